From an optimization exercise on the open Yosys and OpenROAD flow, aimed at a short achievable clock period and few clock cycles; shortcuts taken in it are not production practice.
Function was checked by simulation only, so behaviour that the tests miss may differ from the original.
Runs are listed by start time; runs that overlapped did not see each other's results, and the first one shown may already differ from the original design.
Not every run is shown, and edits may drop behaviour that the tests do not exercise.
Power and IR drop assume default switching activity.

==> flow/design.v <==
module alu(input  logic [31:0] a,
			  input  logic [31:0] b, 
			  input  logic [2:0]  control,
			  output logic [31:0] out, 
			  output logic zero);
		logic [31:0]tmp;
		always_comb
        begin
				tmp = a - b;
				out = 32'h00000000;
				if (control == 3'b010)     
					out = a & b;
				else if( control == 3'b011)    
					out = a | b;
				else if( control == 3'b000)    
					out = a + b;
				else if( control == 3'b001)    
					out = a - b;
				else if( control == 3'b101)    
				begin
					out[31:1] = 31'h0;
					out[0] = (tmp[31] ==  1'b1);
				end
				if (out == 32'h00000000)
					zero = 1;
				else
					zero = 0;
		end
endmodule
module alu_dec(input  logic [1:0] aluop,
					input  logic       op5,
					input  logic [2:0] func3,
					input  logic       func7b5,
					output logic [2:0] alucontrol);
	logic RtypeSub;
	assign RtypeSub = func7b5 & op5;  
	always_comb
		case(aluop)
			2'b00: 
			alucontrol = 3'b000;  
			2'b01: 
			alucontrol = 3'b001;  
			default:
				case(func3)  
					3'b000: 
						if (RtypeSub)
							alucontrol = 3'b001;  
						else
							alucontrol = 3'b000;  
					3'b010: 
						alucontrol = 3'b101;  
					3'b110: 
						alucontrol = 3'b011;  
					3'b111: 
						alucontrol = 3'b010;  
					default: 
						alucontrol = 3'b000;
				endcase
		endcase
	endmodule 
module extend(input  logic [31:7] instr,
				  input  logic [1:0]  immsrc,
				  output logic [31:0] immext);
	always_comb
		case(immsrc)
			3'b00: immext = {{20{instr[31]}}, instr[31:20]};
			3'b01: immext = {{20{instr[31]}}, instr[31:25], instr[11:7]};
			3'b10: immext = {{20{instr[31]}}, instr[7], instr[30:25], instr[11:8], 1'b0};
			3'b11: immext = {{12{instr[31]}}, instr[19:12], instr[20], instr[30:21], 1'b0};
			default: immext = 32'b0;  
		endcase
endmodule
module flopenr #(parameter WIDTH = 8)
		  	       (input  logic               clk,
				     input  logic               reset,
					  input  logic               en,
				     input  logic [WIDTH - 1:0] d,
				     output logic [WIDTH - 1:0] q);
		always_ff @(posedge clk, posedge reset)
			if(reset)
				q <= 0;
			else if(en)
				q <= d;
endmodule 
module flopr #(parameter WIDTH = 8)
				  (input  logic        clk,
				   input  logic        reset,
				   input  logic [WIDTH - 1: 0] d,
				   output logic [WIDTH - 1: 0] q);
		always_ff @(posedge clk, posedge reset)
			if(reset)
				q <= 0;
			else 
				q <= d;
endmodule 
module instr_dec(input  logic [6:0] op,
					  output logic [1:0] immsrc);
	always_comb
		case(op)
			7'b0110011: 
				immsrc = 2'b00;  
			7'b0010011: 
				immsrc = 2'b00;  
			7'b0000011: 
				immsrc = 2'b00;  
			7'b0100011: 
				immsrc = 2'b01;  
			7'b1100011: 
				immsrc = 2'b10;  
			7'b1101111: 
				immsrc = 2'b11;  
			default: 
				immsrc = 2'b00;
		endcase
endmodule 
module main_FSM(input  logic       clk,
					 input  logic       rst,
					 input  logic [6:0] op,
					 output logic       branch,
					 output logic       pcupdate,
					 output logic       regwrite,
					 output logic       memwrite,
					 output logic       irwrite,
					 output logic [1:0] resultsrc,
					 output logic [1:0] alusrca,
					 output logic [1:0] alusrcb,
					 output logic       adrsrc,
					 output logic [1:0] aluop);
	logic [3:0] current_state, next_state;
	always_ff @(posedge clk, posedge rst)
		if(rst)
			current_state <= 0;
		else
			current_state <= next_state;
		always_comb
			begin
				case(current_state)
					0:
					begin
						next_state = 1;
					end
					1:
					begin
						if     (op == 7'b0000011 | op == 7'b0100011) next_state = 2;
						else if(op == 7'b0110011)                    next_state = 6;
						else if(op == 7'b0010011)                    next_state = 8;
						else if(op == 7'b1101111)                    next_state = 9;
						else if(op == 7'b1100011)                    next_state = 10;
						else                                         next_state = 2;
					end
					2:
					begin
						if     (op == 7'b0000011) next_state = 3;
						else if(op == 7'b0100011) next_state = 5;
						else                      next_state = 2;
					end
					3:
					begin
						next_state = 4;
					end
					4:
					begin
						next_state = 0;
					end
					5:
					begin
						next_state = 0;
					end
					6:
					begin
						next_state = 7;
					end
					7:
					begin
						next_state = 0;
					end
					8:
					begin
						next_state = 7;
					end
					9:
					begin
						next_state = 7;
					end
					10:
					begin
						next_state = 0;
					end
					default:
					begin
						next_state = 0;
					end
				endcase
			end
		always_comb
		begin
			case(current_state)
		0:
			begin
				adrsrc = 0;
				irwrite = 1;
				alusrca = 2'b00;
				alusrcb = 2'b10;
				aluop = 2'b00;
				resultsrc = 2'b10;
				pcupdate = 1;
				regwrite = 0;
				memwrite = 0;
				branch = 0;
			end
		1:
			begin
				alusrca = 2'b01;
				alusrcb = 2'b01;
				aluop = 2'b00;
				regwrite = 0;
				memwrite = 0;
				irwrite = 0;
				resultsrc = 0;
				adrsrc = 0;
				pcupdate = 0;
				branch = 0;
			end
		2:
			begin
				alusrca = 2'b10;
				alusrcb = 2'b01;
				aluop = 2'b00;
				regwrite = 0;
				memwrite = 0;
				irwrite = 0;
				resultsrc = 0;
				adrsrc = 0;
				pcupdate = 0;
				branch = 0;
			end
		3:
			begin
				resultsrc = 2'b00;
				adrsrc = 1'b1;
				regwrite = 0;
				memwrite = 0;
				irwrite = 0;
				alusrca = 0;
				alusrcb = 0;
				aluop = 0;
				pcupdate = 0;
				branch = 0;
			end
		4:
			begin
				resultsrc = 2'b01;
				regwrite = 1;
				memwrite = 0;
				irwrite = 0;
				alusrca = 0;
				alusrcb = 0;
				adrsrc = 0;
				aluop = 0;
				pcupdate = 0;
				branch = 0;
			end
		5:
			begin
				resultsrc = 2'b00;
				adrsrc = 1;
				memwrite = 1;
				regwrite = 0;
				irwrite = 0;
				alusrca = 0;
				alusrcb = 0;
				aluop = 0;
				pcupdate = 0;
				branch = 0;
			end
			6:
				begin
					alusrca = 2'b10;
					alusrcb = 2'b00;
					aluop = 2'b10;
					regwrite = 0;
					memwrite = 0;
					irwrite = 0;
					resultsrc = 0;
					adrsrc = 0;
					pcupdate = 0;
					branch = 0;
				end
			7:
				begin
					resultsrc = 2'b00;
					regwrite = 1;
					memwrite = 0;
					irwrite = 0;
					alusrca = 0;
					alusrcb = 0;
					adrsrc = 0;
					aluop = 0;
					pcupdate = 0;
					branch = 0;
				end
			8:
				begin
					alusrca = 2'b10;
					alusrcb = 2'b01;
					aluop = 2'b10;
					regwrite = 0;
					memwrite = 0;
					irwrite = 0;
					resultsrc = 0;
					adrsrc = 0;
					pcupdate = 0;
					branch = 0;
				end
			9:
				begin
					alusrca = 2'b01;
					alusrcb = 2'b10;
					aluop = 2'b00;
					resultsrc = 2'b00;
					pcupdate = 1;
					regwrite = 0;
					memwrite = 0;
					irwrite = 0;
					adrsrc = 0;
					branch = 0;
				end
			10:
				begin
					alusrca = 2'b10;
					alusrcb = 2'b00;
					aluop = 2'b01;
					resultsrc = 2'b00;
					branch = 1;
					regwrite = 0;
					memwrite = 0;
					irwrite = 0;
					adrsrc = 0;
					pcupdate = 0;
					branch = 1;
				end
			default:
				begin
					adrsrc = 0;
					irwrite = 1;
					alusrca = 2'b00;
					alusrcb = 2'b10;
					aluop = 2'b00;
					resultsrc = 2'b10;
					pcupdate = 1;
					regwrite = 0;
					memwrite = 0;
					branch = 0;
				end
			endcase
		end
endmodule						
module mux2(input  logic [31:0] d0,
				input  logic [31:0] d1,
				input  logic        s,
				output logic [31:0] y);
		assign y = s ? d1 : d0;
endmodule 
module mux3(input  logic [31:0] d0,
				input  logic [31:0] d1,
				input  logic [31:0] d2,
				input  logic [1:0]  s,
				output logic [31:0] y);
		assign y = s[1] ? d2 : (s[0] ? d1 : d0);
endmodule 
module reg_file(input  logic        clk,
					 input  logic        we3,
					 input  logic [4:0]  a1, a2, a3,
					 input  logic [31:0] wd3,
					 output logic [31:0] rd1, rd2);
	logic [31:0] rf[31:0];
	always_ff @(posedge clk)
		if (we3) rf[a3] <= wd3;
			assign rd1 = (a1 != 0) ? rf[a1] : 0;
			assign rd2 = (a2 != 0) ? rf[a2] : 0;
endmodule
module controller(input  logic       clk,
						input  logic       reset,
						input  logic [6:0] op,
						input  logic [2:0] func3,
						input  logic       func7b5,
						input  logic       zero,
						output logic [1:0] immsrc,
						output logic [1:0] alusrca,
						output logic [1:0] alusrcb,
						output logic [1:0] resultsrc,
						output logic       adrsrc,
						output logic [2:0] alucontrol,
						output logic       irwrite,
						output logic       pcwrite,
						output logic       regwrite,
						output logic       memwrite);
		logic pcupdate;
		logic branch;
		logic [1:0] aluop ;
		assign pcwrite = ((zero&branch)|pcupdate);
		alu_dec aludec(aluop, op[5], func3, func7b5, alucontrol);
		main_FSM fsm(clk, reset, op, branch, pcupdate, regwrite, memwrite, irwrite, resultsrc, alusrca, alusrcb, adrsrc, aluop);
		instr_dec instrdec(op, immsrc);
endmodule
module datapath(input  logic        clk,
					 input  logic        reset,
					 input  logic        MemWrite,
					 input  logic        RegWrite,
					 input  logic        IRWrite,
					 input  logic        PCWrite,
					 input  logic        AdrSrc,
					 input  logic [1:0]  ALUSrcA,
					 input  logic [1:0]  ALUSrcB,
					 input  logic [1:0]  ImmSrc,
					 input  logic [1:0]  ResultSrc,
					 input  logic [2:0]  ALUControl,
					 input  logic [31:0] rd,
					 output logic        Zero,
					 output logic [31:0] instr,
					 output logic [31:0] Adr,
					 output logic [31:0] WriteData);
			logic [31:0] Result;
			logic [31:0] SrcA, SrcB;
			logic [31:0] ALUOut;
			logic [31:0] OldPC, A;
			logic [31:0] PC;
			logic [31:0] ImmExt;
			logic [31:0] data;
			logic [31:0] rd1, rd2;
			logic [31:0] ALUResult;
			flopenr #(32) PCReg(clk, reset, PCWrite,Result, PC);
			mux2          PCmux(PC, Result, AdrSrc, Adr);
			flopenr #(64) pc_instr(clk, reset, IRWrite, {rd, PC}, {instr, OldPC});
			flopr   #(32) Data(clk, reset, rd, data);
			reg_file      regfile(clk, RegWrite, instr[19:15], instr[24:20],
										 instr[11:7], Result, rd1, rd2);
			flopr   #(64) wrA(clk, reset, {rd1, rd2}, {A, WriteData});
			extend        ext(instr[31:7], ImmSrc, ImmExt);
			mux3          a(PC, OldPC, A, ALUSrcA, SrcA);
			mux3          b(WriteData, ImmExt, 32'd4, ALUSrcB, SrcB);
			alu           ALU1(SrcA, SrcB, ALUControl, ALUResult, Zero);
			flopr   #(32) aluflop(clk, reset, ALUResult, ALUOut);
			mux3          resmux(ALUOut, data, ALUResult, ResultSrc, Result);
endmodule 
module riscvmulti(input  logic        clk, reset,
                  output logic        MemWrite,
                  output logic [31:0] Adr, WriteData,
                  input  logic [31:0] ReadData);
		logic RegWrite, IRWrite, PCWrite, AdrSrc, Zero;
		logic [1:0] ALUSrcA, ALUSrcB, ImmSrc, ResultSrc;
		logic [2:0] ALUControl;
		logic [31:0] instr;
		controller c (clk, reset, instr[6:0], instr[14:12], instr[30], Zero, ImmSrc, ALUSrcA, ALUSrcB, ResultSrc, AdrSrc, ALUControl, IRWrite, PCWrite, RegWrite, MemWrite);
		datapath   dp(clk, reset, MemWrite, RegWrite, IRWrite, PCWrite, AdrSrc, ALUSrcA, ALUSrcB, ImmSrc, ResultSrc, ALUControl, ReadData, Zero, instr, Adr, WriteData);
endmodule 
==> flow/run.sh <==
#!/bin/bash
# synth_recipe.tcl (not shown) runs the flow's synth.tcl, then flattens the netlist and writes it again
# the make line also repeats each setting of config.mk as NAME=value (left out here)
make -C /OpenROAD-flow-scripts/flow DESIGN_CONFIG=/design/flow/config.mk WORK_HOME=/design/flow/orfs CLKGATE_MAP_FILE= SYNTH_SCRIPT=/design/flow/synth_recipe.tcl finish
==> flow/config.mk <==
export PLATFORM = sky130hd
export DESIGN_NAME = riscvmulti
export DESIGN_NICKNAME = riscvmulti
export VERILOG_FILES = /design/flow/design.v
export SDC_FILE = /design/flow/constraint.sdc
export NUM_CORES = 4
export LEC_CHECK = 0
export CAP_MARGIN = 20
export CORE_MARGIN = 2
export CORE_UTILIZATION = 40
export SLEW_MARGIN = 20
==> flow/constraint.sdc <==
create_clock -name core_clock -period 9.0 [get_ports {clk}]
set_input_delay 1.8000 -clock core_clock [delete_from_list [all_inputs] [get_ports {clk}]]
set_output_delay 1.8000 -clock core_clock [all_outputs]
set_load 0.01 [all_outputs]
==> flow_summary.toml, run 1 <==
[sta]
fin_crit_ns = 8.689
fmax_mhz = 115.1
fin_skew_ns = 0.03091
setup_tns_ns = 0
slew_violations = 0
relSlewSlack_pct = 19.52
finalSetupViolations = 0
grt_setup_unrepaired = "false"
post-route-period-util_pct = 96.55
tightest_slew_ns = 1.190
hold_violations = 0

[grt]
gr-total-overflow = 0
grt_pass1_vias = 36659
grt_pass1_wl_mm = 274.3
grt_max_degree = 156
grt.total_usage_pct = 24.58
antenna_found_initial = 4

[synth]
synth-simple-area-share_pct = 4.095
ys_ff_latch = 1252
synth_top_family_by_area = "multiplexers"
netlist_area_um2 = 61880
synth_ff_type = "edfxtp_1"
syn-instance-count = 3614
synth_nets = 3749
yosysWarnings = 10
synth-compound-area-share_pct = 4.438
synth_adder_area_share_pct = 2.066
synth-edff-count = 1024
async_reset_ff_share_pct = 18.21
synth_xor_area_share_pct = 0.1698
synthMuxAreaShare_pct = 28.06
postSynthAreaPerCell_um2 = 17.12
yosysUniqueCellTypes = 78
ys_seq_area_share_pct = 58.91

[clocking]
cts-htree-levels = 4
cts_tree = "built"
cts.sinks = 1252
clkTransAtPathRegs_ns = 0.06
cts-root-buf = "clkbuf_16"
clk_latency_ns = 0.78
clockBufferDepth = 3
cts_inserted_buffers = 134

[placed_design]
gp_congestion = 0.9521
port_buffers = 98
place_inst = 5625
dpl.hpwl_mm = 117.9

[floorplan]
die_h_um = 397.3
initial_utilization_pct = 40.22
die_area_um2 = 157900
num_io_pins = 99
die_w_um = 397.3
core-area_um2 = 153900
rows = 144

[final_layout]
instances_no_fill = 5874
drive_above_1_share_pct = 32.51
fin_nets = 3855
num-fill-cells = 13187
area_growth_pct = 13.59

[critical_path]
crit_arrival_ns = 6.89
worst-path-max-fanout = 21
crit_type = "reg2out"
start_kind = "register"
required_ns = 7.20
end_kind = "output port"

[min_path]
min_path_type = "reg2reg"

[detailed_routing]
via_count = 36669
drc_errors = 0
drtIter0Drc = 4000
dr.pass1.iters = 5
ant_nets = 0
drt-total-wl_mm = 194.4
avgRoutedWirePerCell_um = 33.10
avgViaCountPerCell = 6.243

[status]
outcome = "no timing/DRC/antenna violations"

[run]
drv_cap = 0
==> flip-flops by register name, summed over array words and instances (netlist names) <==
signal / count
dp.Data.q: 32
dp.aluflop.q: 32
dp.wrA.q: 64
dp.PCReg.q: 32
dp.pc_instr.q: 64
c.fsm.current_state: 4
dp.regfile.rf: 1024
==> worst max-delay path: stages, from the launching register on <==
cell	delay (ns)
dfrtp_1	0.45
inv_1	0.12
ha_1	0.34
nand2_1	0.16
a21oi_4	0.27
buf_4	0.31
mux2i_1	0.10
or2_2	0.31
ha_1	0.53
inv_1	0.18
a21oi_1	0.19
o31ai_1	0.13
a211oi_1	0.56
a31oi_1	0.33
a311oi_1	0.56
xnor2_1	0.24
o41a_1	0.41
a21oi_2	0.19
mux2_2	0.17
clkdlybuf4s50_1	0.53
==> timing repair <==
item                                    in CTS  in global routing
hold buffers                                 0                  0
pin swaps                                    0                  1
resized for setup                            1                 15
endpoints found under the setup margin       1                 16
cloned                                       0                  1
buffers inserted                             0                  2
==> stage by stage <==
| stage | area [µm²] | utilization (%) | setup slack (ns) | hold WS (ns) |
|---|---|---|---|---|
| finish | 70290 | 45.68 | 0.3107 | 0.5044 |
| global route | 70280 | 45.68 | 0.002721 | 0.5169 |
| global placement | 65920 | 42.84 | 0.8691 | 0.4890 |
| detailed placement | 65970 | 42.87 | 0.8138 | 0.4948 |
| floorplan | 61880 | - | 0.9521 | 0.4800 |
| CTS | 70180 | 45.61 | 0.03637 | 0.5073 |
==> cell usage after synthesis, types with 13 or more instances <==
library cell	number	share of area (%)
dfrtp_1	228	9.2
mux4_2	640	23
nand3b_1	13	0.16
nor4_1	15	0.15
nand2_1	124	0.75
ha_1	99	2.0
a31oi_1	16	0.16
o21ai_0	97	0.78
a211oi_1	15	0.18
inv_1	105	0.64
nor2b_1	15	0.15
buf_2	14	0.11
edfxtp_1	1024	50
nand4_1	15	0.15
o31ai_1	14	0.17
nor3_1	23	0.19
clkbuf_1	168	1.0
mux2_4	30	0.73
nand3_1	22	0.18
buf_1	72	0.44
a21oi_1	156	1.3
nor2_1	231	1.4
mux2_2	100	1.8
o22ai_1	14	0.14
mux2i_1	137	2.2
or2_2	37	0.37
==> layer usage <==
metal,share of wire [%],wire length (µm),GRT usage (%),vias to the layer above
li1,-,-,-,14983
met1,39,75720,33.07,19520
met2,49,95650,40.38,1806
met3,8.0,15620,4.120,356
met4,3.8,7398,8.854,4
met5,0.010,20,0,-
==> cells in the final DEF, fill, tap and decap left out, types with 13 or more instances in the layout <==
master           Yosys  routed
inv_1              105     104
mux4_2             640     640
a211oi_1            15      15
a31oi_1             16      13
nor2_4               0      35
o21ai_2              0      28
edfxtp_1          1024    1024
mux2_2             100     100
clkdlybuf4s50_1      0      98
clkinv_2             0      19
mux2i_1            137     137
mux2_4              30      31
ha_1                99      99
nor4_1              15      13
a21oi_1            156     150
clkbuf_16            0     136
clkinv_1             0      15
nand4_1             15      15
buf_4                0     119
o21ai_0             97      67
o31ai_1             14      14
clkbuf_1           168      39
nor3_1              23      23
dfrtp_1            228     217
nor2b_1             15      15
o22ai_1             14      13
nand3_1             22      22
nand3b_1            13      13
nor2_1             231     195
or2_2               37      37
nand2_1            124     123
==> final timing paths <==
kind	start	end	slack (ns)	cells after the start
min reg2reg	dp.pc_instr.q[19]	dp.pc_instr.q[19]	0.50	1
max in group asynchronous	reset	c.fsm.current_state[3]	6.13	3
min	dp.pc_instr.q[19]	dp.pc_instr.q[19]	0.50	1
min in group asynchronous	reset	dp.wrA.q[23]	1.50	2
max	c.fsm.current_state[0]	Adr[0]	0.31	19
max reg2reg	c.fsm.current_state[0]	dp.PCReg.q[12]	1.74	24
==> cell families after synthesis <==
logic type,after synthesis
xor gates and xnor gates,12
muxes,907
buffers and inverters,362
adders and majority gates,101
AOI/OAI and AO/OA,435
DFF,1252
and+or+nand+nor,545
==> cell type report <==
| type | instances | area, µm² | area share [%] |
|---|---|---|---|
| Timing Repair Buffer | 226 | 2046 | 2.910 |
| Sequential cell | 1252 | 36490 | 51.92 |
| Inverter | 105 | 401.6 | 0.5714 |
| Clock buffer | 182 | 3646 | 5.187 |
| Antenna cell | 3 | 7.507 | 0.01068 |
| Multi-Input combinational cell | 2001 | 24570 | 34.96 |
| Tap cell | 2044 | 2557 | 3.638 |
| Clock inverter | 61 | 564.3 | 0.8028 |
Testbench counts, summed over its fixed seeds: cycles 141,991.
Power of run 1 is not shown: default switching activity piles up to over one toggle a cycle in this logic, so the estimate is an artifact.
==> inputs of run 2 (changes only) <==
==> flow/design.v (replaced) <==
module riscvmulti(input  logic        clk, reset,
                  output logic        MemWrite,
                  output logic [31:0] Adr, WriteData,
                  input  logic [31:0] ReadData);
  localparam logic [6:0] OP_R = 7'b0110011, OP_I = 7'b0010011, OP_LW = 7'b0000011,
                         OP_SW = 7'b0100011, OP_BEQ = 7'b1100011, OP_JAL = 7'b1101111;
  localparam int NC = 16;    
  logic [11:2] fa;                  
  logic        id_v;                
  logic [31:0] ir, id_pc;
  logic [31:0] pcn;                 
  logic        ex_v;                
  logic [31:0] ex_a, ex_b, ex_sd, ex_tgt;    
  logic [4:0]  ex_rd;
  logic        ex_wr, ex_sub, ex_and, ex_or, ex_slt, ex_ld, ex_st, ex_br;
  logic        m_v;                 
  logic [31:0] m_adr;
  logic        mm_wr, mm_ld;        
  logic [4:0]  mm_rd;
  logic [31:0] mm_res;
  logic        w_v;                 
  logic [4:0]  w_rd;
  logic [31:0] w_d;
  logic [31:1][31:0] rf;
  logic [NC-1:0]       ic_v;
  logic [NC-1:0][11:6] ic_tag;
  logic [NC-1:0][31:0] ic_dat;
  logic          cs_hit, cf_hit, fa_seq, fa_same;
  logic [31:0]   cs_dat, cf_dat;
  logic [31:0] ex_sum, ex_res;
  logic        ex_eq, ex_taken;
  assign ex_sum = ex_a + ex_b + {31'b0, ex_sub};
  always_comb begin
    if (ex_and)      ex_res = ex_a & ex_b;
    else if (ex_or)  ex_res = ex_a | ex_b;
    else if (ex_slt) ex_res = {31'b0, ex_sum[31]};
    else             ex_res = ex_sum;
  end
  assign ex_eq    = (ex_a == ex_b);
  assign ex_taken = ex_v & ex_br & ex_eq;
  logic [6:0]  op;
  logic [4:0]  rs1, rs2, rd;
  logic [2:0]  f3;
  logic        is_r, is_i, is_lw, is_sw, is_beq, is_jal, is_jmp, is_alu;
  logic        d_sub, d_and, d_or, d_slt;
  logic [31:0] imm_i, imm_s, imm_b, imm_j, tgt_b, tgt_j, pc4, succ;
  logic [31:0] rv1, rv2o, rv2, bo;
  logic        stall, id_go;
  assign op  = ir[6:0];
  assign rd  = ir[11:7];
  assign f3  = ir[14:12];
  assign rs1 = ir[19:15];
  assign rs2 = ir[24:20];
  assign is_r   = (op == OP_R);
  assign is_i   = (op == OP_I);
  assign is_lw  = (op == OP_LW);
  assign is_sw  = (op == OP_SW);
  assign is_beq = (op == OP_BEQ);
  assign is_jal = (op == OP_JAL);
  assign is_jmp = is_jal | (is_beq & (rs1 == rs2));    
  assign is_alu = is_r | is_i;
  assign d_slt  = is_alu & (f3 == 3'b010);
  assign d_sub  = (is_r & ir[30] & (f3 == 3'b000)) | d_slt;
  assign d_and  = is_alu & (f3 == 3'b111);
  assign d_or   = is_alu & (f3 == 3'b110);
  assign imm_i = {{20{ir[31]}}, ir[31:20]};
  assign imm_s = {{20{ir[31]}}, ir[31:25], ir[11:7]};
  assign imm_b = {{20{ir[31]}}, ir[7], ir[30:25], ir[11:8], 1'b0};
  assign imm_j = {{12{ir[31]}}, ir[19:12], ir[20], ir[30:21], 1'b0};
  assign tgt_b = id_pc + imm_b;
  assign tgt_j = id_pc + imm_j;
  assign pc4   = id_pc + 32'd4;
  assign succ  = ~is_jmp ? pc4 : is_jal ? tgt_j : tgt_b;    
  logic byp1_ex, byp2_ex, byp1_mm, byp2_mm, byp1_w, byp2_w;
  assign byp1_ex = ex_v & ex_wr & (ex_rd == rs1);
  assign byp2_ex = ex_v & ex_wr & (ex_rd == rs2);
  assign byp1_mm = mm_wr & (mm_rd == rs1);
  assign byp2_mm = mm_wr & (mm_rd == rs2);
  assign byp1_w  = w_v & (w_rd == rs1);
  assign byp2_w  = w_v & (w_rd == rs2);
  always_comb begin
    if (rs1 == 5'd0)  rv1 = 32'b0;
    else if (byp1_ex) rv1 = ex_res;
    else if (byp1_mm) rv1 = mm_res;
    else if (byp1_w)  rv1 = w_d;
    else              rv1 = rf[rs1];
    if (rs2 == 5'd0)  rv2o = 32'b0;
    else if (byp2_mm) rv2o = mm_res;
    else if (byp2_w)  rv2o = w_d;
    else              rv2o = rf[rs2];
    rv2 = byp2_ex ? ex_res : rv2o;
    if (is_jal)             bo = 32'd4;
    else if (is_sw)         bo = imm_s;
    else if (is_i | is_lw)  bo = d_sub ? ~imm_i : imm_i;
    else if (byp2_ex)       bo = d_sub ? ~ex_res : ex_res;
    else                    bo = d_sub ? ~rv2o : rv2o;
  end
  logic use1, use2;
  assign use1  = is_alu | is_lw | is_sw | (is_beq & ~is_jmp);
  assign use2  = is_r | is_sw | (is_beq & ~is_jmp);
  assign stall = id_v & (((ex_v & ex_ld & (ex_rd != 5'd0)) &
                          ((use1 & (ex_rd == rs1)) | (use2 & (ex_rd == rs2)))) |
                         (mm_ld & ((use1 & (mm_rd == rs1)) | (use2 & (mm_rd == rs2)))));
  assign id_go = id_v & ~stall & ~ex_taken;            
  logic        m_next, c_hit, fetch, take, f_jal, f_jmp;
  logic [31:0] fw;
  logic [11:2] fa_nx;
  assign m_next = ex_v & (ex_ld | ex_st);              
  assign c_hit  = (fa_seq & cs_hit) | (fa_same & cf_hit);
  assign fetch  = (~m_v | c_hit) & ~stall;
  assign fw     = ~m_v ? ReadData : fa_seq ? cs_dat : cf_dat;
  assign take   = fetch & ~ex_taken;                   
  assign f_jal  = (fw[6:0] == OP_JAL);
  assign f_jmp  = f_jal | ((fw[6:0] == OP_BEQ) & (fw[19:15] == fw[24:20]));
  logic [11:2] f_tj, f_tb;
  assign f_tj   = fa + {fw[20], fw[30:22]};
  assign f_tb   = fa + {fw[7], fw[30:25], fw[11:9]};
  logic s_br, s_j, s_b, s_seq, s_hold;
  assign s_br   = ex_taken;
  assign s_j    = take & f_jal;
  assign s_b    = take & ~f_jal & f_jmp;
  assign s_seq  = take & ~f_jmp;
  assign s_hold = ~take & ~ex_taken;
  assign fa_nx  = ({10{s_br}} & ex_tgt[11:2]) | ({10{s_j}} & f_tj) | ({10{s_b}} & f_tb) |
                  ({10{s_seq}} & (fa + 10'd1)) | ({10{s_hold}} & fa);
  assign Adr = m_v ? m_adr : {20'b0, fa, 2'b0};
  logic [11:2] s;
  logic        cs_h, cf_h;
  assign s    = fa + 10'd1;
  assign cs_h = ic_v[s[5:2]] & (ic_tag[s[5:2]] == s[11:6]) & ~(MemWrite & (m_adr[11:2] == s));
  assign cf_h = ic_v[fa[5:2]] & (ic_tag[fa[5:2]] == fa[11:6]) & ~(MemWrite & (m_adr[11:2] == fa));
  always_ff @(posedge clk, posedge reset)
    if (reset) begin
      fa       <= '0;
      mm_wr    <= 1'b0;
      mm_ld    <= 1'b0;
      w_v      <= 1'b0;
      id_v     <= 1'b0;
      ex_v     <= 1'b0;
      m_v      <= 1'b0;
      MemWrite <= 1'b0;
      ic_v     <= '0;
      fa_seq   <= 1'b0;
      fa_same  <= 1'b0;
      pcn      <= 32'b0;
    end else begin
      fa    <= fa_nx;
      mm_wr <= ex_v & ex_wr;
      mm_ld <= ex_v & ex_ld & (ex_rd != 5'd0);
      w_v   <= mm_wr | mm_ld;
      if (ex_taken)   id_v <= 1'b0;
      else if (take)  id_v <= 1'b1;
      else if (id_go) id_v <= 1'b0;
      ex_v     <= id_go & (is_alu | is_lw | is_sw | (is_beq & ~is_jmp) | is_jal);
      m_v      <= m_next;
      MemWrite <= ex_v & ex_st;
      fa_seq   <= take & ~f_jmp;
      fa_same  <= ~take & ~ex_taken;
      if (ex_taken)  pcn <= ex_tgt;
      else if (id_v) pcn <= succ;
      if (~m_v)
        ic_v[fa[5:2]] <= 1'b1;
      else if (MemWrite & (ic_tag[m_adr[5:2]] == m_adr[11:6]))
        ic_v[m_adr[5:2]] <= 1'b0;
    end
  always_ff @(posedge clk) begin
    if (take) begin
      ir    <= fw;
      id_pc <= id_v ? succ : pcn;
    end
    if (~m_v) begin
      ic_tag[fa[5:2]] <= fa[11:6];
      ic_dat[fa[5:2]] <= ReadData;
    end
    cs_hit <= cs_h;
    cs_dat <= ic_dat[s[5:2]];
    cf_hit <= cf_h | ~m_v;                  
    cf_dat <= ~m_v ? ReadData : ic_dat[fa[5:2]];
    begin
      ex_a   <= is_jal ? id_pc : rv1;
      ex_b   <= bo;
      ex_sd  <= rv2;
      ex_tgt <= tgt_b;
      ex_rd  <= rd;
      ex_wr  <= (is_alu | is_jal) & (rd != 5'd0);
      ex_sub <= d_sub;
      ex_and <= d_and;
      ex_or  <= d_or;
      ex_slt <= d_slt;
      ex_ld  <= is_lw;
      ex_st  <= is_sw;
      ex_br  <= is_beq & ~is_jmp;
    end
    m_adr     <= ex_sum;
    WriteData <= ex_sd;
    mm_rd     <= ex_rd;
    mm_res    <= ex_res;
    w_rd      <= mm_rd;
    w_d       <= mm_ld ? ReadData : mm_res;
  end
  always_ff @(posedge clk)
    for (int r = 1; r < 32; r++)
      if (w_v & (w_rd == 5'(r))) rf[r] <= w_d;
endmodule
--- a/flow/config.mk
+++ b/flow/config.mk
@@ -5,7 +5,10 @@
 export SDC_FILE = /design/flow/constraint.sdc
 export NUM_CORES = 4
 export LEC_CHECK = 0
+export ABC_CLOCK_PERIOD_IN_PS = 2500
 export CAP_MARGIN = 20
 export CORE_MARGIN = 2
-export CORE_UTILIZATION = 40
+export CORE_UTILIZATION = 30
+export PLACE_DENSITY = 0.45
+export SETUP_SLACK_MARGIN = 5
 export SLEW_MARGIN = 20
==> flow_summary.toml, run 2 <==
[floorplan]
core-area_um2 = 358700
die_h_um = 603.7
die_w_um = 603.7
rows = 220
initial_utilization_pct = 30.08
num_io_pins = 99
die_area_um2 = 364500

[final_layout]
largest-register = "rf"
final_cell_mix = "1664 x edfxtp_1, 901 x mux4_2, 652 x nand2_1"
largest_reg_flops = 992
final_area_um2 = 125900
seqCellArea_um2 = 58600
drive_above_1_share_pct = 27.69
area_growth_pct = 16.71
instances_no_fill = 12623
fin_nets = 7826
mostFrequentLayoutCell = "edfxtp_1"
num-fill-cells = 34235
multi_input_area_um2 = 47790
finish.utilization_pct = 35.11

[grt]
grt_pass1_vias = 74620
grt.total_usage_pct = 23.53
gr-total-overflow = 0
antenna_found_initial = 31
grt_pass1_wl_mm = 609.7
grt_max_degree = 153

[min_path]
min_path_type = "reg2reg"
hold_start = "ex_sd[20]"

[synth]
syn-instance-count = 7598
yosysMostFrequentCell = "edfxtp_1"
synth-edff-count = 1664
async_reset_ff_share_pct = 3.227
synth_nets = 7783
synth_top_area_share_pct = 46.31
synth_ff_type = "edfxtp_1"
postSynthAreaPerCell_um2 = 14.20
yosysTopAreaCell = "edfxtp_1"
yosysUniqueCellTypes = 99
netlist_area_um2 = 107900
ys_seq_area_share_pct = 54.27
ys_ff_latch = 2076
yosysWarnings = 1
synthTopCellsByArea = "edfxtp_1 46%, mux4_2 19%, dfxtp_1 6.4%"
synth_top_cells_by_count = "1664 x edfxtp_1, 901 x mux4_2, 661 x nand2_1"

[sta]
setup_tns_ns = 0
finalSetupViolations = 0
post-route-period-util_pct = 46.28
fin_crit_ns = 4.165
grt_setup_unrepaired = "true"
hold_slack_ns = 0.3029
fin_ws_ns = 4.835
hold_violations = 0
fmax_mhz = 240.1
tightest_slew_ns = 1.224
relSlewSlack_pct = 18.12
slew_violations = 0
fin_skew_ns = 0.06763

[placed_design]
dpl.hpwl_mm = 262.3
place_ws_ns = 2.961
placed_cell_area_um2 = 114900
port_buffers = 98
gp_congestion = 0.9054
place_inst = 12056

[pwr]
power_density_nw_per_um2 = 331.4
p_leak_nw = 44.10
fin_total_pwr_mw = 41.73
ir_drop_mv = 0.3507

[clocking]
clockBufferDepth = 4
clk_latency_ns = 0.94
cts_inserted_buffers = 231
cts-root-buf = "clkbuf_16"
cts_tree = "built"
cts.sinks = 2076
hold_buffers = 0
cts-htree-levels = 4
clkTransAtPathRegs_ns = 0.06

[run]
drv_cap = 0

[critical_path]
worst-path-max-fanout = 4
timing.rr.start = "ir[20]"
crit_type = "reg2out"
required_ns = 7.20
crit_arrival_ns = 2.37
start_kind = "register"
end_kind = "output port"
crit_path_start = "m_v"

[detailed_routing]
drtIter0Drc = 9352
drt-total-wl_mm = 441.2
drc_errors = 0
ant_nets = 0
avgViaCountPerCell = 6.004
via_count = 75786
dr.pass1.iters = 6
avgRoutedWirePerCell_um = 34.96

[status]
outcome = "no timing/DRC/antenna violations"
-- run 2: final timing paths --
kind	endpoint	slack (ns)	depth (start not counted)
min in group asynchronous	ic_v[11]	1.22	2
hold reg to reg	WriteData[20]	0.30	0
hold / removal	WriteData[20]	0.30	0
max in group asynchronous	m_v	6.48	3
setup / recovery	Adr[7]	4.83	6
setup reg to reg	ex_b[26]	4.94	14
-- run 2: timing repair --
action,CTS,global route
resized for setup,318,144
buffers inserted,76,30
pin swaps,21,16
cloned,14,5
setup endpoints to repair,923,315
endpoints found under the hold margin,0,0
-- run 2: kinds of logic after synthesis --
kind of cell               Yosys count  share of synthesized area, %
AOI/OAI and AO/OA                 1593                         10.55
xor gates and xnor gates           218                         1.790
adders and majority gates          151                         1.800
buffers and inverters              825                         3.125
DFF                               2076                         54.27
muxes                             1257                         22.38
and+or+nand+nor                   1478                         6.086
-- run 2: routing by layer --
metal | global-route usage, % | routed length, µm
met2 | 36.98 | 200300
met4 | 9.825 | 21230
met1 | 32.10 | 182700
met5 | 0 | 52
met3 | 4.093 | 36960
-- run 2: critical path: stages, from the launching register on --
cell and delay [ns]:
dfrtp_4 0.50, buf_12 0.14, buf_8 0.12, buf_6 0.12, buf_16 0.13, mux2_4 0.31, buf_8 0.14
-- run 2: where the power goes --
| group | leakage, nW | switching, mW | internal, mW |
|---|---|---|---|
| clock network | 3.75 | 4.19 | 5.63 |
| registers | 20.0 | 2.03 | 13.6 |
| logic | 20.3 | 9.48 | 6.79 |
-- run 2: cell type report --
class                           instances  share of cell area (%)
Antenna cell                            9                 0.01789
Clock buffer                          319                   5.106
Clock inverter                        114                  0.9897
Inverter                              168                  0.5435
Multi-Input combinational cell       4699                   37.95
Sequential cell                      2076                   46.54
Tap cell                             4773                   4.743
Timing Repair Buffer                  465                   4.112
Testbench counts for the RTL of run 2, summed over its fixed seeds: cycles 45,481.
==> inputs of run 3 (changes only) <==
--- a/flow/design.v
+++ b/flow/design.v
@@ -6,9 +6,12 @@
                          OP_SW = 7'b0100011, OP_BEQ = 7'b1100011, OP_JAL = 7'b1101111;
   localparam int NC = 16;    
   logic [11:2] fa;                  
+  logic [31:0] adr_q;               
   logic        id_v;                
   logic [31:0] ir, id_pc;
   logic [31:0] pcn;                 
+  logic [31:1] s1_oh, s2_oh;
+  logic        b1_ex, b1_mm, b1_w, b2_ex, b2_mm, b2_w;
   logic        ex_v;                
   logic [31:0] ex_a, ex_b, ex_sd, ex_tgt;    
   logic [4:0]  ex_rd;
@@ -71,23 +74,25 @@
   assign tgt_j = id_pc + imm_j;
   assign pc4   = id_pc + 32'd4;
   assign succ  = ~is_jmp ? pc4 : is_jal ? tgt_j : tgt_b;    
-  logic byp1_ex, byp2_ex, byp1_mm, byp2_mm, byp1_w, byp2_w;
-  assign byp1_ex = ex_v & ex_wr & (ex_rd == rs1);
-  assign byp2_ex = ex_v & ex_wr & (ex_rd == rs2);
-  assign byp1_mm = mm_wr & (mm_rd == rs1);
-  assign byp2_mm = mm_wr & (mm_rd == rs2);
-  assign byp1_w  = w_v & (w_rd == rs1);
-  assign byp2_w  = w_v & (w_rd == rs2);
+  logic [31:0] rf1, rf2;
   always_comb begin
-    if (rs1 == 5'd0)  rv1 = 32'b0;
-    else if (byp1_ex) rv1 = ex_res;
-    else if (byp1_mm) rv1 = mm_res;
-    else if (byp1_w)  rv1 = w_d;
-    else              rv1 = rf[rs1];
-    if (rs2 == 5'd0)  rv2o = 32'b0;
-    else if (byp2_mm) rv2o = mm_res;
-    else if (byp2_w)  rv2o = w_d;
-    else              rv2o = rf[rs2];
+    rf1 = 32'b0;
+    rf2 = 32'b0;
+    for (int k = 1; k < 32; k++) begin
+      rf1 = rf1 | ({32{s1_oh[k]}} & rf[k]);
+      rf2 = rf2 | ({32{s2_oh[k]}} & rf[k]);
+    end
+  end
+  logic byp2_ex;
+  assign byp2_ex = b2_ex;
+  always_comb begin
+    if (b1_ex)        rv1 = ex_res;
+    else if (b1_mm)   rv1 = mm_res;
+    else if (b1_w)    rv1 = w_d;
+    else              rv1 = rf1;
+    if (b2_mm)        rv2o = mm_res;
+    else if (b2_w)    rv2o = w_d;
+    else              rv2o = rf2;
     rv2 = byp2_ex ? ex_res : rv2o;
     if (is_jal)             bo = 32'd4;
     else if (is_sw)         bo = imm_s;
@@ -110,11 +115,23 @@
   assign fetch  = (~m_v | c_hit) & ~stall;
   assign fw     = ~m_v ? ReadData : fa_seq ? cs_dat : cf_dat;
   assign take   = fetch & ~ex_taken;                   
-  assign f_jal  = (fw[6:0] == OP_JAL);
-  assign f_jmp  = f_jal | ((fw[6:0] == OP_BEQ) & (fw[19:15] == fw[24:20]));
+  logic [31:0] cw;
+  logic        r_jal, r_jmp, c_jal, c_jmp;
+  logic [11:2] r_tj, r_tb, c_tj, c_tb;
+  assign cw     = fa_seq ? cs_dat : cf_dat;
+  assign r_jal  = (ReadData[6:0] == OP_JAL);
+  assign r_jmp  = r_jal | ((ReadData[6:0] == OP_BEQ) & (ReadData[19:15] == ReadData[24:20]));
+  assign c_jal  = (cw[6:0] == OP_JAL);
+  assign c_jmp  = c_jal | ((cw[6:0] == OP_BEQ) & (cw[19:15] == cw[24:20]));
+  assign r_tj   = fa + {ReadData[20], ReadData[30:22]};
+  assign r_tb   = fa + {ReadData[7], ReadData[30:25], ReadData[11:9]};
+  assign c_tj   = fa + {cw[20], cw[30:22]};
+  assign c_tb   = fa + {cw[7], cw[30:25], cw[11:9]};
+  assign f_jal  = m_v ? c_jal : r_jal;
+  assign f_jmp  = m_v ? c_jmp : r_jmp;
   logic [11:2] f_tj, f_tb;
-  assign f_tj   = fa + {fw[20], fw[30:22]};
-  assign f_tb   = fa + {fw[7], fw[30:25], fw[11:9]};
+  assign f_tj   = m_v ? c_tj : r_tj;
+  assign f_tb   = m_v ? c_tb : r_tb;
   logic s_br, s_j, s_b, s_seq, s_hold;
   assign s_br   = ex_taken;
   assign s_j    = take & f_jal;
@@ -123,7 +140,18 @@
   assign s_hold = ~take & ~ex_taken;
   assign fa_nx  = ({10{s_br}} & ex_tgt[11:2]) | ({10{s_j}} & f_tj) | ({10{s_b}} & f_tb) |
                   ({10{s_seq}} & (fa + 10'd1)) | ({10{s_hold}} & fa);
-  assign Adr = m_v ? m_adr : {20'b0, fa, 2'b0};
+  assign Adr = adr_q;
+  logic [4:0]  n1, n2;
+  logic        id_wr;
+  logic [31:1] n1_oh, n2_oh;
+  assign n1    = take ? fw[19:15] : rs1;
+  assign n2    = take ? fw[24:20] : rs2;
+  assign id_wr = (is_alu | is_jal) & (rd != 5'd0);
+  always_comb
+    for (int k = 1; k < 32; k++) begin
+      n1_oh[k] = (n1 == 5'(k));
+      n2_oh[k] = (n2 == 5'(k));
+    end
   logic [11:2] s;
   logic        cs_h, cf_h;
   assign s    = fa + 10'd1;
@@ -132,6 +160,7 @@
   always_ff @(posedge clk, posedge reset)
     if (reset) begin
       fa       <= '0;
+      adr_q    <= 32'b0;
       mm_wr    <= 1'b0;
       mm_ld    <= 1'b0;
       w_v      <= 1'b0;
@@ -145,6 +174,7 @@
       pcn      <= 32'b0;
     end else begin
       fa    <= fa_nx;
+      adr_q <= m_next ? ex_sum : {20'b0, fa_nx, 2'b0};
       mm_wr <= ex_v & ex_wr;
       mm_ld <= ex_v & ex_ld & (ex_rd != 5'd0);
       w_v   <= mm_wr | mm_ld;
@@ -164,6 +194,14 @@
         ic_v[m_adr[5:2]] <= 1'b0;
     end
   always_ff @(posedge clk) begin
+    s1_oh <= n1_oh;
+    s2_oh <= n2_oh;
+    b1_ex <= id_go & id_wr & (rd == n1);
+    b2_ex <= id_go & id_wr & (rd == n2);
+    b1_mm <= ex_v & ex_wr & (ex_rd == n1);
+    b2_mm <= ex_v & ex_wr & (ex_rd == n2);
+    b1_w  <= (mm_wr | mm_ld) & (mm_rd == n1);
+    b2_w  <= (mm_wr | mm_ld) & (mm_rd == n2);
     if (take) begin
       ir    <= fw;
       id_pc <= id_v ? succ : pcn;
==> flow/flow/run.sh (new file) <==
#!/bin/bash
set -euo pipefail
bash standard.sh SETUP_SLACK_MARGIN=6.5 finish > standard.log 2>&1
==> flow/standard.sh (new file) <==
#!/bin/bash
# synth_recipe.tcl (not shown) runs the flow's synth.tcl, then flattens the netlist and writes it again
# the make line also repeats each setting of config.mk as NAME=value (left out here)
make -C /OpenROAD-flow-scripts/flow DESIGN_CONFIG=/design/flow/config.mk WORK_HOME=/design/flow/orfs CLKGATE_MAP_FILE= SYNTH_SCRIPT=/design/flow/synth_recipe.tcl "${@:-finish}"
--- a/flow/config.mk
+++ b/flow/config.mk
@@ -10,5 +10,4 @@
 export CORE_MARGIN = 2
 export CORE_UTILIZATION = 30
 export PLACE_DENSITY = 0.45
-export SETUP_SLACK_MARGIN = 5
 export SLEW_MARGIN = 20
removed: flow/run.sh
==> flow_summary.toml, run 3 <==
[final_layout]
final_area_um2 = 145700
mostFrequentLayoutCell = "edfxtp_1"
finish.utilization_pct = 41.76
fin_nets = 9182
final_cell_mix = "1664 x edfxtp_1, 668 x buf_4, 602 x a22o_1"
instances_no_fill = 13840
largest-register = "rf"
drive_above_1_share_pct = 42.55
area_growth_pct = 38.85
largest_reg_flops = 992

[floorplan]
initial_utilization_pct = 30.08
die_w_um = 595.4
die_h_um = 595.4
rows = 217
core-area_um2 = 348900
num_io_pins = 99
die_area_um2 = 354500

[synth]
ys_seq_area_share_pct = 57.44
yosysWarnings = 1
yosysMostFrequentCell = "edfxtp_1"
async_reset_ff_share_pct = 4.596
synth_top_area_share_pct = 47.62
yosysTopAreaCell = "edfxtp_1"
netlist_area_um2 = 104900
ys_ff_latch = 2154
synth_nets = 8039
synth_top_cells_by_count = "1664 x edfxtp_1, 602 x a22o_1, 491 x clkbuf_1"
syn-instance-count = 7861
synth-edff-count = 1664
synthTopCellsByArea = "edfxtp_1 48%, mux4_2 8.8%, dfxtp_1 7.5%"
yosysUniqueCellTypes = 99
synth_ff_type = "edfxtp_1"
postSynthAreaPerCell_um2 = 13.35

[sta]
setup_tns_ns = 0
hold_violations = 0
slew_violations = 0
relSlewSlack_pct = 18.87
fin_skew_ns = 0.1452
tightest_slew_ns = 1.215
grt_setup_unrepaired = "true"
fmax_mhz = 275.4
finalSetupViolations = 0
post-route-period-util_pct = 40.34
fin_crit_ns = 3.631

[clocking]
cts.sinks = 2154
clkTransAtPathRegs_ns = 0.06
clk_latency_ns = 1.01
cts_inserted_buffers = 240
cts-root-buf = "clkbuf_16"
clockBufferDepth = 4
cts_tree = "built"
hold_buffers = 0
cts-htree-levels = 4

[placed_design]
dpl.hpwl_mm = 285.2
place_inst = 12170
placed_cell_area_um2 = 112100
port_buffers = 98
gp_congestion = 0.9062

[min_path]
hold_depth = 0
hold_start = "ex_sd[22]"
min_to = "WriteData[22]"
min_path_type = "reg2reg"

[critical_path]
start_kind = "register"
crit_arrival_ns = 4.51
r2r_slack_ns = 5.37
end_kind = "register"
required_ns = 9.88
timing.rr.start = "ex_b[0]"
rr_endpoint = "ex_b[28]"
crit_type = "reg2reg"
reg2reg_depth = 15
worst-path-max-fanout = 6

[grt]
grt.total_usage_pct = 30.43
antenna_found_initial = 52
grt_pass1_wl_mm = 748.5
grt_pass1_vias = 85450
grt_max_degree = 178
gr-total-overflow = 0

[pwr]
p_clk_share_pct = 20.6
switchingPower_mw = 18.83
swShare_pct = 37.24
ir_drop_mv = 0.3815
p_comb_share_pct = 47.3
p_leak_nw = 52.56
power_density_nw_per_um2 = 347.2
internal_power_mw = 31.75
p_seq_share_pct = 32.1

[run]
drv_cap = 0

[detailed_routing]
avgRoutedWirePerCell_um = 41.08
ant_nets = 0
avgViaCountPerCell = 6.549
dr.pass1.iters = 9
drc_errors = 0
drtIter0Drc = 15286
drt-total-wl_mm = 568.6
via_count = 90635

[status]
outcome = "no timing/DRC/antenna violations"
## run 3: cell count changes after synthesis, sizes merged, moves of 65 or more
cell | before | now
mux2 | 235 | 360
nand2 | 661 | 390
a32o | 158 | 2
mux4 | 901 | 408
o32ai | 5 | 70
nor2 | 335 | 403
a22oi | 24 | 340
a221oi | 20 | 342
clkbuf | 420 | 492
a22o | 284 | 602
nand4 | 43 | 158
buf | 237 | 159
## run 3: kinds of logic after synthesis
| group | after synthesis | share of synthesized area (%) |
|---|---|---|
| XOR/XNOR | 222 | 1.853 |
| buffers and inverters | 799 | 2.927 |
| AND/OR/NAND/NOR | 1393 | 6.247 |
| adder cells (fa/ha/maj) | 144 | 1.767 |
| AO/OA/AOI/OAI | 2312 | 16.47 |
| flip-flops | 2154 | 57.44 |
| multiplexers | 837 | 13.29 |
## run 3: final cells by class
cell class,count,area (µm²)
fillers,31315,203200
inverters,148,684.4
clock inverters,135,1528
clock buffers,315,6558
flip-flops and latches,2154,60610
diodes,29,72.57
well taps,4599,5754
repair buffers,1537,20240
repair inverters,8,108.9
multi-input cells,4915,50140
## run 3: worst max-delay path by stage
stage,slack [ns],endpoint,start,cells past startpoint
finish,5.37,ex_b[28],ex_b[0],15
global route,5.33,adr_q[10],ReadData[22],16
CTS,5.52,adr_q[10],ReadData[22],16
detailed placement,2.95,adr_q[5],ReadData[6],11
global placement,2.94,adr_q[5],ReadData[6],11
floorplan,4.84,adr_q[10],ReadData[22],15
## run 3: through the flow
step	hold slack, ns	worst slack (ns)	power (mW)
2_1_floorplan	0.3096	4.844	24.62
4_1_cts	0.3260	5.522	47.28
6_report	0.3009	5.369	50.58
5_1_grt	0.3303	5.325	51.84
3_3_place_gp	0.3172	2.938	29.84
3_5_place_dp	0.3121	2.946	30.04
## run 3: power groups by stage
stage	Clock (mW)	Combinational (mW)	Sequential (mW)
global route	10.9	24.6	16.4
floorplan	0	9.27	15.3
global placement	0	13.7	16.2
detailed placement	0	13.7	16.3
finish	10.4	23.9	16.2
CTS	10.5	20.7	16.0
## run 3: timing repair
item / CTS / global route
resized for setup: 2531 / 726
setup buffers: 738 / 257
pin swaps: 565 / 447
setup endpoints to repair: 1578 / 1368
cloned: 174 / 22
## run 3: metal layers
layer	vias to the layer above	wire, µm	GRT usage (%)
li1	34357	-	-
met1	46324	210800	39.48
met2	7722	236500	44.16
met3	2194	73080	8.879
met4	38	47980	19.72
met5	-	273	0.06761
## run 3: critical path, stage by stage, from the launching register on
cell      delay [ns]
dfxtp_4         0.37
fa_2            0.29
inv_2           0.06
fa_2            0.39
nor2b_2         0.17
o211ai_1        0.12
buf_4           0.17
a31o_4          0.29
a211o_1         0.34
a31oi_4         0.26
nor4b_4         0.26
o32ai_2         0.13
buf_4           0.20
a21oi_4         0.16
a21oi_2         0.09
a21oi_2         0.23
Testbench counts for the RTL of run 3, summed over its fixed seeds: cycles 45,481.
==> inputs of run 4 (changes only) <==
==> flow/run.sh (new file) <==
#!/bin/bash
# synth_recipe.tcl (not shown) runs the flow's synth.tcl, then flattens the netlist and writes it again
# the make line also repeats each setting of config.mk as NAME=value (left out here)
make -C /OpenROAD-flow-scripts/flow DESIGN_CONFIG=/design/flow/config.mk WORK_HOME=/design/flow/orfs CLKGATE_MAP_FILE= SYNTH_SCRIPT=/design/flow/synth_recipe.tcl finish
--- a/flow/config.mk
+++ b/flow/config.mk
@@ -10,4 +10,5 @@
 export CORE_MARGIN = 2
 export CORE_UTILIZATION = 30
 export PLACE_DENSITY = 0.45
+export SETUP_SLACK_MARGIN = 5
 export SLEW_MARGIN = 20
removed: flow/flow/run.sh
removed: flow/standard.sh
==> flow_summary.toml, run 4 <==
[status]
outcome = "no timing/DRC/antenna violations"

[final_layout]
final_area_um2 = 122000
area_growth_pct = 16.22
num-fill-cells = 33497
largest_reg_flops = 992
instances_no_fill = 12737
final_cell_mix = "1664 x edfxtp_1, 602 x a22o_1, 408 x mux4_2"
mostFrequentLayoutCell = "edfxtp_1"
finish.utilization_pct = 34.95
drive_above_1_share_pct = 22.43
fin_nets = 8075
largest-register = "rf"

[critical_path]
crit_arrival_ns = 4.84
end_kind = "register"
crit_type = "reg2reg"
crit_path_max_incr_delay_ns = 0.84
crit_family = "compound AO/OA/AOI/OAI gates"
rr_endpoint = "ex_b[2]"
path_cells = "buf_4, a22o_1, a221oi_1, nand4_1, o32ai_1, nor2_1, a21oi_1, o21ai_0, mux2i_1, xnor2_1, o211ai_1"
critPathBufInv = 1
cp.depth = 11
critical-path-slowest-cell = "dfxtp_2"
worst-path-max-fanout = 23
r2r_slack_ns = 4.93
crit_end = "ex_b[2]"
start_kind = "register"
crit_path_start = "s2_oh[9]"
timing.rr.start = "s2_oh[9]"
reg2reg_depth = 11
required_ns = 9.77

[synth]
netlist_area_um2 = 104900
async_reset_ff_share_pct = 4.596
postSynthAreaPerCell_um2 = 13.35
yosysWarnings = 1
ys_seq_area_share_pct = 57.44
ys_ff_latch = 2154
yosysUniqueCellTypes = 99
yosysMostFrequentCell = "edfxtp_1"
synth-edff-count = 1664
synth_top_cells_by_count = "1664 x edfxtp_1, 602 x a22o_1, 491 x clkbuf_1"
synth_ff_type = "edfxtp_1"
yosysTopAreaCell = "edfxtp_1"
synth_nets = 8039
synth_top_area_share_pct = 47.62
synthTopCellsByArea = "edfxtp_1 48%, mux4_2 8.8%, dfxtp_1 7.5%"
syn-instance-count = 7861

[sta]
finalSetupViolations = 0
hold_violations = 0
fin_skew_ns = 0.1694
fmax_mhz = 246.0
relSlewSlack_pct = 8.521
tightest_slew_ns = 1.372
fin_crit_ns = 4.066
grt_setup_unrepaired = "true"
setup_tns_ns = 0
slew_violations = 0
post-route-period-util_pct = 45.17

[clocking]
clk_latency_ns = 1.02
cts.sinks = 2154
clockBufferDepth = 4
hold_buffers = 0
cts_tree = "built"
cts-root-buf = "clkbuf_16"
cts-htree-levels = 4
cts_inserted_buffers = 243
clkTransAtPathRegs_ns = 0.06

[pwr]
p_leak_nw = 41.90
power_density_nw_per_um2 = 339.5
ir_drop_mv = 0.3186

[detailed_routing]
drt-total-wl_mm = 499.0
dr.pass1.iters = 8
ant_nets = 0
avgViaCountPerCell = 6.446
drc_errors = 0
drtIter0Drc = 12666
avgRoutedWirePerCell_um = 39.18
via_count = 82106

[floorplan]
rows = 217
die_w_um = 595.4
die_h_um = 595.4
die_area_um2 = 354500
num_io_pins = 99
core-area_um2 = 348900
initial_utilization_pct = 30.08

[min_path]
min_path_type = "reg2reg"

[grt]
grt_pass1_wl_mm = 671.9
antenna_found_initial = 45
grt.total_usage_pct = 27.10
gr-total-overflow = 0
grt_max_degree = 147
grt_pass1_vias = 78290

[placed_design]
placed_cell_area_um2 = 111900
port_buffers = 98
place_inst = 12164
dpl.hpwl_mm = 287.5
gp_congestion = 0.9053

[run]
drv_cap = 0
## run 4: area by class of cell
cell class | count | area, µm² | area share (%)
sequential | 2154 | 60410 | 49.53
tap | 4599 | 5754 | 4.718
clock buffer | 328 | 6738 | 5.525
timing repair buffer | 438 | 3905 | 3.202
clock inverter | 127 | 1325 | 1.086
antenna | 31 | 77.57 | 0.06361
inverter | 148 | 619.3 | 0.5079
multi-input combinational | 4912 | 43130 | 35.36
## run 4: metal layers
layer  track usage [%]  up-vias  part of all wire (%)
met2             40.50     6244                    43
met4             15.66       16                   6.8
met5           0.09466        -                 0.027
met3             6.863     1577                    11
met1             35.56    42312                    39
li1                  -    31957                     -
## run 4: per-stage QoR
step	worst slack (ns)	power, mW	hold slack, ns
floorplan	4.738	24.63	0.3096
global placement	3.026	29.98	0.3176
detailed placement	3.167	30.18	0.3121
CTS	4.693	40.88	0.3260
global route	4.907	42.84	0.3286
finish	4.934	41.40	0.3187
## run 4: worst min path at each step
stage	from	to	slack, ns	cells past startpoint
after detailed placement	ex_sd[18]	WriteData[18]	0.31	0
after floorplan	ex_sd[0]	WriteData[0]	0.31	0
after global placement	ex_sd[24]	WriteData[24]	0.32	0
after global routing	ex_sd[0]	WriteData[0]	0.33	0
final	ex_sd[9]	WriteData[9]	0.32	0
after CTS	ex_sd[18]	WriteData[18]	0.33	0
## run 4: logic make-up (layout without fill, tap and decap cells)
family,after synthesis,count (layout),synth area share [%]
compound gates,2312,2313,16.47
flops,2154,2154,57.44
simple gates,1393,1395,6.247
mux,837,838,13.29
buf+inv,799,1041,2.927
xor+xnor,222,222,1.853
fa+ha+maj,144,144,1.767
other cells,0,31,0
## run 4: power breakdown
part           internal [mW]  switching, mW
logic                   6.53           8.43
registers               14.0           2.16
clock network           5.89           4.42
## run 4: timing repair
item	4_1_cts	5_1_grt
gates resized for setup	130	124
pin swaps	11	14
endpoints found under the setup margin	786	341
gates cloned	3	3
buffers inserted	29	48
==> inputs of run 5 (changes only) <==
--- a/flow/design.v
+++ b/flow/design.v
@@ -129,17 +129,22 @@
   assign c_tb   = fa + {cw[7], cw[30:25], cw[11:9]};
   assign f_jal  = m_v ? c_jal : r_jal;
   assign f_jmp  = m_v ? c_jmp : r_jmp;
-  logic [11:2] f_tj, f_tb;
-  assign f_tj   = m_v ? c_tj : r_tj;
-  assign f_tb   = m_v ? c_tb : r_tb;
-  logic s_br, s_j, s_b, s_seq, s_hold;
-  assign s_br   = ex_taken;
-  assign s_j    = take & f_jal;
-  assign s_b    = take & ~f_jal & f_jmp;
-  assign s_seq  = take & ~f_jmp;
-  assign s_hold = ~take & ~ex_taken;
-  assign fa_nx  = ({10{s_br}} & ex_tgt[11:2]) | ({10{s_j}} & f_tj) | ({10{s_b}} & f_tb) |
-                  ({10{s_seq}} & (fa + 10'd1)) | ({10{s_hold}} & fa);
+  logic        tr, tc;
+  logic [11:2] fa1, early_nx, late_nx, late_a;
+  assign tr       = take & ~m_v;                       
+  assign tc       = take & m_v;                        
+  assign fa1      = fa + 10'd1;
+  assign early_nx = ({10{ex_taken}} & ex_tgt[11:2]) |
+                    ({10{tc & c_jal}} & c_tj) | ({10{tc & ~c_jal & c_jmp}} & c_tb) |
+                    ({10{tc & ~c_jmp}} & fa1) | ({10{~take & ~ex_taken}} & fa);
+  assign late_nx  = ({10{tr & r_jal}} & r_tj) | ({10{tr & ~r_jal & r_jmp}} & r_tb) |
+                    ({10{tr & ~r_jmp}} & fa1);
+  assign late_a   = ({10{~m_next & tr & r_jal}} & r_tj) | ({10{~m_next & tr & ~r_jal & r_jmp}} & r_tb) |
+                    ({10{~m_next & tr & ~r_jmp}} & fa1);
+  assign fa_nx    = early_nx | late_nx;
+  logic [31:0] adr_nx;
+  assign adr_nx   = ({32{m_next}} & ex_sum) |
+                    {20'b0, ({10{~m_next}} & early_nx) | late_a, 2'b0};
   assign Adr = adr_q;
   logic [4:0]  n1, n2;
   logic        id_wr;
@@ -174,7 +179,7 @@
       pcn      <= 32'b0;
     end else begin
       fa    <= fa_nx;
-      adr_q <= m_next ? ex_sum : {20'b0, fa_nx, 2'b0};
+      adr_q <= adr_nx;
       mm_wr <= ex_v & ex_wr;
       mm_ld <= ex_v & ex_ld & (ex_rd != 5'd0);
       w_v   <= mm_wr | mm_ld;
==> flow/flow/run.sh (new file) <==
#!/bin/bash
set -euo pipefail
bash standard.sh SETUP_SLACK_MARGIN=6.5 finish > standard.log 2>&1
==> flow/standard.sh (new file) <==
#!/bin/bash
# synth_recipe.tcl (not shown) runs the flow's synth.tcl, then flattens the netlist and writes it again
# the make line also repeats each setting of config.mk as NAME=value (left out here)
make -C /OpenROAD-flow-scripts/flow DESIGN_CONFIG=/design/flow/config.mk WORK_HOME=/design/flow/orfs CLKGATE_MAP_FILE= SYNTH_SCRIPT=/design/flow/synth_recipe.tcl "${@:-finish}"
--- a/flow/config.mk
+++ b/flow/config.mk
@@ -10,5 +10,4 @@
 export CORE_MARGIN = 2
 export CORE_UTILIZATION = 30
 export PLACE_DENSITY = 0.45
-export SETUP_SLACK_MARGIN = 5
 export SLEW_MARGIN = 20
removed: flow/run.sh
==> flow_summary.toml, run 5 <==
[status]
outcome = "no timing/DRC/antenna violations"

[floorplan]
num_io_pins = 99
initial_utilization_pct = 30.11
die_h_um = 598.7
die_w_um = 598.7
rows = 218
die_area_um2 = 358500
core-area_um2 = 352400

[clocking]
cts_inserted_buffers = 238
cts-root-buf = "clkbuf_16"
hold_buffers = 0
cts.sinks = 2154
clkTransAtPathRegs_ns = 0.06
clockBufferDepth = 4
clk_latency_ns = 1.03
cts_tree = "built"
cts-htree-levels = 4

[critical_path]
crit_type = "reg2reg"
crit_arrival_ns = 4.41
r2r_slack_ns = 5.38
required_ns = 9.79
worst-path-max-fanout = 6
reg2reg_depth = 11
start_kind = "register"
end_kind = "register"

[grt]
grt_max_degree = 107
grt_pass1_vias = 84663
grt_pass1_wl_mm = 745.9
grt.total_usage_pct = 30.20
antenna_found_initial = 53
gr-total-overflow = 0

[placed_design]
port_buffers = 98
dpl.hpwl_mm = 281.8
placed_cell_area_um2 = 113500
gp_congestion = 0.8977

[sta]
post-route-period-util_pct = 40.25
finalSetupViolations = 0
setup_tns_ns = 0
relSlewSlack_pct = 17.27
grt_setup_unrepaired = "true"
hold_violations = 0
tightest_slew_ns = 1.241
fmax_mhz = 276.1
fin_skew_ns = 0.1246
fin_crit_ns = 3.622
slew_violations = 0

[detailed_routing]
ant_nets = 0
avgRoutedWirePerCell_um = 40.63
drt-total-wl_mm = 570.7
drc_errors = 0
drtIter0Drc = 14139
avgViaCountPerCell = 6.408
via_count = 89996
dr.pass1.iters = 9

[final_layout]
largest_reg_flops = 992
fin_nets = 9254
largest-register = "rf"
num-fill-cells = 31798
final_area_um2 = 147300
final_cell_mix = "1664 x edfxtp_1, 656 x buf_4, 420 x mux4_2"
finish.utilization_pct = 41.79
drive_above_1_share_pct = 45.46
area_growth_pct = 38.79
mostFrequentLayoutCell = "edfxtp_1"

[synth]
ys_seq_area_share_pct = 56.80
netlist_area_um2 = 106100
yosysMostFrequentCell = "edfxtp_1"
yosysUniqueCellTypes = 96
synth-edff-count = 1664
syn-instance-count = 7917
synth_nets = 8109
synth_ff_type = "edfxtp_1"
synth_top_area_share_pct = 47.09
postSynthAreaPerCell_um2 = 13.40
async_reset_ff_share_pct = 4.596
yosysWarnings = 1
yosysTopAreaCell = "edfxtp_1"
synth_top_cells_by_count = "1664 x edfxtp_1, 619 x mux2_2, 490 x nor2_1"
synthTopCellsByArea = "edfxtp_1 47%, mux4_2 8.9%, dfxtp_1 7.4%"
ys_ff_latch = 2154

[pwr]
p_leak_nw = 52.69
ir_drop_mv = 0.4165
power_density_nw_per_um2 = 334.0

[min_path]
min_path_type = "reg2reg"
hold_depth = 0

[run]
drv_cap = 0
[run 5: logic make-up after synthesis]
family                   after synthesis  share of synthesized area [%]
AND/OR/NAND/NOR                     1463                          6.368
adder cells (fa/ha/maj)              158                          1.927
AO/OA/AOI/OAI                       2035                          14.13
buffers and inverters                781                          2.840
flip-flops                          2154                          56.80
XOR/XNOR                             242                          2.010
multiplexers                        1084                          15.92
[run 5: worst max-delay path: stages (launching register included)]
cell and delay [ns]:
dfrtp_4 0.56, ha_4 0.20, inv_1 0.07, fa_2 0.49, and3_4 0.23, and3_4 0.19
or3_4 0.48, nor3_4 0.42, nand2_2 0.18, mux2i_4 0.26, buf_6 0.19, a32o_1 0.19
[run 5: report_power, final]
group | internal [mW] | total, mW | switching, mW
registers | 13.9 | 16.0 | 2.09
clock network | 6.02 | 10.5 | 4.51
logic | 11.3 | 22.6 | 11.3
[run 5: metal layers]
metal | share of wire, % | track usage, %
met5 | 0.048 | 0.1604
met3 | 12 | 9.035
met1 | 36 | 36.79
met4 | 9.1 | 20.84
met2 | 43 | 45.87
[run 5: layout make-up]
| type | instances | area [µm²] | area share, % |
|---|---|---|---|
| tap | 4730 | 5918 | 4.018 |
| antenna | 43 | 107.6 | 0.07306 |
| multi-input combinational | 4992 | 51750 | 35.14 |
| timing repair inverter | 3 | 66.31 | 0.04502 |
| sequential | 2154 | 60600 | 41.14 |
| inverter | 162 | 763.2 | 0.5182 |
| timing repair buffer | 1511 | 19860 | 13.48 |
| clock buffer | 305 | 6472 | 4.395 |
| clock inverter | 144 | 1752 | 1.189 |
[run 5: worst paths after layout]
check,start,endpoint
min in group asynchronous,reset,ic_v[7]
hold reg to reg,ex_sd[26],WriteData[26]
setup reg to reg,fa[3],ic_tag[32]
setup / recovery,fa[3],ic_tag[32]
max in group asynchronous,reset,pcn[30]
hold / removal,ex_sd[26],WriteData[26]
[run 5: what timing repair did]
action,CTS,global route
gates cloned,156,24
setup buffers,676,321
resized for setup,2353,1026
pin swaps,431,469
endpoints found under the setup margin,1950,1308
[run 5: through the flow]
step / std cells / setup slack [ns] / hold slack, ns / power (mW)
detailed placement: 12375 / 2.870 / 0.3121 / 29.83
CTS: 13656 / 5.473 / 0.3053 / 46.31
finish: 14044 / 5.378 / 0.2892 / 49.19
floorplan: 7917 / 5.192 / 0.3096 / 24.78
global placement: 12375 / 2.886 / 0.3207 / 29.64
global route: 14014 / 5.325 / 0.3212 / 50.45
Testbench counts for the RTL of run 5, summed over its fixed seeds: cycles 45,481.
==> inputs of run 6 (changes only) <==
--- a/flow/design.v
+++ b/flow/design.v
@@ -15,7 +15,8 @@
   logic        ex_v;                
   logic [31:0] ex_a, ex_b, ex_sd, ex_tgt;    
   logic [4:0]  ex_rd;
-  logic        ex_wr, ex_sub, ex_and, ex_or, ex_slt, ex_ld, ex_st, ex_br;
+  logic        ex_wr, ex_sub, ex_and, ex_or, ex_slt, ex_ld, ex_st, ex_br, ex_jal, ex_ar;
+  logic [31:0] ex_link;             
   logic        m_v;                 
   logic [31:0] m_adr;
   logic        mm_wr, mm_ld;        
@@ -32,13 +33,12 @@
   logic [31:0]   cs_dat, cf_dat;
   logic [31:0] ex_sum, ex_res;
   logic        ex_eq, ex_taken;
-  assign ex_sum = ex_a + ex_b + {31'b0, ex_sub};
-  always_comb begin
-    if (ex_and)      ex_res = ex_a & ex_b;
-    else if (ex_or)  ex_res = ex_a | ex_b;
-    else if (ex_slt) ex_res = {31'b0, ex_sum[31]};
-    else             ex_res = ex_sum;
-  end
+  logic [32:0] ex_s33;
+  assign ex_s33 = {ex_a, 1'b1} + {ex_b, ex_sub};
+  assign ex_sum = ex_s33[32:1];
+  assign ex_res = ({32{ex_ar}} & ex_sum) | ({32{ex_and}} & (ex_a & ex_b)) |
+                  ({32{ex_or}} & (ex_a | ex_b)) | {31'b0, ex_slt & ex_sum[31]} |
+                  ({32{ex_jal}} & ex_link);
   assign ex_eq    = (ex_a == ex_b);
   assign ex_taken = ex_v & ex_br & ex_eq;
   logic [6:0]  op;
@@ -94,8 +94,7 @@
     else if (b2_w)    rv2o = w_d;
     else              rv2o = rf2;
     rv2 = byp2_ex ? ex_res : rv2o;
-    if (is_jal)             bo = 32'd4;
-    else if (is_sw)         bo = imm_s;
+    if (is_sw)         bo = imm_s;
     else if (is_i | is_lw)  bo = d_sub ? ~imm_i : imm_i;
     else if (byp2_ex)       bo = d_sub ? ~ex_res : ex_res;
     else                    bo = d_sub ? ~rv2o : rv2o;
@@ -220,7 +219,10 @@
     cf_hit <= cf_h | ~m_v;                  
     cf_dat <= ~m_v ? ReadData : ic_dat[fa[5:2]];
     begin
-      ex_a   <= is_jal ? id_pc : rv1;
+      ex_a   <= rv1;
+      ex_link <= pc4;
+      ex_jal <= is_jal;
+      ex_ar  <= ~d_and & ~d_or & ~d_slt & ~is_jal;
       ex_b   <= bo;
       ex_sd  <= rv2;
       ex_tgt <= tgt_b;
==> flow_summary.toml, run 6 <==
[status]
outcome = "no timing/DRC/antenna violations"

[synth]
synth-edff-count = 1664
netlist_area_um2 = 105800
synth_ff_type = "edfxtp_1"
ys_ff_latch = 2187
postSynthAreaPerCell_um2 = 12.77
yosysMostFrequentCell = "edfxtp_1"
synth_top_cells_by_count = "1664 x edfxtp_1, 794 x nand2_1, 588 x o21ai_0"
synth_top_area_share_pct = 47.24
yosysUniqueCellTypes = 91
synthTopCellsByArea = "edfxtp_1 47%, mux4_2 8.9%, dfxtp_1 8.0%"
synth_nets = 8477
yosysTopAreaCell = "edfxtp_1"
syn-instance-count = 8283
ys_seq_area_share_pct = 57.61
async_reset_ff_share_pct = 4.527
yosysWarnings = 1

[grt]
antenna_found_initial = 74
grt.total_usage_pct = 31.04
grt_pass1_wl_mm = 764.5
grt_pass1_vias = 87321
gr-total-overflow = 0
grt_max_degree = 92

[sta]
finalSetupViolations = 0
relSlewSlack_pct = 19.63
post-route-period-util_pct = 38.58
grt_setup_unrepaired = "true"
fin_skew_ns = 0.1228
setup_tns_ns = 0
slew_violations = 0
fin_crit_ns = 3.472
hold_violations = 0
tightest_slew_ns = 1.172
fmax_mhz = 288.0

[pwr]
swShare_pct = 38.71
ir_drop_mv = 0.3470
internal_power_mw = 33.21
p_leak_nw = 54.62
p_seq_share_pct = 30.7
switchingPower_mw = 20.98
p_clk_share_pct = 20.3
power_density_nw_per_um2 = 360.4
p_comb_share_pct = 49.0

[critical_path]
cpMostUsedCell = "a21o_1"
required_ns = 9.80
crit_path_max_incr_delay_ns = 0.53
crit_type = "reg2reg"
end_kind = "register"
critPathBufInv = 2
worst-path-max-fanout = 6
critical-path-slowest-cell = "dfrtp_4"
crit_family = "compound AO/OA/AOI/OAI gates"
crit_arrival_ns = 4.27
start_kind = "register"
path_cells = "buf_12, buf_16, mux2_4, fa_2, a21o_1, a21o_1, a21o_1, a21oi_2, xnor2_1, a222oi_1, nand4b_1, mux2_4"

[clocking]
cts-root-buf = "clkbuf_16"
cts-htree-levels = 5
clkTransAtPathRegs_ns = 0.07
cts_tree = "built"
clk_latency_ns = 0.97
clockBufferDepth = 4
cts_inserted_buffers = 263
hold_buffers = 0
cts.sinks = 2187

[floorplan]
rows = 218
num_io_pins = 99
die_area_um2 = 357300
die_w_um = 597.8
core-area_um2 = 351900
die_h_um = 597.8
initial_utilization_pct = 30.06

[placed_design]
gp_congestion = 0.9119
placed_cell_area_um2 = 113000
port_buffers = 98
dpl.hpwl_mm = 287.8

[detailed_routing]
drtIter0Drc = 16162
dr.pass1.iters = 9
drt-total-wl_mm = 588.5
drc_errors = 0
avgViaCountPerCell = 6.570
ant_nets = 0
via_count = 94348
avgRoutedWirePerCell_um = 40.98

[final_layout]
area_growth_pct = 42.14
fin_nets = 9674
final_area_um2 = 150300
seqCellArea_um2 = 61260
num-fill-cells = 31529
mostFrequentLayoutCell = "edfxtp_1"
multi_input_area_um2 = 52950
largest_reg_flops = 992
drive_above_1_share_pct = 45.16
final_cell_mix = "1664 x edfxtp_1, 632 x buf_4, 420 x mux4_2"
largest-register = "rf"

[run]
drv_cap = 0

[min_path]
min_path_type = "reg2reg"
[run 6: through the flow]
step           total power [mW]  std cells  util [%]  hold WS [ns]  setup slack, ns
2_1_floorplan             25.59       8283         -        0.3096            5.319
5_1_grt                   55.43      14320     42.70        0.3270            5.505
4_1_cts                   49.37      14032     40.41        0.3244            5.631
3_3_place_gp              30.68      12607     32.11        0.3143            3.698
3_5_place_dp              30.90      12608     32.11        0.3157            3.682
6_report                  54.19      14360     42.73        0.3242            5.528
[run 6: cells by family after synthesis]
logic type	synth area share, %
AOI/OAI and AO/OA	16.20
muxes	11.98
buffers and inverters	3.014
and+or+nand+nor	7.352
DFF	57.61
adders and majority gates	1.949
xor gates and xnor gates	1.895
[run 6: area by class of cell]
type | instances | share of cell area [%]
timing repair buffer | 1555 | 13.81
clock buffer | 343 | 4.812
clock inverter | 133 | 0.9321
sequential | 2187 | 40.75
timing repair inverter | 6 | 0.05825
inverter | 175 | 0.5018
multi-input combinational | 5292 | 35.22
tap | 4620 | 3.845
antenna | 49 | 0.08156
[run 6: power groups by stage]
| stage | Sequential, mW | Clock, mW | Combinational [mW] |
|---|---|---|---|
| 4_1_cts | 16.2 | 11.0 | 22.1 |
| 5_1_grt | 16.8 | 11.4 | 27.2 |
| 3_3_place_gp | 16.3 | 0 | 14.4 |
| 2_1_floorplan | 15.6 | 0 | 10.0 |
| 6_report | 16.6 | 11.0 | 26.6 |
| 3_5_place_dp | 16.4 | 0 | 14.5 |
[run 6: layer usage]
layer  vias up  track usage [%]  share of wire [%]
met5         -                0              0.033
met4        28            19.75                8.6
met3      2323            10.13                 14
met2      8468            45.06                 41
met1     47929            39.73                 36
li1      35600                -                  -
[run 6: repair_timing]
item	CTS	global route
pin swaps	605	622
cloned	157	37
buffers inserted	791	241
setup endpoints to repair	1809	1279
gates resized for setup	2640	1567
[run 6: final timing paths]
| kind | from | slack, ns | cells past startpoint | end |
|---|---|---|---|---|
| worst max-delay path | fa_seq | 5.53 | 12 | adr_q[8] |
| worst min-delay path | ex_sd[2] | 0.32 | 0 | WriteData[2] |
| worst max register to register | fa_seq | 5.53 | 12 | adr_q[8] |
| worst min register to register | ex_sd[2] | 0.32 | 0 | WriteData[2] |
| max in group asynchronous | reset | 6.69 | 4 | adr_q[0] |
| min in group asynchronous | reset | 1.51 | 3 | fa[8] |
Testbench counts for the RTL of run 6, summed over its fixed seeds: cycles 45,481.
==> inputs of run 7 (changes only) <==
--- a/flow/design.v
+++ b/flow/design.v
@@ -113,19 +113,19 @@
   assign c_hit  = (fa_seq & cs_hit) | (fa_same & cf_hit);
   assign fetch  = (~m_v | c_hit) & ~stall;
   assign fw     = ~m_v ? ReadData : fa_seq ? cs_dat : cf_dat;
-  assign take   = fetch & ~ex_taken;                   
+  logic        id_redir;
+  assign id_redir = id_v & is_beq & is_jmp & ~ex_taken;
+  assign take   = fetch & ~ex_taken & ~id_redir;       
   logic [31:0] cw;
   logic        r_jal, r_jmp, c_jal, c_jmp;
-  logic [11:2] r_tj, r_tb, c_tj, c_tb;
+  logic [11:2] r_tj, c_tj;
   assign cw     = fa_seq ? cs_dat : cf_dat;
   assign r_jal  = (ReadData[6:0] == OP_JAL);
-  assign r_jmp  = r_jal | ((ReadData[6:0] == OP_BEQ) & (ReadData[19:15] == ReadData[24:20]));
+  assign r_jmp  = r_jal;
   assign c_jal  = (cw[6:0] == OP_JAL);
-  assign c_jmp  = c_jal | ((cw[6:0] == OP_BEQ) & (cw[19:15] == cw[24:20]));
+  assign c_jmp  = c_jal;
   assign r_tj   = fa + {ReadData[20], ReadData[30:22]};
-  assign r_tb   = fa + {ReadData[7], ReadData[30:25], ReadData[11:9]};
   assign c_tj   = fa + {cw[20], cw[30:22]};
-  assign c_tb   = fa + {cw[7], cw[30:25], cw[11:9]};
   assign f_jal  = m_v ? c_jal : r_jal;
   assign f_jmp  = m_v ? c_jmp : r_jmp;
   logic        tr, tc;
@@ -133,13 +133,11 @@
   assign tr       = take & ~m_v;                       
   assign tc       = take & m_v;                        
   assign fa1      = fa + 10'd1;
-  assign early_nx = ({10{ex_taken}} & ex_tgt[11:2]) |
-                    ({10{tc & c_jal}} & c_tj) | ({10{tc & ~c_jal & c_jmp}} & c_tb) |
-                    ({10{tc & ~c_jmp}} & fa1) | ({10{~take & ~ex_taken}} & fa);
-  assign late_nx  = ({10{tr & r_jal}} & r_tj) | ({10{tr & ~r_jal & r_jmp}} & r_tb) |
-                    ({10{tr & ~r_jmp}} & fa1);
-  assign late_a   = ({10{~m_next & tr & r_jal}} & r_tj) | ({10{~m_next & tr & ~r_jal & r_jmp}} & r_tb) |
-                    ({10{~m_next & tr & ~r_jmp}} & fa1);
+  assign early_nx = ({10{ex_taken}} & ex_tgt[11:2]) | ({10{id_redir}} & tgt_b[11:2]) |
+                    ({10{tc & c_jal}} & c_tj) | ({10{tc & ~c_jal}} & fa1) |
+                    ({10{~take & ~ex_taken & ~id_redir}} & fa);
+  assign late_nx  = ({10{tr & r_jal}} & r_tj) | ({10{tr & ~r_jal}} & fa1);
+  assign late_a   = ({10{~m_next & tr & r_jal}} & r_tj) | ({10{~m_next & tr & ~r_jal}} & fa1);
   assign fa_nx    = early_nx | late_nx;
   logic [31:0] adr_nx;
   assign adr_nx   = ({32{m_next}} & ex_sum) |
@@ -182,14 +180,14 @@
       mm_wr <= ex_v & ex_wr;
       mm_ld <= ex_v & ex_ld & (ex_rd != 5'd0);
       w_v   <= mm_wr | mm_ld;
-      if (ex_taken)   id_v <= 1'b0;
+      if (ex_taken | id_redir) id_v <= 1'b0;
       else if (take)  id_v <= 1'b1;
       else if (id_go) id_v <= 1'b0;
       ex_v     <= id_go & (is_alu | is_lw | is_sw | (is_beq & ~is_jmp) | is_jal);
       m_v      <= m_next;
       MemWrite <= ex_v & ex_st;
       fa_seq   <= take & ~f_jmp;
-      fa_same  <= ~take & ~ex_taken;
+      fa_same  <= ~take & ~ex_taken & ~id_redir;
       if (ex_taken)  pcn <= ex_tgt;
       else if (id_v) pcn <= succ;
       if (~m_v)
==> flow_summary.toml, run 7 <==
[final_layout]
largest-register = "rf"
area_growth_pct = 35.79
largest_reg_flops = 992
fin_nets = 8914
drive_above_1_share_pct = 39.95
mostFrequentLayoutCell = "edfxtp_1"
num-fill-cells = 31714
final_cell_mix = "1664 x edfxtp_1, 643 x a22o_1, 483 x buf_4"

[critical_path]
required_ns = 9.84
crit_family = "compound AO/OA/AOI/OAI gates"
crit_arrival_ns = 4.39
crit_type = "reg2reg"
end_kind = "register"
start_kind = "register"
crit_path_max_incr_delay_ns = 0.53
worst-path-max-fanout = 5
critical-path-slowest-cell = "dfrtp_4"
critPathBufInv = 1
reg2reg_depth = 14
cp.depth = 14
path_cells = "buf_12, mux2_4, ha_4, a21o_1, a21oi_2, nor2b_1, o21a_1, o41a_1, a21o_1, a21oi_2, xnor2_2, o31ai_2, a211o_1, mux2_4"

[synth]
synth_top_cells_by_count = "1664 x edfxtp_1, 643 x a22o_1, 470 x clkbuf_1"
syn-instance-count = 7778
ys_ff_latch = 2187
yosysTopAreaCell = "edfxtp_1"
synth_nets = 7961
netlist_area_um2 = 105300
yosysMostFrequentCell = "edfxtp_1"
yosysWarnings = 1
synth_ff_type = "edfxtp_1"
postSynthAreaPerCell_um2 = 13.54
synth_top_area_share_pct = 47.46
yosysUniqueCellTypes = 96
synthTopCellsByArea = "edfxtp_1 47%, mux4_2 9.0%, dfxtp_1 8.1%"
synth-edff-count = 1664
async_reset_ff_share_pct = 4.527
ys_seq_area_share_pct = 57.87

[run]
drv_cap = 0

[sta]
grt_setup_unrepaired = "true"
finalSetupViolations = 0
hold_violations = 0
fmax_mhz = 282.1
setup_tns_ns = 0
tightest_slew_ns = 1.278
post-route-period-util_pct = 39.39
slew_violations = 0
fin_ws_ns = 5.455
relSlewSlack_pct = 14.82
fin_crit_ns = 3.545
fin_skew_ns = 0.09601

[detailed_routing]
avgRoutedWirePerCell_um = 40.40
via_count = 88205
drtIter0Drc = 15299
drc_errors = 0
avgViaCountPerCell = 6.495
dr.pass1.iters = 12
drt-total-wl_mm = 548.7
ant_nets = 0

[grt]
grt_pass1_vias = 82719
antenna_found_initial = 42
grt_max_degree = 164
gr-total-overflow = 0
grt.total_usage_pct = 29.29
grt_pass1_wl_mm = 723.6

[floorplan]
core-area_um2 = 349400
die_w_um = 596.4
die_h_um = 596.4
initial_utilization_pct = 30.13
num_io_pins = 99
rows = 217
die_area_um2 = 355700

[pwr]
ir_drop_mv = 0.2958
p_leak_nw = 51.90
power_density_nw_per_um2 = 345.2

[clocking]
cts-root-buf = "clkbuf_16"
hold_buffers = 0
clkTransAtPathRegs_ns = 0.06
cts_inserted_buffers = 241
clk_latency_ns = 0.99
clockBufferDepth = 4
cts-htree-levels = 4
cts.sinks = 2187
cts_tree = "built"

[placed_design]
port_buffers = 98
gp_congestion = 0.9107
place_ws_ns = 3.840
dpl.hpwl_mm = 281.4

[min_path]
min_path_type = "reg2reg"
hold_depth = 0

[status]
outcome = "no timing/DRC/antenna violations"
run 7: cell count changes after synthesis, sizes merged, moves of 16 or more:
| cell | previous run | this run |
|---|---|---|
| a22o | 359 | 643 |
| nand2 | 794 | 330 |
| nor2 | 372 | 419 |
| mux2 | 243 | 353 |
| o21ai | 597 | 200 |
| a211oi | 47 | 63 |
| clkbuf | 515 | 474 |
| a22oi | 365 | 338 |
| buf | 132 | 171 |
run 7: final timing paths:
| kind | start | endpoint | slack [ns] |
|---|---|---|---|
| worst max-delay path | fa_seq | adr_q[11] | 5.45 |
| worst min-delay path | ex_sd[10] | WriteData[10] | 0.33 |
| worst max register to register | fa_seq | adr_q[11] | 5.45 |
| worst min register to register | ex_sd[10] | WriteData[10] | 0.33 |
| max in group asynchronous | reset | fa[4] | 6.84 |
| min in group asynchronous | reset | fa[5] | 1.55 |
run 7: metrics by stage:
stage	util (%)	hold WS, ns	area, µm²	instances	total power [mW]
floorplan	-	0.3096	105800	7778	24.74
global placement	32.16	0.3150	112400	12081	29.58
detailed placement	32.16	0.3121	112400	12083	29.77
CTS	39.21	0.3264	137000	13262	46.15
global route	40.91	0.3341	142900	13565	50.67
finish	40.92	0.3265	143000	13580	49.36
run 7: layout make-up:
| class | count | area [µm²] | area share [%] |
|---|---|---|---|
| repair inverters | 6 | 98.84 | 0.06914 |
| repair buffers | 1348 | 18250 | 12.77 |
| diodes | 40 | 100.1 | 0.07001 |
| inverters | 169 | 752.0 | 0.5260 |
| multi-input cells | 4778 | 48890 | 34.19 |
| clock buffers | 332 | 6837 | 4.782 |
| well taps | 4599 | 5754 | 4.025 |
| flip-flops and latches | 2187 | 61200 | 42.81 |
| clock inverters | 121 | 1091 | 0.7631 |
run 7: cell families (layout without fill, tap and decap cells):
family | after synthesis | in the layout | synth area share, %
flip-flops | 2187 | 2187 | 57.87
other | 0 | 40 | 0
adder cells (fa/ha/maj) | 149 | 149 | 1.813
AO/OA/AOI/OAI | 2290 | 2291 | 16.50
buffers and inverters | 815 | 1976 | 3.047
multiplexers | 817 | 817 | 13.18
AND/OR/NAND/NOR | 1297 | 1298 | 5.735
XOR/XNOR | 223 | 223 | 1.855
run 7: power by group:
group / total [mW] / leakage [nW] / switching (mW) / internal, mW
Clock: 10.2 / 3.89 / 4.49 / 5.70
Combinational: 22.7 / 27.0 / 11.2 / 11.6
Sequential: 16.4 / 21.0 / 2.31 / 14.1
run 7: repair_timing:
item                        CTS  global route
pin swaps                   415           358
resized for setup          2092           791
hold endpoints to repair      0             0
setup buffers               593           254
gates cloned                133            24
setup endpoints to repair  1799          1347
run 7: per-layer routing:
layer	wire [µm]	vias to the layer above	GRT usage, %
met5	549	-	0.8114
met1	209500	45509	39.00
li1	-	33613	-
met4	42690	22	17.46
met2	228100	7272	42.44
met3	67840	1789	7.888
Testbench counts for the RTL of run 7, summed over its fixed seeds: cycles 45,994.
==> inputs of run 8 (changes only) <==
--- a/flow/design.v
+++ b/flow/design.v
@@ -113,19 +113,29 @@
   assign c_hit  = (fa_seq & cs_hit) | (fa_same & cf_hit);
   assign fetch  = (~m_v | c_hit) & ~stall;
   assign fw     = ~m_v ? ReadData : fa_seq ? cs_dat : cf_dat;
-  logic        id_redir;
-  assign id_redir = id_v & is_beq & is_jmp & ~ex_taken;
-  assign take   = fetch & ~ex_taken & ~id_redir;       
+  assign take   = fetch & ~ex_taken;                   
   logic [31:0] cw;
   logic        r_jal, r_jmp, c_jal, c_jmp;
-  logic [11:2] r_tj, c_tj;
+  logic [11:2] r_tj, r_tb, c_tj, c_tb;
   assign cw     = fa_seq ? cs_dat : cf_dat;
   assign r_jal  = (ReadData[6:0] == OP_JAL);
-  assign r_jmp  = r_jal;
-  assign c_jal  = (cw[6:0] == OP_JAL);
-  assign c_jmp  = c_jal;
+  assign r_jmp  = r_jal | ((ReadData[6:0] == OP_BEQ) & (ReadData[19:15] == ReadData[24:20]));
+  logic        cs_jal, cs_jmp, cf_jal, cf_jmp;
+  logic [11:2] cs_tj, cs_tb, cf_tj, cf_tb;
+  assign cs_jal = (cs_dat[6:0] == OP_JAL);
+  assign cs_jmp = cs_jal | ((cs_dat[6:0] == OP_BEQ) & (cs_dat[19:15] == cs_dat[24:20]));
+  assign cf_jal = (cf_dat[6:0] == OP_JAL);
+  assign cf_jmp = cf_jal | ((cf_dat[6:0] == OP_BEQ) & (cf_dat[19:15] == cf_dat[24:20]));
+  assign cs_tj  = fa + {cs_dat[20], cs_dat[30:22]};
+  assign cs_tb  = fa + {cs_dat[7], cs_dat[30:25], cs_dat[11:9]};
+  assign cf_tj  = fa + {cf_dat[20], cf_dat[30:22]};
+  assign cf_tb  = fa + {cf_dat[7], cf_dat[30:25], cf_dat[11:9]};
+  assign c_jal  = fa_seq ? cs_jal : cf_jal;
+  assign c_jmp  = fa_seq ? cs_jmp : cf_jmp;
   assign r_tj   = fa + {ReadData[20], ReadData[30:22]};
-  assign c_tj   = fa + {cw[20], cw[30:22]};
+  assign r_tb   = fa + {ReadData[7], ReadData[30:25], ReadData[11:9]};
+  assign c_tj   = ({10{fa_seq}} & cs_tj) | ({10{~fa_seq}} & cf_tj);
+  assign c_tb   = ({10{fa_seq}} & cs_tb) | ({10{~fa_seq}} & cf_tb);
   assign f_jal  = m_v ? c_jal : r_jal;
   assign f_jmp  = m_v ? c_jmp : r_jmp;
   logic        tr, tc;
@@ -133,11 +143,13 @@
   assign tr       = take & ~m_v;                       
   assign tc       = take & m_v;                        
   assign fa1      = fa + 10'd1;
-  assign early_nx = ({10{ex_taken}} & ex_tgt[11:2]) | ({10{id_redir}} & tgt_b[11:2]) |
-                    ({10{tc & c_jal}} & c_tj) | ({10{tc & ~c_jal}} & fa1) |
-                    ({10{~take & ~ex_taken & ~id_redir}} & fa);
-  assign late_nx  = ({10{tr & r_jal}} & r_tj) | ({10{tr & ~r_jal}} & fa1);
-  assign late_a   = ({10{~m_next & tr & r_jal}} & r_tj) | ({10{~m_next & tr & ~r_jal}} & fa1);
+  assign early_nx = ({10{ex_taken}} & ex_tgt[11:2]) |
+                    ({10{tc & c_jal}} & c_tj) | ({10{tc & ~c_jal & c_jmp}} & c_tb) |
+                    ({10{tc & ~c_jmp}} & fa1) | ({10{~take & ~ex_taken}} & fa);
+  assign late_nx  = ({10{tr & r_jal}} & r_tj) | ({10{tr & ~r_jal & r_jmp}} & r_tb) |
+                    ({10{tr & ~r_jmp}} & fa1);
+  assign late_a   = ({10{~m_next & tr & r_jal}} & r_tj) | ({10{~m_next & tr & ~r_jal & r_jmp}} & r_tb) |
+                    ({10{~m_next & tr & ~r_jmp}} & fa1);
   assign fa_nx    = early_nx | late_nx;
   logic [31:0] adr_nx;
   assign adr_nx   = ({32{m_next}} & ex_sum) |
@@ -180,14 +192,14 @@
       mm_wr <= ex_v & ex_wr;
       mm_ld <= ex_v & ex_ld & (ex_rd != 5'd0);
       w_v   <= mm_wr | mm_ld;
-      if (ex_taken | id_redir) id_v <= 1'b0;
+      if (ex_taken)   id_v <= 1'b0;
       else if (take)  id_v <= 1'b1;
       else if (id_go) id_v <= 1'b0;
       ex_v     <= id_go & (is_alu | is_lw | is_sw | (is_beq & ~is_jmp) | is_jal);
       m_v      <= m_next;
       MemWrite <= ex_v & ex_st;
       fa_seq   <= take & ~f_jmp;
-      fa_same  <= ~take & ~ex_taken & ~id_redir;
+      fa_same  <= ~take & ~ex_taken;
       if (ex_taken)  pcn <= ex_tgt;
       else if (id_v) pcn <= succ;
       if (~m_v)
==> flow_summary.toml, run 8 <==
[synth]
yosysMostFrequentCell = "edfxtp_1"
synth_ff_type = "edfxtp_1"
synth_top_family_by_area = "compound AO/OA/AOI/OAI gates"
synth-simple-area-share_pct = 6.299
synthMuxAreaShare_pct = 13.22
synth_nets = 8255
syn-instance-count = 8050
synthTopCellsByArea = "edfxtp_1 47%, mux4_2 8.8%, dfxtp_1 8.0%"
synth_top_cells_by_count = "1664 x edfxtp_1, 592 x a22o_1, 537 x clkbuf_1"
async_reset_ff_share_pct = 4.527
ys_ff_latch = 2187
ys_seq_area_share_pct = 57.08
synth_xor_area_share_pct = 2.084
synth_top_area_share_pct = 46.81
postSynthAreaPerCell_um2 = 13.26
synth-compound-area-share_pct = 16.36
yosysWarnings = 1
synth-edff-count = 1664
netlist_area_um2 = 106800
yosysUniqueCellTypes = 91
synth_adder_area_share_pct = 2.075
yosysTopAreaCell = "edfxtp_1"

[detailed_routing]
avgRoutedWirePerCell_um = 41.81
ant_nets = 0
drtIter0Drc = 16806
avgViaCountPerCell = 6.519
drc_errors = 0
dr.pass1.iters = 7
via_count = 93082
drt-total-wl_mm = 596.9

[grt]
grt_max_degree = 149
gr-total-overflow = 0
grt.total_usage_pct = 31.02
antenna_found_initial = 81
grt_pass1_vias = 87101
grt_pass1_wl_mm = 776.7

[placed_design]
dpl.hpwl_mm = 294.6
gp_congestion = 0.9109
place_ws_ns = 3.029
place_inst = 12512
port_buffers = 98

[critical_path]
timing.rr.start = "fa[3]"
rr_endpoint = "cs_dat[17]"
critPathBufInv = 1
path_cells = "buf_6"
critical-path-slowest-cell = "dfrtp_4"
worst-path-max-fanout = 2
crit_family = "flip-flops"
end_kind = "output port"
cp.depth = 1
crit_type = "reg2out"
crit_arrival_ns = 1.65
reg2reg_depth = 14
r2r_slack_ns = 5.61
crit_path_max_incr_delay_ns = 0.56
start_kind = "register"
required_ns = 7.20

[sta]
hold_slack_ns = 0.3257
grt_setup_unrepaired = "true"
fin_ws_ns = 5.553
fmax_mhz = 290.1
hold_violations = 0
post-route-period-util_pct = 38.31
setup_tns_ns = 0
finalSetupViolations = 0
slew_violations = 0
tightest_slew_ns = 1.196
relSlewSlack_pct = 20.27
fin_skew_ns = 0.07707
fin_crit_ns = 3.448

[final_layout]
instances_no_fill = 14278
num-fill-cells = 32078
largest_reg_flops = 992
area_growth_pct = 40.29
final_cell_mix = "1664 x edfxtp_1, 647 x buf_4, 592 x a22o_1"
mostFrequentLayoutCell = "edfxtp_1"
drive_above_1_share_pct = 42.57
fin_nets = 9444
largest-register = "rf"

[pwr]
p_leak_nw = 54.69
power_density_nw_per_um2 = 350.8
fin_total_pwr_mw = 52.54
ir_drop_mv = 0.3815

[clocking]
clockBufferDepth = 4
clk_latency_ns = 0.95
cts-root-buf = "clkbuf_16"
hold_buffers = 0
cts-htree-levels = 5
clkTransAtPathRegs_ns = 0.06
cts_inserted_buffers = 264
cts.sinks = 2187
cts_tree = "built"

[floorplan]
die_w_um = 600.5
initial_utilization_pct = 30.06
rows = 219
die_area_um2 = 360600
die_h_um = 600.5
core-area_um2 = 355100
num_io_pins = 99

[run]
drv_cap = 0

[min_path]
hold_depth = 0
hold_start = "ex_sd[0]"
min_path_type = "reg2reg"
min_to = "WriteData[0]"

[status]
outcome = "no timing/DRC/antenna violations"
run 8: cell count changes in the layout (fill, tap and decap cells not counted), sizes merged, moves of 35 or more:
cell | previous run | this run
diode | 40 | 75
buf | 1264 | 1463
nand2 | 330 | 470
o21ai | 200 | 263
a22o | 643 | 592
mux2i | 44 | 82
run 8: worst max path at each step:
stage | startpoint | endpoint | slack [ns]
2_1_floorplan | ReadData[6] | fa[6] | 4.99
3_3_place_gp | ReadData[18] | adr_q[10] | 2.83
3_5_place_dp | ReadData[18] | adr_q[10] | 3.03
4_1_cts | adr_q[8] | Adr[8] | 5.48
5_1_grt | adr_q[8] | Adr[8] | 5.53
6_report | adr_q[8] | Adr[8] | 5.55
run 8: layer usage:
layer  routed length [µm]  vias to the layer above  track usage, %
met3                82180                     2108           9.281
met4                46690                       42           19.02
met5                  343                        -               0
li1                     -                    35131               -
met1               219700                    47594           40.53
met2               248000                     8207           44.99
run 8: cell type report:
cell class | instances | area, µm² | share of cell area (%)
inverter | 155 | 704.4 | 0.4704
antenna | 75 | 187.7 | 0.1253
timing repair inverter | 16 | 250.2 | 0.1671
clock buffer | 341 | 7333 | 4.897
clock inverter | 138 | 1570 | 1.048
timing repair buffer | 1557 | 20870 | 13.94
multi-input combinational | 5058 | 51630 | 34.48
tap | 4751 | 5944 | 3.969
sequential | 2187 | 61270 | 40.91
run 8: kinds of logic after synthesis:
kind of cell,count (synthesis)
DFF,2187
xor gates and xnor gates,254
adders and majority gates,171
AOI/OAI and AO/OA,2339
and+or+nand+nor,1448
buffers and inverters,808
muxes,843
run 8: report_power, final:
part,switching [mW],internal [mW],leakage [nW]
sequential,2.43,14.2,21.0
combinational,12.5,12.1,29.3
clock,4.73,6.58,4.36
total,19.7,32.9,54.7
run 8: timing repair:
action | CTS | global route
gates cloned | 161 | 35
pin swaps | 538 | 458
setup endpoints to repair | 1864 | 1238
hold endpoints to repair | 0 | 0
gates resized for setup | 2652 | 801
buffers inserted | 780 | 236
run 8: metrics by stage:
stage	cell area, µm²	util, %
after floorplan	107000	-
final	149800	42.17
after detailed placement	114100	32.12
after CTS	143400	40.39
after global routing	149700	42.16
after global placement	114000	32.10
Testbench counts for the RTL of run 8, summed over its fixed seeds: cycles 45,481.
==> inputs of run 9 (changes only) <==
--- a/flow/config.mk
+++ b/flow/config.mk
@@ -8,6 +8,6 @@
 export ABC_CLOCK_PERIOD_IN_PS = 2500
 export CAP_MARGIN = 20
 export CORE_MARGIN = 2
-export CORE_UTILIZATION = 30
-export PLACE_DENSITY = 0.45
+export CORE_UTILIZATION = 35
+export PLACE_DENSITY = 0.5
 export SLEW_MARGIN = 20
==> flow_summary.toml, run 9 <==
[floorplan]
die_h_um = 556.3
die_w_um = 556.3
initial_utilization_pct = 35.23
die_area_um2 = 309400
core-area_um2 = 303000
num_io_pins = 99
rows = 202

[pwr]
p_leak_nw = 54.07
p_clk_share_pct = 20.8
switchingPower_mw = 19.40
power_density_nw_per_um2 = 350.6
p_comb_share_pct = 47.2
p_seq_share_pct = 31.9
fin_total_pwr_mw = 51.74
internal_power_mw = 32.33
ir_drop_mv = 0.4606
swShare_pct = 37.51

[final_layout]
largest-register = "rf"
final_area_um2 = 147600
drive_above_1_share_pct = 42.62
instances_no_fill = 13401
mostFrequentLayoutCell = "edfxtp_1"
fin_nets = 9378
num-fill-cells = 25363
largest_reg_flops = 992
area_growth_pct = 38.22
final_cell_mix = "1664 x edfxtp_1, 657 x buf_4, 592 x a22o_1"

[sta]
post-route-period-util_pct = 37.59
fin_ws_ns = 5.617
finalSetupViolations = 0
tightest_slew_ns = 1.258
grt_setup_unrepaired = "true"
fmax_mhz = 295.6
setup_tns_ns = 0
fin_skew_ns = 0.1507
slew_violations = 0
fin_crit_ns = 3.383
hold_violations = 0
relSlewSlack_pct = 16.16

[placed_design]
dpl.hpwl_mm = 278.8
place_inst = 11727
placed_cell_area_um2 = 113000
gp_congestion = 0.9211
port_buffers = 98
place_ws_ns = 3.284

[critical_path]
path_cells = "buf_12, clkinvlp_4, buf_6, ha_4, a21o_1, a21oi_2, xnor2_2, buf_4, buf_6, nor2_4, a211o_4, nor3_4, and2_4, a21oi_4, a221o_1"
end_kind = "register"
crit_arrival_ns = 4.03
cpMostUsedCell = "buf_6"
worst-path-max-fanout = 5
start_kind = "register"
reg2reg_depth = 15
rr_endpoint = "ic_tag[5]"
timing.rr.start = "fa[3]"
required_ns = 9.64
crit_path_max_incr_delay_ns = 0.52
critical-path-slowest-cell = "dfrtp_4"
crit_type = "reg2reg"
r2r_slack_ns = 5.62

[grt]
grt_max_degree = 89
gr-total-overflow = 0
grt_pass1_wl_mm = 743.4
antenna_found_initial = 59
grt_pass1_vias = 86808
grt.total_usage_pct = 34.67

[clocking]
hold_buffers = 0
cts_inserted_buffers = 241
cts_tree = "built"
clk_latency_ns = 1.03
cts-root-buf = "clkbuf_16"
cts-htree-levels = 4
clkTransAtPathRegs_ns = 0.07
clockBufferDepth = 4
cts.sinks = 2187

[detailed_routing]
highest_layer = "met5"
drt-total-wl_mm = 565.0
met2RoutedLength_mm = 235.4
avgRoutedWirePerCell_um = 42.16
ant_nets = 0
drtIter0Drc = 16452
dr_wl_met3_mm = 80.80
dr.pass1.iters = 8
avgViaCountPerCell = 6.957
met1Wirelength_mm = 196.8
drc_errors = 0
via_count = 93237

[synth]
synth-edff-count = 1664
yosysUniqueCellTypes = 91
yosysMostFrequentCell = "edfxtp_1"
synth_ff_type = "edfxtp_1"
yosysWarnings = 1
async_reset_ff_share_pct = 4.527
synth_top_cells_by_count = "1664 x edfxtp_1, 592 x a22o_1, 537 x clkbuf_1"
postSynthAreaPerCell_um2 = 13.26
synthTopCellsByArea = "edfxtp_1 47%, mux4_2 8.8%, dfxtp_1 8.0%"
syn-instance-count = 8050
yosysTopAreaCell = "edfxtp_1"
ys_ff_latch = 2187
netlist_area_um2 = 106800
synth_top_area_share_pct = 46.81
synth_nets = 8255
ys_seq_area_share_pct = 57.08

[run]
drv_cap = 0

[min_path]
hold_depth = 0
min_to = "WriteData[12]"
min_path_type = "reg2reg"
hold_start = "ex_sd[12]"

[status]
outcome = "no timing/DRC/antenna violations"
[run 9: timing repair]
action                                  in CTS  in global routing
setup buffers                              739                257
endpoints found under the setup margin    1592               1297
resized for setup                         2664                740
pin swaps                                  543                428
cloned                                     156                 28
[run 9: per-layer routing]
layer	track usage [%]	vias to the layer above
li1	-	34921
met1	43.60	47046
met2	50.31	8787
met3	11.40	2449
met4	24.02	34
met5	0	-
[run 9: worst max-delay path by stage]
stage / start / slack, ns / cells past startpoint / endpoint
after floorplan: ReadData[6] / 4.99 / 12 / fa[6]
after global placement: ReadData[15] / 3.13 / 10 / adr_q[10]
after detailed placement: ReadData[15] / 3.28 / 10 / adr_q[10]
after CTS: adr_q[11] / 5.59 / 1 / Adr[11]
after global routing: fa[3] / 5.57 / 15 / ic_tag[5]
final: fa[3] / 5.62 / 15 / ic_tag[5]
[run 9: cell families after synthesis]
family                     synth area share, %
xor gates and xnor gates                 2.084
and+or+nand+nor                          6.299
buffers and inverters                    2.887
DFF                                      57.08
adders and majority gates                2.075
muxes                                    13.22
AOI/OAI and AO/OA                        16.36
[run 9: metrics by stage]
| step | hold slack (ns) | utilization, % |
|---|---|---|
| after detailed placement | 0.3121 | 37.27 |
| after global placement | 0.3188 | 37.27 |
| after global routing | 0.3297 | 48.66 |
| final | 0.3258 | 48.69 |
| after floorplan | 0.3096 | - |
| after CTS | 0.3259 | 46.75 |
[run 9: cell type report]
type | count | area (µm²) | share of cell area (%)
flip-flops and latches | 2187 | 61250 | 41.51
multi-input cells | 5058 | 51830 | 35.12
repair buffers | 1516 | 19980 | 13.54
clock buffers | 300 | 6560 | 4.446
well taps | 3978 | 4977 | 3.373
clock inverters | 152 | 1882 | 1.275
inverters | 155 | 719.4 | 0.4876
repair inverters | 14 | 254.0 | 0.1721
diodes | 41 | 102.6 | 0.06953
[run 9: worst max-delay path, delay by kind of cell, from the launching register on]
family / cells / cell delay [ns]
flops: 1 / 0.52
simple gates: 3 / 0.48
xor+xnor: 1 / 0.17
buf+inv: 5 / 0.63
compound gates: 5 / 1.15
fa+ha+maj: 1 / 0.18
[run 9: power groups by stage]
stage	Combinational (mW)	Clock, mW	Sequential [mW]
final	24.4	10.8	16.5
after floorplan	9.56	0	15.6
after detailed placement	14.3	0	16.6
after global routing	25.0	11.2	16.7
after global placement	14.2	0	16.5
after CTS	21.6	10.8	16.4
==> inputs of run 10 (changes only) <==
--- a/flow/design.v
+++ b/flow/design.v
@@ -19,6 +19,7 @@
   logic [31:0] ex_link;             
   logic        m_v;                 
   logic [31:0] m_adr;
+  logic        m_st;                
   logic        mm_wr, mm_ld;        
   logic [4:0]  mm_rd;
   logic [31:0] mm_res;
@@ -169,8 +170,10 @@
   logic [11:2] s;
   logic        cs_h, cf_h;
   assign s    = fa + 10'd1;
-  assign cs_h = ic_v[s[5:2]] & (ic_tag[s[5:2]] == s[11:6]) & ~(MemWrite & (m_adr[11:2] == s));
-  assign cf_h = ic_v[fa[5:2]] & (ic_tag[fa[5:2]] == fa[11:6]) & ~(MemWrite & (m_adr[11:2] == fa));
+  logic m_wr;
+  assign m_wr = m_v & m_st;
+  assign cs_h = ic_v[s[5:2]] & (ic_tag[s[5:2]] == s[11:6]) & ~(m_wr & (m_adr[11:2] == s));
+  assign cf_h = ic_v[fa[5:2]] & (ic_tag[fa[5:2]] == fa[11:6]) & ~(m_wr & (m_adr[11:2] == fa));
   always_ff @(posedge clk, posedge reset)
     if (reset) begin
       fa       <= '0;
@@ -204,7 +207,7 @@
       else if (id_v) pcn <= succ;
       if (~m_v)
         ic_v[fa[5:2]] <= 1'b1;
-      else if (MemWrite & (ic_tag[m_adr[5:2]] == m_adr[11:6]))
+      else if (m_wr & (ic_tag[m_adr[5:2]] == m_adr[11:6]))
         ic_v[m_adr[5:2]] <= 1'b0;
     end
   always_ff @(posedge clk) begin
@@ -247,6 +250,7 @@
       ex_br  <= is_beq & ~is_jmp;
     end
     m_adr     <= ex_sum;
+    m_st      <= ex_st;
     WriteData <= ex_sd;
     mm_rd     <= ex_rd;
     mm_res    <= ex_res;
--- a/flow/config.mk
+++ b/flow/config.mk
@@ -8,6 +8,6 @@
 export ABC_CLOCK_PERIOD_IN_PS = 2500
 export CAP_MARGIN = 20
 export CORE_MARGIN = 2
-export CORE_UTILIZATION = 35
-export PLACE_DENSITY = 0.5
+export CORE_UTILIZATION = 30
+export PLACE_DENSITY = 0.45
 export SLEW_MARGIN = 20
==> flow_summary.toml, run 10 <==
[synth]
netlist_area_um2 = 107000
synth_ff_type = "edfxtp_1"
synth_top_area_share_pct = 46.69
async_reset_ff_share_pct = 4.525
postSynthAreaPerCell_um2 = 13.31
synth-edff-count = 1664
yosysTopAreaCell = "edfxtp_1"
ys_seq_area_share_pct = 56.95
synth_nets = 8245
yosysMostFrequentCell = "edfxtp_1"
yosysWarnings = 1
ys_ff_latch = 2188
synth_top_cells_by_count = "1664 x edfxtp_1, 590 x a22o_1, 541 x clkbuf_1"
syn-instance-count = 8040
synthTopCellsByArea = "edfxtp_1 47%, mux4_2 8.8%, dfxtp_1 7.9%"
yosysUniqueCellTypes = 100

[critical_path]
end_kind = "register"
cpMostUsedCell = "ha_4"
path_cells = "clkinvlp_4, ha_4, a21o_1, a21oi_4, xnor2_4, nor3b_4, ha_4, clkinv_8, nor3_4, nand2_4, o31ai_4, a32o_1, nand2_2, a22o_1"
worst-path-max-fanout = 6
critPathBufInv = 2
crit_path_max_incr_delay_ns = 0.53
crit_type = "reg2reg"
critical-path-slowest-cell = "dfrtp_4"
crit_family = "compound AO/OA/AOI/OAI gates"
required_ns = 9.65
r2r_slack_ns = 5.52
start_kind = "register"
crit_arrival_ns = 4.12

[grt]
antenna_found_initial = 44
grt.total_usage_pct = 29.89
gr-total-overflow = 0
grt_max_degree = 197
grt_pass1_vias = 86011
grt_pass1_wl_mm = 752.7

[sta]
tightest_slew_ns = 1.240
hold_violations = 0
finalSetupViolations = 0
fin_crit_ns = 3.477
grt_setup_unrepaired = "true"
fin_skew_ns = 0.1230
slew_violations = 0
post-route-period-util_pct = 38.64
relSlewSlack_pct = 17.21
fmax_mhz = 287.6

[final_layout]
area_growth_pct = 36.99
final_area_um2 = 146600
largest_reg_flops = 992
largest-register = "rf"
final_cell_mix = "1664 x edfxtp_1, 590 x a22o_1, 530 x buf_4"
seqCellArea_um2 = 61260
mostFrequentLayoutCell = "edfxtp_1"
fin_nets = 9220
multi_input_area_um2 = 51410
drive_above_1_share_pct = 40.14
num-fill-cells = 32217

[detailed_routing]
dr.pass1.iters = 10
highest_layer = "met5"
met2RoutedLength_mm = 243.7
met1Wirelength_mm = 212.4
drt-total-wl_mm = 574.4
drtIter0Drc = 14332
via_count = 91682
ant_nets = 0
avgViaCountPerCell = 6.538
avgRoutedWirePerCell_um = 40.96
drc_errors = 0
dr_wl_met3_mm = 71.00

[placed_design]
gp_congestion = 0.8967
dpl.hpwl_mm = 286.1
placed_cell_area_um2 = 114000
port_buffers = 98

[pwr]
p_clk_share_pct = 20.0
internal_power_mw = 32.44
p_comb_share_pct = 48.0
p_leak_nw = 53.16
fin_total_pwr_mw = 51.95
ir_drop_mv = 0.4304
power_density_nw_per_um2 = 354.3
swShare_pct = 37.56
switchingPower_mw = 19.51
p_seq_share_pct = 32.0

[clocking]
clockBufferDepth = 4
cts-root-buf = "clkbuf_16"
hold_buffers = 0
cts_inserted_buffers = 241
cts-htree-levels = 4
cts_tree = "built"
clkTransAtPathRegs_ns = 0.06
clk_latency_ns = 1.00
cts.sinks = 2188

[min_path]
min_path_type = "reg2reg"

[floorplan]
die_h_um = 601.3
initial_utilization_pct = 30.11
num_io_pins = 99
die_area_um2 = 361500
die_w_um = 601.3
core-area_um2 = 355400
rows = 219

[run]
drv_cap = 0

[status]
outcome = "no timing/DRC/antenna violations"
==> run 10: cell count changes after synthesis, moves of 9 or more <==
| cell | before | now |
|---|---|---|
| buf_1 | 91 | 61 |
| buf_2 | 22 | 55 |
| mux2i_1 | 79 | 56 |
| o211ai_1 | 39 | 28 |
| a211oi_1 | 60 | 69 |
| mux2_2 | 344 | 354 |
| a21o_1 | 54 | 70 |
| nor2_1 | 402 | 386 |
| nand2_1 | 469 | 388 |
| o21ai_0 | 259 | 275 |
| a211o_1 | 12 | 26 |
| a21oi_1 | 328 | 347 |
==> run 10: per-stage QoR <==
| step | cells | setup WS, ns | util (%) | TNS (ns) | hold WS [ns] |
|---|---|---|---|---|---|
| final | 14024 | 5.523 | 41.25 | 0 | 0.2447 |
| after floorplan | 8040 | -1.792 | - | -722.20 | 0.3096 |
| after CTS | 13716 | 5.599 | 39.64 | 0 | 0.2556 |
| after global placement | 12483 | 2.681 | 32.08 | 0 | 0.3117 |
| after global routing | 13991 | 5.444 | 41.23 | 0 | 0.2635 |
| after detailed placement | 12483 | 2.621 | 32.08 | 0 | 0.3121 |
==> run 10: final timing paths <==
check | from | endpoint | depth (start not counted)
setup / recovery | fa[3] | ic_tag[34] | 14
hold / removal | ex_sd[22] | WriteData[22] | 0
setup reg to reg | fa[3] | ic_tag[34] | 14
hold reg to reg | ex_sd[22] | WriteData[22] | 0
max in group asynchronous | reset | adr_q[1] | 3
min in group asynchronous | reset | ic_v[6] | 2
==> run 10: kinds of logic after synthesis <==
group,count (synthesis),share of synthesized area [%]
AO/OA/AOI/OAI,2402,16.70
XOR/XNOR,256,2.108
adder cells (fa/ha/maj),171,2.069
buffers and inverters,814,2.944
flip-flops,2188,56.95
multiplexers,834,13.15
AND/OR/NAND/NOR,1375,6.083
==> run 10: power by group through the flow <==
stage | Combinational [mW] | Sequential (mW) | Clock (mW)
2_1_floorplan | 9.66 | 15.6 | 0
3_3_place_gp | 14.2 | 16.6 | 0
3_5_place_dp | 14.3 | 16.7 | 0
4_1_cts | 21.7 | 16.5 | 10.4
5_1_grt | 25.6 | 16.8 | 10.8
6_report | 24.9 | 16.6 | 10.4
==> run 10: layout make-up <==
type,count,area share (%)
flip-flops and latches,2188,41.78
multi-input cells,5046,35.07
repair buffers,1383,12.98
clock buffers,348,4.828
well taps,4751,4.054
clock inverters,106,0.7092
inverters,152,0.4659
diodes,47,0.08022
repair inverters,3,0.03243
==> run 10: what timing repair did <==
item / in CTS / in global routing
pin swaps: 503 / 460
endpoints found under the setup margin: 1913 / 1692
cloned: 148 / 29
setup buffers: 631 / 231
gates resized for setup: 2519 / 758
==> run 10: per-layer routing <==
metal	GRT usage, %	vias to the layer above
met3	8.974	2096
met4	18.33	27
li1	-	34690
met5	0.4228	-
met1	38.29	47062
met2	44.18	7807
Testbench counts for the RTL of run 10, summed over its fixed seeds: cycles 45,481.

## static timing again, ports no longer ideal
Ports are ideal in the flow. The routed layouts listed here were re-timed in OpenROAD.
Step 1: set_driving_cell puts a clkbuf_16 on clk and a buf_2 on each other input, an assumption about the parent block.
Step 2 also shifts input and output timing later by t, the mid clock arrival at the registers, as if the neighbouring blocks saw the same clock.
Three values: ideal ports, drivers, drivers and shift; two values: the first two.
run | t (ns) | slack for setup (ns) | clock arrival spread, ns
run 1 | 0.845 | 0.311 / 0.232 / 1.076 | 0.031 / 0.031
run 2 | 1.011 | 4.835 / 4.731 / 4.032 | 0.071 / 0.071
run 3 | 1.053 | 5.369 / 5.369 / 4.442 | 0.148 / 0.149
run 4 | 1.035 | 4.934 / 4.934 / 4.106 | 0.184 / 0.185
run 5 | 1.067 | 5.378 / 5.378 / 4.533 | 0.136 / 0.136
run 6 | 1.019 | 5.528 / 5.528 / 4.679 | 0.144 / 0.144
run 7 | 1.059 | 5.455 / 5.381 / 4.511 | 0.097 / 0.097
run 8 | 1.010 | 5.553 / 5.448 / 4.776 | 0.091 / 0.091
run 9 | 1.047 | 5.617 / 5.515 / 4.643 | 0.171 / 0.171
run 10 | 1.043 | 5.523 / 5.523 / 4.481 | 0.123 / 0.123
After both steps every run listed still meets setup and hold. The setup slack of run 10, which loses most, moves by 0.000 ns with the drivers and by -1.042 ns with both steps.
